Context: an optimization exercise on an open-source flow, tuned for small area. The choices shown serve that exercise and are no tape-out recipe.
RTL that was checked went through simulation tests only; none was proved equivalent to the original.
The runs stand in the order in which they began. Some may have run side by side, so a run need not build on the results above it, and the first need not be the original design.
The series may have gaps, and a smaller design here may also do less where the tests do not look.
For runs 3 and 4, only the layout was checked, not whether the RTL still works.
The clock cells of runs 6 to 11 come from the design's own scripts or RTL, not from TritonCTS.
The flow treats the clock pin as an ideal source. Dropping or thinning the clock tree relies on that and would not hold on a real chip.
No activity file was given, so power comes from the tool's default toggle rates.

## flow/run.sh

```bash
#!/bin/bash
# synth_recipe.tcl (not shown) runs the flow's synth.tcl, then flattens the netlist and writes it again
# the make line also repeats each setting of config.mk as NAME=value (left out here)
make -C /OpenROAD-flow-scripts/flow DESIGN_CONFIG=/design/flow/config.mk WORK_HOME=/design/flow/orfs CLKGATE_MAP_FILE= SYNTH_SCRIPT=/design/flow/synth_recipe.tcl finish
```

## flow/config.mk

```make
export PLATFORM = sky130hd
export DESIGN_NAME = top
export DESIGN_NICKNAME = top
export VERILOG_FILES = /design/flow/design.v
export SDC_FILE = /design/flow/constraint.sdc
export NUM_CORES = 4
export LEC_CHECK = 0
export CAP_MARGIN = 20
export CORE_MARGIN = 2
export CORE_UTILIZATION = 40
export PLACE_DENSITY = 0.6
export SLEW_MARGIN = 20
```

## flow/constraint.sdc

```tcl
create_clock -name core_clock -period 10.0 [get_ports {clock}]
set_input_delay 2.0000 -clock core_clock [delete_from_list [all_inputs] [get_ports {clock}]]
set_output_delay 2.0000 -clock core_clock [all_outputs]
set_load 0.01 [all_outputs]
```

## flow/design.v

```verilog
module debouncer( 
    input clock, reset, noisy,
    output reg clean 
);
    reg [19:0] count;
    reg new_input;
    always @(posedge clock)
    begin
        if (reset) begin 
            new_input <= noisy; 
            clean <= noisy; 
            count <= 20'd0;
        end
        else  
        begin 
            if (noisy != new_input) begin
                new_input <= noisy; 
                count <= 0;
            end
            else if (count == 20'd100)  
                clean <= new_input;
            else 
                count <= count + 20'd1;
        end
    end
endmodule
module display(
    input clock,
    input reset,
    input [5:0] d1,
    input [5:0] d2,
    input [5:0] d3,
    input [5:0] d4,
    input [5:0] d5,
    input [5:0] d6,
    input [5:0] d7,
    input [5:0] d8,
    output [7:0] dec_cat,
    output [7:0] an
    );    
    reg [2:0] selected;
    always @(posedge clock, posedge reset) begin
        if(reset) begin
            selected <= 3'd0;
        end
        else begin
            if(timer1ms) begin
                selected <= selected + 3'd1;
            end
        end
    end
    reg [7:0] cathode;
    always @* begin
        case(selected)
            3'b000:  cathode = {segments[d1[4:1]], ~d1[0]};
            3'b001:  cathode = {segments[d2[4:1]], ~d2[0]};
            3'b010:  cathode = {segments[d3[4:1]], ~d3[0]};
            3'b011:  cathode = {segments[d4[4:1]], ~d4[0]};
            3'b100:  cathode = {segments[d5[4:1]], ~d5[0]};
            3'b101:  cathode = {segments[d6[4:1]], ~d6[0]};
            3'b110:  cathode = {segments[d7[4:1]], ~d7[0]};
            default: cathode = {segments[d8[4:1]], ~d8[0]};  
        endcase
    end
    reg [7:0] anode;
    always @* begin
        case(selected)
            3'b000:  anode = (d1[5] == 1'b1) ? 8'b0111_1111 : 8'b1111_1111; 
            3'b001:  anode = (d2[5] == 1'b1) ? 8'b1011_1111 : 8'b1111_1111;
            3'b010:  anode = (d3[5] == 1'b1) ? 8'b1101_1111 : 8'b1111_1111;
            3'b011:  anode = (d4[5] == 1'b1) ? 8'b1110_1111 : 8'b1111_1111;
            3'b100:  anode = (d5[5] == 1'b1) ? 8'b1111_0111 : 8'b1111_1111;
            3'b101:  anode = (d6[5] == 1'b1) ? 8'b1111_1011 : 8'b1111_1111;
            3'b110:  anode = (d7[5] == 1'b1) ? 8'b1111_1101 : 8'b1111_1111;
            default: anode = (d8[5] == 1'b1) ? 8'b1111_1110 : 8'b1111_1111;  
        endcase
    end
    wire [6:0] segments [15:0];
    assign segments[0] = 7'b1000000;
    assign segments[1] = 7'b1111001;
    assign segments[2] = 7'b0100100;
    assign segments[3] = 7'b0110000;
    assign segments[4] = 7'b0011001;
    assign segments[5] = 7'b0010010;
    assign segments[6] = 7'b0000010;
    assign segments[7] = 7'b1111000;
    assign segments[8] = 7'b0000000;
    assign segments[9] = 7'b0010000;
    assign segments[10] = 7'b0001000;
    assign segments[11] = 7'b0000011;
    assign segments[12] = 7'b1000110;
    assign segments[13] = 7'b0100001;
    assign segments[14] = 7'b0000110;
    assign segments[15] = 7'b0001110;
    reg timer1ms;
    reg [16:0] counter;
    always @(posedge clock, posedge reset) begin
        if(reset) begin
            timer1ms <=  1'b0;
            counter  <= 17'd0;
        end
        else begin
            if(counter == 17'd10) begin
                timer1ms <= 1'b1;
                counter <= 17'd0;
            end
            else begin
                timer1ms <= 1'b0;
                counter <= counter + 17'd1;
            end
        end
    end
    assign an = anode;
    assign dec_cat = cathode;
endmodule
module fuel_pump(
    input clock, reset, ignition, switch, pedal,
    output status
);
localparam OFF = 0;
localparam ON = 1;
reg EA, PE;
always @(posedge clock, posedge reset) 
begin
    if(reset) begin
        EA <= OFF;
    end else begin
        EA <= PE;
    end
end
always @* 
begin
    case(EA)
        OFF:
            if(switch && pedal && ignition)     PE <= ON;
            else            PE <= OFF;
        ON:
            if(!ignition)   PE <= OFF;
            else            PE <= ON;
        default: PE <= OFF;
    endcase    
end
assign status = (EA == ON) ? 1 : 0;
endmodule
module siren_generator(
    input enable_siren, half_hz_enable,
    output[2:0] siren
);
assign siren = (enable_siren && half_hz_enable) ? 3'b001 :
               (enable_siren && !half_hz_enable) ? 3'b100 : 0;
endmodule
module time_parameters(
    input clock,
    input reset,
    input [1:0]  time_param_sel,
    input [3:0]  time_value, 
    input        reprogram, 
    input [1:0]  interval,
    output [3:0] value
);
localparam P_T_ARM_DELAY       = 2'b00;
localparam P_T_DRIVER_DELAY    = 2'b01;
localparam P_T_PASSENGER_DELAY = 2'b10;
localparam P_T_ALARM_ON        = 2'b11;
reg [3:0] T_ARM_DELAY;               
reg [3:0] T_DRIVER_DELAY;            
reg [3:0] T_PASSENGER_DELAY;         
reg [3:0] T_ALARM_ON;                
always @(posedge clock, posedge reset) begin
    if(reset) begin
        T_ARM_DELAY       <= 4'b0110;    
        T_DRIVER_DELAY    <= 4'b1000;    
        T_PASSENGER_DELAY <= 4'b1111;    
        T_ALARM_ON        <= 4'b1010;    
    end
    else begin
        if(reprogram) begin
            case(time_param_sel)
                2'b00: T_ARM_DELAY       <= time_value;
                2'b01: T_DRIVER_DELAY    <= time_value;
                2'b10: T_PASSENGER_DELAY <= time_value;
                2'b11: T_ALARM_ON        <= time_value;
                default: T_ALARM_ON      <= time_value;
            endcase
        end
    end
end
assign value  =  (interval == P_T_ARM_DELAY)         ? T_ARM_DELAY      :
                 (interval == P_T_DRIVER_DELAY)      ? T_DRIVER_DELAY   :
                 (interval == P_T_PASSENGER_DELAY)   ? T_PASSENGER_DELAY: 
                 (interval == P_T_ALARM_ON)          ? T_ALARM_ON : 4'b0000;
endmodule
module timer(
    input clock, reset, start_timer, 
    input[3:0] value,
    output expired, one_hz_enable, half_hz_enable,
    output[3:0] value_display,
    output[1:0] EA_DISPLAY
);
localparam IDLE = 0;
localparam LOAD = 1;
localparam OPERATE = 2;
localparam DONE = 3;
reg[1:0] EA, PE;
reg[30:0] t, hz_counter;
reg[3:0] t_seg;
reg ohze, hhze;
always @(posedge clock, posedge reset)
begin
    if(reset) begin
        EA <= IDLE;
    end else begin
        EA <= PE;
    end
end
always @*
begin
    case(EA)
    IDLE: 
    begin
        if(start_timer) PE <= LOAD;
        else PE <= IDLE;
    end
    LOAD:      
    begin
            PE <= OPERATE;
    end
    OPERATE: 
    begin
            if(start_timer)      PE <= LOAD;
            else if(t_seg<=0)    PE <= DONE;
            else                 PE <= OPERATE;
    end
    DONE:
    begin
            PE <= IDLE;
    end
    default: PE <= IDLE;
    endcase
end
always @(posedge clock, posedge reset)
begin
    if(reset) begin
        t_seg <= 0;
        t <= 0;  
    end else begin
        case(EA)
        LOAD:
        begin
            t_seg <= value;
            t <= 0;     
        end
        OPERATE: 
        begin
            if(t < 10_000) begin
                t <= t + 1;
            end else begin
                t <= 0;
                t_seg <= t_seg - 1;
            end    
        end
        default:
        begin
            t <= 0;
            t_seg <= 0;
        end
        endcase
    end
end
always @(posedge clock, posedge reset)
begin
    if(reset) begin
        hhze <= 0;
        ohze <= 0;
        hz_counter <= 0;
    end else begin
        if(hz_counter < 10_000) begin
            hz_counter <= hz_counter + 1;
            if(hz_counter == 5_000)
                hhze <= 1;
        end else begin
            hhze <= 0;
            ohze <= !ohze;
            hz_counter <= 0;
        end
    end
end
assign expired = (EA == DONE);
assign one_hz_enable = ohze;
assign half_hz_enable = hhze;
assign value_display = t_seg;
assign EA_DISPLAY = EA;
endmodule
module fsm(
    input clock, reset, ignition, door_driver, door_pass, one_hz_enable, expired, reprogram,
    output start_timer, status, enable_siren, 
    output[1:0] interval, ARM_EA_DISPLAY,
    output[2:0] EA_DISPLAY
);
localparam SET = 0;
localparam OFF = 1;
localparam TRIGGER = 2;
localparam ON = 3;
localparam STOP_ALARM = 4;
localparam WAIT_IGNITION_OFF = 0;
localparam WAIT_DOOR_OPEN = 1;
localparam WAIT_DOOR_CLOSE = 2;
localparam START_ARM_DELAY = 3;
reg[2:0] EA, PE;
reg[1:0] ARM_EA, ARM_PE, time_sel;
wire arm;
always @(posedge clock, posedge reset)
begin
    if(reset) begin
        EA <= SET;
    end else begin
        EA <= PE;
    end
end
always @*
begin
    if(reprogram) begin 
        PE <= SET;
    end else begin 
    if(ignition)  PE <= OFF;
    else begin
        case(EA)
            SET:
            begin
                if(door_driver || door_pass)    PE <= TRIGGER;
                else        PE <= SET;
            end
            OFF:
            begin
                if(expired && arm)  PE <= SET;
                else PE <= OFF;
            end
            TRIGGER:
            begin
                if(expired)     PE <= ON;
                else            PE <= TRIGGER;
            end
            ON:
            begin
                if(!door_driver && !door_pass)     PE <= STOP_ALARM;
                else    PE <= ON;
            end
            STOP_ALARM:
            begin
                if(expired)     PE <= SET;
                else if(door_driver || door_pass)   PE <= ON;
                else    PE <= STOP_ALARM;
            end
            default: PE <= SET;
        endcase
        end
    end
end
always @(posedge clock, posedge reset)
begin
    if(reset) begin
        ARM_EA <= WAIT_IGNITION_OFF;
    end else begin
        ARM_EA <= ARM_PE;
    end
end
always @*
begin
    case(ARM_EA)
        WAIT_IGNITION_OFF:
        begin
            if(!ignition)     ARM_PE <= WAIT_DOOR_OPEN;
            else        ARM_PE <= WAIT_IGNITION_OFF;
        end 
        WAIT_DOOR_OPEN:
        begin
            if(ignition) ARM_PE <= WAIT_IGNITION_OFF;
            else if(door_driver)       ARM_PE <= WAIT_DOOR_CLOSE;
            else        ARM_PE <= WAIT_DOOR_OPEN;
        end
        WAIT_DOOR_CLOSE:
        begin
            if(ignition)      ARM_PE <= WAIT_IGNITION_OFF;
            else if(!door_driver && !door_pass)      ARM_PE <= START_ARM_DELAY;
            else        ARM_PE <= WAIT_DOOR_CLOSE;
        end 
        START_ARM_DELAY:
        begin
            if(ignition)      ARM_PE <= WAIT_IGNITION_OFF;
            else if(door_driver || door_pass)   ARM_PE <= WAIT_DOOR_CLOSE;
            else        ARM_PE <= START_ARM_DELAY;
        end 
        default: ARM_PE <= WAIT_IGNITION_OFF;
    endcase
end
always @(posedge clock, posedge reset)
begin
    if(reset) begin
        time_sel <= 1;
    end else begin
        case(EA)
            SET:
            begin
                if(door_pass) time_sel <= 2;
                else time_sel <= 1;
            end
            OFF:   time_sel <= 0;
            TRIGGER:   time_sel <= 3;
        endcase
    end
end
assign start_timer = (EA == TRIGGER && expired)        || 
                     (EA == OFF && ARM_EA == WAIT_DOOR_CLOSE && ARM_PE == START_ARM_DELAY)  ||
                     (EA == SET && PE == TRIGGER)     ||
                     (EA == ON && PE == STOP_ALARM);
assign arm = (ARM_EA == START_ARM_DELAY);
assign status = ((EA == SET && (one_hz_enable)) || (EA == TRIGGER) || (EA == ON) || EA == (STOP_ALARM));
assign enable_siren = (EA == ON || EA == STOP_ALARM);
assign interval = time_sel;
assign EA_DISPLAY = EA;
assign ARM_EA_DISPLAY = ARM_EA;
endmodule
module top(
    input clock, reset, ignition, door_driver, door_pass, hidden_sw, pedal, reprogram,
    input[1:0] time_select_param,
    input[3:0] time_value,
    output status, fuel_pump_status,
    output[2:0] siren,
    output[7:0] an, dec_cat
);
wire[2:0] EA, PE;
wire c_ignition, c_door_driver, c_door_pass, c_hidden_sw, c_pedal, c_reprogram;
wire tsp1, tsp0, t3, t2, t1, t0; 
wire[1:0] ARM_EA, TIMER_EA, interval;
wire one_hz_enable, half_hz_enable, expired, start_timer, arm, enable_siren;
wire[3:0] value, value_display;
debouncer DEB_IG(
    clock, reset, ignition, c_ignition
);
debouncer DEB_DOOR_DRIVER(
    clock, reset, door_driver, c_door_driver
);
debouncer DEB_DOOR_PASS(
    clock, reset, door_pass, c_door_pass
);
debouncer DEB_HIDDEN_SW(
    clock, reset, hidden_sw, c_hidden_sw
);
debouncer DEB_PEDAL(
    clock, reset, pedal, c_pedal
);
debouncer DEB_REPROGRAM(
    clock, reset, reprogram, c_reprogram
);
debouncer DEB_TIME_SELECT_PARAM_1(
    clock, reset, time_select_param[1], tsp1
);
debouncer DEB_TIME_SELECT_PARAM_0(
    clock, reset, time_select_param[0], tsp0
);
debouncer DEB_TIME_VALUE_3(
    clock, reset, time_value[3], t3
);
debouncer DEB_TIME_VALUE_2(
    clock, reset, time_value[2], t2
);
debouncer DEB_TIME_VALUE_1(
    clock, reset, time_value[1], t1
);
debouncer DEB_TIME_VALUE_0(
    clock, reset, time_value[0], t0
);
fuel_pump FUEL_PUMP_DRIVER(
    clock, reset, c_ignition, c_hidden_sw, c_pedal, fuel_pump_status
);
siren_generator SIREN_GENERATOR_DRIVER(
    enable_siren, half_hz_enable, siren
);
time_parameters TIME_CONTROL_DRIVER(
    clock, reset, {tsp1, tsp0}, {t3, t2, t1, t0}, c_reprogram, interval, value
);
timer TIMER_DRIVER(
    clock, reset, start_timer, value, expired, one_hz_enable, half_hz_enable, value_display, TIMER_EA
);
display DISPLAY_DRIVER(
    .clock(clock), .reset(reset), 
    .d1({1'b1, 1'b0, EA, 1'b0}), 
    .d2({1'b1, 2'b00, ARM_EA, 1'b0}), 
    .d3(6'd0),
    .d4({1'b1, 2'b0, {tsp1, tsp0}, 1'b0}), 
    .d5({1'b1, {t3,t2,t1,t0}, 1'b0}), 
    .d6(6'd0), 
    .d7({1'b1, 2'b00, TIMER_EA, 1'b0}), 
    .d8({1'b1, value_display, 1'b0}),
    .an(an), .dec_cat(dec_cat)
);
fsm FSM_DRIVER(
    .clock(clock), 
    .reset(reset), 
    .ignition(c_ignition), 
    .door_driver(c_door_driver), 
    .door_pass(c_door_pass), 
    .one_hz_enable(one_hz_enable), 
    .expired(expired), 
    .reprogram(c_reprogram),
    .start_timer(start_timer), 
    .status(status), 
    .enable_siren(enable_siren), 
    .interval(interval), 
    .ARM_EA_DISPLAY(ARM_EA),
    .EA_DISPLAY(EA)
);
endmodule
```

==> results.py, run 1 <==
metrics = {
    "status": {
        "outcome": "no timing/DRC/antenna violations",
    },
    "power_and_ir_drop": {
        "pwr-share-clk": 0.475,
        "switchingPower_uw": 911,
        "leakagePower_uw": 0.00728,
        "p_seq_frac": 0.437,
        "p_sw_frac": 0.239,
        "internal_power_uw": 2890,
        "p_comb_frac": 0.088,
        "irDropWorstVdd_uv": 150,
        "totalPowerFinal_uw": 3800,
        "power_density_nw_per_um2": 178,
    },
    "detailed_routing": {
        "via_per_inst": 5.43,
        "drt_iter0_markers": 1062,
        "drc": 0,
        "routed-via-count": 15000,
        "dr.pass1.iters": 5,
        "routed_wl_um": 39800,
        "wire_per_inst_um": 14.4,
        "ant_nets": 0,
    },
    "critical_path": {
        "critical_path_class": "reg -> out",
        "critPathLaunchType": "flip-flop",
        "critPathLaunch": "DISPLAY_DRIVER.selected[2]$_DFFE_PP0P_",
        "crit_required_ns": 8.00,
        "end_kind": "primary output",
        "r2r_end": "DEB_IG.clean$_DFFE_PP_",
        "critPathCapture": "dec_cat[1]",
        "arrival_ns": 3.49,
        "r2r_setup_slack_ns": 7.68,
        "reg2reg_depth": 4,
        "r2r-start": "DEB_IG.count[3]$_SDFFE_PP0N_",
        "worstPathMaxFanout": 15,
    },
    "timing": {
        "fin_worst_skew_ns": 0.0177,
        "finalSetupViolCount": 0,
        "hold_viol_final": 0,
        "relSlewSlack": 0.406,
        "slew_violations": 0,
        "tns_ns": 0,
        "fin_crit_sh": 0.549,
        "finalCriticalPeriod_ns": 5.49,
        "worst-slew-pin-transition_ns": 0.879,
        "grt_setup_unrepaired": "false",
        "fin_hold_ws_ns": 0.465,
        "fmax_ghz": 0.182,
    },
    "final_layout": {
        "fin_util": 0.460,
        "area_growth_pct": 13.9,
        "antenna_cells": 0,
        "instances_no_fill": 2764,
        "nets": 2181,
        "biggestRegsByFlops": "TIMER_DRIVER.hz_counter: 31 flops, TIMER_DRIVER.t: 31 flops",
        "drive_gt1_frac": 0.0705,
    },
    "cts": {
        "cts_root_buffer": "clkbuf_16",
        "cts_buffer_depth": 3,
        "cts_hold_buf": 0,
        "htree_levels": 2,
        "path_clk_slew_ns": 0.06,
        "cts_tree": "built",
        "clk_latency_ns": 0.57,
        "cts-resized-gates": 0,
        "cts_setup_buffers": 0,
        "cts_sinks": 379,
        "cts_buffers": 43,
    },
    "synthesis": {
        "synthArstFlopShare": 0.303,
        "yosysWarnings": 6,
        "yosysSeqAreaShare": 0.449,
        "avgSynthCellArea_sq_um": 9.04,
        "synthFlopType": "dfxtp_1",
        "synth_cell_type_count": 78,
        "ys_seq_elements": 379,
        "synth_edf_count": 24,
        "synth_top_area_share": 0.256,
        "synthTopCellsByArea": "dfxtp_1 26%, dfrtp_1 14%, xnor2_1 4.6%",
        "netlist_instances": 2073,
        "synth_area_leader_cell": "dfxtp_1",
        "synth_area_sq_um": 18700,
    },
    "min_path": {
        "hp-class": "reg -> reg",
        "holdPathStages": 1,
    },
    "floorplan": {
        "initial_utilization": 0.404,
        "dieHeight_um": 221,
        "die_area_sq_um": 48600,
        "pin_count": 35,
        "rows": 79,
        "die_w_um": 221,
        "core-area_sq_um": 46500,
    },
    "run": {
        "timing.max_cap.violations": 0,
    },
    "place": {
        "dp.cells": 2685,
        "gp_routability_congestion": 0.833,
        "portBuffers": 30,
        "dpl.hpwl_um": 27300,
    },
    "global_route": {
        "grt_util_all_layers": 0.164,
        "grt_overflow_total": 0,
        "antenna_found_initial": 0,
        "grt_pass1_vias": 14000,
        "grt_max_degree": 69,
        "grt_pass1_wl_um": 67300,
    },
}
## logic make-up after synthesis
logic type                 after synthesis  synth area share
other                                    2          0.000401
adders and majority gates               46            0.0304
AOI/OAI and AO/OA                      337             0.105
buffers and inverters                  154            0.0323
DFF                                    379             0.449
and+or+nand+nor                        934             0.271
xor gates and xnor gates               165            0.0771
muxes                                   56            0.0344
## Yosys cell counts (24+ instances only)
cell type and number:
dfxtp_1 240, nor2_1 192, nand2_1 150, o21ai_0 123
a21oi_1 121, nand3_1 111, dfrtp_1 105, xnor2_1 98
inv_1 85, nand4_1 77, or3_1 77, nor4_1 72
xor2_1 67, nor3_1 65, ha_1 44, or4_1 39
and4_1 38, clkbuf_1 37, mux2_2 28, edfxtp_1 24
mux2i_1 24
## through the flow
stage / setup slack [ns] / area [sq um]
2_1_floorplan: 3.09 / 18900
3_3_place_gp: 5.18 / 19700
3_5_place_dp: 5.18 / 19700
4_1_cts: 4.56 / 21300
5_1_grt: 4.25 / 21300
6_report: 4.51 / 21300
## final cells by class
cell class / instances / area (sq um)
fill: 4441 / 25100
sequential: 379 / 8420
inverter: 91 / 347
clock inverter: 24 / 425
multi-input combinational: 1576 / 9860
clock buffer: 55 / 1220
timing repair buffer: 32 / 315
tap: 607 / 759
## layer usage
layer | part of all wire | routed length, um | GRT usage | vias to the layer above
li1 | - | - | - | 7605
met1 | 0.48 | 19200 | 0.223 | 7127
met2 | 0.46 | 18300 | 0.269 | 206
met3 | 0.039 | 1540 | 0.0316 | 58
met4 | 0.019 | 754 | 0.0440 | 0
met5 | 0 | 0 | 0 | -
## power by group through the flow
stage	sequential [uW]	clock [uW]	combinational, uW
finish	1660	1810	333
global route	1670	1920	377
CTS	1660	1860	333
detailed placement	1700	0	331
global placement	1690	0	329
floorplan	1660	0	266
## layout by cell type (no fill, tap or decap), types with 44 or more instances in the layout
| cell | n |
|---|---|
| dfxtp_1 | 240 |
| nor2_1 | 192 |
| nand2_1 | 150 |
| o21ai_0 | 123 |
| a21oi_1 | 121 |
| nand3_1 | 111 |
| dfrtp_1 | 105 |
| xnor2_1 | 98 |
| inv_1 | 84 |
| or3_1 | 77 |
| nand4_1 | 77 |
| nor4_1 | 72 |
| xor2_1 | 67 |
| nor3_1 | 65 |
| clkbuf_16 | 45 |
| ha_1 | 44 |
## critical path, cell delays in order (launching register included)
cell	delay [ns]
dfrtp_1	0.59
inv_1	0.16
ha_1	0.33
nor4_1	0.62
inv_1	0.32
o221ai_1	0.28
clkdlybuf4s50_1	0.62
## worst min-delay path by stage
stage | slack (ns) | from | endpoint
2_1_floorplan | 0.43 | TIMER_DRIVER.t[0]$_DFF_PP0_ | TIMER_DRIVER.t[0]$_DFF_PP0_
3_3_place_gp | 0.45 | TIMER_DRIVER.t[0]$_DFF_PP0_ | TIMER_DRIVER.t[0]$_DFF_PP0_
3_5_place_dp | 0.46 | TIMER_DRIVER.t[0]$_DFF_PP0_ | TIMER_DRIVER.t[0]$_DFF_PP0_
4_1_cts | 0.46 | TIMER_DRIVER.t[0]$_DFF_PP0_ | TIMER_DRIVER.t[0]$_DFF_PP0_
5_1_grt | 0.51 | TIMER_DRIVER.ohze$_DFFE_PP0N_ | TIMER_DRIVER.ohze$_DFFE_PP0N_
6_report | 0.46 | TIMER_DRIVER.t[0]$_DFF_PP0_ | TIMER_DRIVER.t[0]$_DFF_PP0_
==> inputs of run 2 (changes only) <==
==> flow/design.v (replaced) <==
module debouncer(
    input clock, reset, noisy,
    output reg clean
);
    reg [6:0] count;
    reg new_input;
    wire change = noisy ^ new_input;
    wire done   = count[6] & count[5] & count[4] & count[2] & count[0];
    always @(posedge clock) begin
        new_input <= noisy;
        if (reset | change)
            count <= 7'd75;
        else
            count <= {count[5:0], count[6] ^ count[0]};
        if (reset | (~change & done))
            clean <= noisy;
    end
endmodule
module display(
    input clock,
    input reset,
    input [2:0] ea,
    input [1:0] arm_ea,
    input [1:0] tsp,
    input [3:0] tv,
    input [1:0] timer_ea,
    input [3:0] tseg,
    output reg [7:0] dec_cat,
    output reg [7:0] an
    );
    reg [2:0] selected;
    reg [3:0] counter;
    wire tick = &counter;
    always @(posedge clock, posedge reset) begin
        if (reset) begin
            selected <= 3'd0;
            counter  <= 4'd4;
        end else begin
            if (tick) begin
                selected <= selected + 3'd1;
                counter  <= 4'd5;
            end else
                counter  <= counter + 4'd1;
        end
    end
    reg [3:0] nib;
    always @* begin
        case (selected)
            3'd0:    nib = {1'b0, ea};
            3'd1:    nib = {2'b00, arm_ea};
            3'd3:    nib = {2'b00, tsp};
            3'd4:    nib = tv;
            3'd6:    nib = {2'b00, timer_ea};
            3'd7:    nib = tseg;
            default: nib = 4'd0;
        endcase
    end
    reg [6:0] seg;
    always @* begin
        case (nib)
            4'd0:  seg = 7'b1000000;
            4'd1:  seg = 7'b1111001;
            4'd2:  seg = 7'b0100100;
            4'd3:  seg = 7'b0110000;
            4'd4:  seg = 7'b0011001;
            4'd5:  seg = 7'b0010010;
            4'd6:  seg = 7'b0000010;
            4'd7:  seg = 7'b1111000;
            4'd8:  seg = 7'b0000000;
            4'd9:  seg = 7'b0010000;
            4'd10: seg = 7'b0001000;
            4'd11: seg = 7'b0000011;
            4'd12: seg = 7'b1000110;
            4'd13: seg = 7'b0100001;
            4'd14: seg = 7'b0000110;
            default: seg = 7'b0001110;
        endcase
    end
    always @* begin
        dec_cat = {seg, 1'b1};
        an = 8'hff;
        case (selected)
            3'd0: an[7] = 1'b0;
            3'd1: an[6] = 1'b0;
            3'd3: an[4] = 1'b0;
            3'd4: an[3] = 1'b0;
            3'd6: an[1] = 1'b0;
            3'd7: an[0] = 1'b0;
            default: ;
        endcase
    end
endmodule
module fuel_pump(
    input clock, reset, ignition, switch, pedal,
    output reg status
);
always @(posedge clock, posedge reset)
    if (reset)
        status <= 1'b0;
    else
        status <= ignition & (status | (switch & pedal));
endmodule
module siren_generator(
    input enable_siren, half_hz_enable,
    output[2:0] siren
);
assign siren = {enable_siren & ~half_hz_enable, 1'b0, enable_siren & half_hz_enable};
endmodule
module time_parameters(
    input clock,
    input reset,
    input [1:0]  time_param_sel,
    input [3:0]  time_value,
    input        reprogram,
    input [1:0]  interval,
    output reg [3:0] value
);
reg [3:0] T_ARM_DELAY, T_DRIVER_DELAY, T_PASSENGER_DELAY, T_ALARM_ON;
always @(posedge clock, posedge reset) begin
    if (reset) begin
        T_ARM_DELAY       <= 4'b0110;
        T_DRIVER_DELAY    <= 4'b1000;
        T_PASSENGER_DELAY <= 4'b1111;
        T_ALARM_ON        <= 4'b1010;
    end else if (reprogram) begin
        case (time_param_sel)
            2'b00: T_ARM_DELAY       <= time_value;
            2'b01: T_DRIVER_DELAY    <= time_value;
            2'b10: T_PASSENGER_DELAY <= time_value;
            default: T_ALARM_ON      <= time_value;
        endcase
    end
end
always @* begin
    case (interval)
        2'b00: value = T_ARM_DELAY;
        2'b01: value = T_DRIVER_DELAY;
        2'b10: value = T_PASSENGER_DELAY;
        default: value = T_ALARM_ON;
    endcase
end
endmodule
module timer(
    input clock, reset, start_timer,
    input [3:0] value,
    output expired, one_hz_enable, half_hz_enable,
    output [3:0] value_display,
    output [1:0] EA_DISPLAY
);
localparam IDLE = 0;
localparam LOAD = 1;
localparam OPERATE = 2;
localparam DONE = 3;
localparam [13:0] START = 14'd13323;
reg [1:0] EA, PE;
reg [13:0] t, hz_counter;
reg [3:0] t_seg;
reg ohze, hhze;
wire t_end  = ~|{t[13:10], t[8], t[6], t[4], t[2:0]};
wire hz_end = ~|{hz_counter[13:10], hz_counter[8], hz_counter[6], hz_counter[4], hz_counter[2:0]};
wire hz_mid = &{hz_counter[13], hz_counter[11], hz_counter[2:0]} &
              ~|{hz_counter[12], hz_counter[9], hz_counter[7], hz_counter[6], hz_counter[3]};
always @(posedge clock, posedge reset)
    if (reset) EA <= IDLE;
    else       EA <= PE;
always @* begin
    case (EA)
    IDLE:    PE = start_timer ? LOAD : IDLE;
    LOAD:    PE = OPERATE;
    OPERATE: PE = start_timer ? LOAD : (t_seg == 4'd0) ? DONE : OPERATE;
    default: PE = IDLE;
    endcase
end
always @(posedge clock) begin
    if (EA == OPERATE && !t_end)
        t <= {t[12:0], t[13] ^ t[12]};
    else
        t <= START;
    case (EA)
    LOAD:    t_seg <= value;
    OPERATE: if (t_end) t_seg <= t_seg - 4'd1;
    default: t_seg <= 4'd0;
    endcase
end
always @(posedge clock) begin
    if (reset | hz_end)
        hz_counter <= START;
    else
        hz_counter <= {hz_counter[12:0], hz_counter[13] ^ hz_counter[12]};
    if (reset)
        ohze <= 1'b0;
    else if (hz_end)
        ohze <= ~ohze;
    if (reset | hz_end)
        hhze <= 1'b0;
    else if (hz_mid)
        hhze <= 1'b1;
end
assign expired = (EA == DONE);
assign one_hz_enable = ohze;
assign half_hz_enable = hhze;
assign value_display = t_seg;
assign EA_DISPLAY = EA;
endmodule
module fsm(
    input clock, reset, ignition, door_driver, door_pass, one_hz_enable, expired, reprogram,
    output start_timer, status, enable_siren, 
    output[1:0] interval, ARM_EA_DISPLAY,
    output[2:0] EA_DISPLAY
);
localparam SET = 0;
localparam OFF = 1;
localparam TRIGGER = 2;
localparam ON = 3;
localparam STOP_ALARM = 4;
localparam WAIT_IGNITION_OFF = 0;
localparam WAIT_DOOR_OPEN = 1;
localparam WAIT_DOOR_CLOSE = 2;
localparam START_ARM_DELAY = 3;
reg[2:0] EA, PE;
reg[1:0] ARM_EA, ARM_PE, time_sel;
wire arm;
always @(posedge clock, posedge reset)
begin
    if(reset) begin
        EA <= SET;
    end else begin
        EA <= PE;
    end
end
always @*
begin
    if(reprogram) begin 
        PE <= SET;
    end else begin 
    if(ignition)  PE <= OFF;
    else begin
        case(EA)
            SET:
            begin
                if(door_driver || door_pass)    PE <= TRIGGER;
                else        PE <= SET;
            end
            OFF:
            begin
                if(expired && arm)  PE <= SET;
                else PE <= OFF;
            end
            TRIGGER:
            begin
                if(expired)     PE <= ON;
                else            PE <= TRIGGER;
            end
            ON:
            begin
                if(!door_driver && !door_pass)     PE <= STOP_ALARM;
                else    PE <= ON;
            end
            STOP_ALARM:
            begin
                if(expired)     PE <= SET;
                else if(door_driver || door_pass)   PE <= ON;
                else    PE <= STOP_ALARM;
            end
            default: PE <= SET;
        endcase
        end
    end
end
always @(posedge clock, posedge reset)
begin
    if(reset) begin
        ARM_EA <= WAIT_IGNITION_OFF;
    end else begin
        ARM_EA <= ARM_PE;
    end
end
always @*
begin
    case(ARM_EA)
        WAIT_IGNITION_OFF:
        begin
            if(!ignition)     ARM_PE <= WAIT_DOOR_OPEN;
            else        ARM_PE <= WAIT_IGNITION_OFF;
        end 
        WAIT_DOOR_OPEN:
        begin
            if(ignition) ARM_PE <= WAIT_IGNITION_OFF;
            else if(door_driver)       ARM_PE <= WAIT_DOOR_CLOSE;
            else        ARM_PE <= WAIT_DOOR_OPEN;
        end
        WAIT_DOOR_CLOSE:
        begin
            if(ignition)      ARM_PE <= WAIT_IGNITION_OFF;
            else if(!door_driver && !door_pass)      ARM_PE <= START_ARM_DELAY;
            else        ARM_PE <= WAIT_DOOR_CLOSE;
        end 
        START_ARM_DELAY:
        begin
            if(ignition)      ARM_PE <= WAIT_IGNITION_OFF;
            else if(door_driver || door_pass)   ARM_PE <= WAIT_DOOR_CLOSE;
            else        ARM_PE <= START_ARM_DELAY;
        end 
        default: ARM_PE <= WAIT_IGNITION_OFF;
    endcase
end
always @(posedge clock, posedge reset)
begin
    if(reset) begin
        time_sel <= 1;
    end else begin
        case(EA)
            SET:
            begin
                if(door_pass) time_sel <= 2;
                else time_sel <= 1;
            end
            OFF:   time_sel <= 0;
            TRIGGER:   time_sel <= 3;
        endcase
    end
end
assign start_timer = (EA == TRIGGER && expired)        || 
                     (EA == OFF && ARM_EA == WAIT_DOOR_CLOSE && ARM_PE == START_ARM_DELAY)  ||
                     (EA == SET && PE == TRIGGER)     ||
                     (EA == ON && PE == STOP_ALARM);
assign arm = (ARM_EA == START_ARM_DELAY);
assign status = ((EA == SET && (one_hz_enable)) || (EA == TRIGGER) || (EA == ON) || EA == (STOP_ALARM));
assign enable_siren = (EA == ON || EA == STOP_ALARM);
assign interval = time_sel;
assign EA_DISPLAY = EA;
assign ARM_EA_DISPLAY = ARM_EA;
endmodule
module top(
    input clock, reset, ignition, door_driver, door_pass, hidden_sw, pedal, reprogram,
    input[1:0] time_select_param,
    input[3:0] time_value,
    output status, fuel_pump_status,
    output[2:0] siren,
    output[7:0] an, dec_cat
);
wire[2:0] EA;
wire c_ignition, c_door_driver, c_door_pass, c_hidden_sw, c_pedal, c_reprogram;
wire[1:0] tsp;
wire[3:0] tv;
wire[1:0] ARM_EA, TIMER_EA, interval;
wire one_hz_enable, half_hz_enable, expired, start_timer, enable_siren;
wire[3:0] value, value_display;
debouncer DEB_IG(clock, reset, ignition, c_ignition);
debouncer DEB_DOOR_DRIVER(clock, reset, door_driver, c_door_driver);
debouncer DEB_DOOR_PASS(clock, reset, door_pass, c_door_pass);
debouncer DEB_HIDDEN_SW(clock, reset, hidden_sw, c_hidden_sw);
debouncer DEB_PEDAL(clock, reset, pedal, c_pedal);
debouncer DEB_REPROGRAM(clock, reset, reprogram, c_reprogram);
debouncer DEB_TIME_SELECT_PARAM_1(clock, reset, time_select_param[1], tsp[1]);
debouncer DEB_TIME_SELECT_PARAM_0(clock, reset, time_select_param[0], tsp[0]);
debouncer DEB_TIME_VALUE_3(clock, reset, time_value[3], tv[3]);
debouncer DEB_TIME_VALUE_2(clock, reset, time_value[2], tv[2]);
debouncer DEB_TIME_VALUE_1(clock, reset, time_value[1], tv[1]);
debouncer DEB_TIME_VALUE_0(clock, reset, time_value[0], tv[0]);
fuel_pump FUEL_PUMP_DRIVER(clock, reset, c_ignition, c_hidden_sw, c_pedal, fuel_pump_status);
siren_generator SIREN_GENERATOR_DRIVER(enable_siren, half_hz_enable, siren);
time_parameters TIME_CONTROL_DRIVER(clock, reset, tsp, tv, c_reprogram, interval, value);
timer TIMER_DRIVER(clock, reset, start_timer, value, expired, one_hz_enable, half_hz_enable,
                   value_display, TIMER_EA);
display DISPLAY_DRIVER(
    .clock(clock), .reset(reset),
    .ea(EA), .arm_ea(ARM_EA), .tsp(tsp), .tv(tv), .timer_ea(TIMER_EA), .tseg(value_display),
    .an(an), .dec_cat(dec_cat)
);
fsm FSM_DRIVER(
    .clock(clock),
    .reset(reset),
    .ignition(c_ignition),
    .door_driver(c_door_driver),
    .door_pass(c_door_pass),
    .one_hz_enable(one_hz_enable),
    .expired(expired),
    .reprogram(c_reprogram),
    .start_timer(start_timer),
    .status(status),
    .enable_siren(enable_siren),
    .interval(interval),
    .ARM_EA_DISPLAY(ARM_EA),
    .EA_DISPLAY(EA)
);
endmodule
==> run 2 against run 1 <==
Net effect:
- register-to-register slack improved by 0.08 ns
- non-clock buffer count did not move
- count of clock-buffer cells in the layout down 35
- flip-flop and latch count decreased by 204
- worst hold slack lost 0.044 ns
- critical endpoint is now dec_cat[4]
- largest cell class is now registers
- largest power group is now sequential cells
==> results.py, run 2 <==
metrics = {
    "status": {
        "outcome": "no timing/DRC/antenna violations",
    },
    "synthesis": {
        "synth_adder_area_share": 0.0376,
        "synth_edf_count": 16,
        "yosysWarnings": 6,
        "synth_compound_area_frac": 0.0730,
        "synthTopCellsByCount": "126 x dfxtp_1, 43 x nand3_1, 41 x and3_1",
        "netlist_instances": 591,
        "synthFlopType": "dfxtp_1",
        "synth_area_leader_cell": "dfxtp_1",
        "synth_top_area_share": 0.379,
        "synthXorXnorAreaFrac": 0.0527,
        "synthTopCellsByArea": "dfxtp_1 38%, dfrtp_1 8.3%, edfxtp_1 7.2%",
        "ys_seq_elements": 175,
        "synth_area_sq_um": 6650,
        "avgSynthCellArea_sq_um": 11.3,
        "yosysSeqAreaShare": 0.577,
        "synth.area.mux_share": 0.0506,
        "synth_cell_type_count": 56,
        "synth_top_family_by_area": "simple AND/OR/NAND/NOR gates",
        "yosys.area_share.simple": 0.178,
        "yosysMostFrequentCell": "dfxtp_1",
        "synthArstFlopShare": 0.189,
    },
    "critical_path": {
        "cp_top_family": "compound AO/OA/AOI/OAI gates",
        "arrival_ns": 3.68,
        "worst-path-buf-inv": 3,
        "crit_required_ns": 8.00,
        "critical_path_class": "reg -> out",
        "cp_cell_sequence": "inv_1 > ha_1 > nor2_1 > o21ai_0 > a21o_1 > inv_1 > ha_1 > and2_1 > nor2_1 > o22ai_1 > a21oi_1 > clkdlybuf4s50_1",
        "worstPathMaxFanout": 10,
        "end_kind": "primary output",
        "critPathLaunchType": "flip-flop",
        "cp_slowest_cell": "clkdlybuf4s50_1",
        "cpPeakStageDelay_ns": 0.55,
    },
    "global_route": {
        "grt_overflow_total": 0,
        "grt_pass1_wl_um": 20500,
        "grt_util_all_layers": 0.143,
        "antenna_found_initial": 0,
        "grt_pass1_vias": 4341,
        "grt_max_degree": 80,
    },
    "detailed_routing": {
        "routed_wl_um": 11700,
        "drc": 0,
        "drt_iter0_markers": 205,
        "wire_per_inst_um": 13.7,
        "ant_nets": 0,
        "via_per_inst": 4.96,
        "dr.pass1.iters": 5,
        "routed-via-count": 4234,
    },
    "cts": {
        "cts_hold_buf": 0,
        "cts-resized-gates": 0,
        "path_clk_slew_ns": 0.07,
        "cts_buffer_depth": 2,
        "cts_root_buffer": "clkbuf_16",
        "cts_buffers": 17,
        "cts_sinks": 175,
        "clk_latency_ns": 0.42,
        "htree_levels": 4,
        "cts_tree": "built",
        "cts_setup_buffers": 0,
    },
    "power_and_ir_drop": {
        "p_sw_frac": 0.256,
        "internal_power_uw": 1240,
        "leakagePower_uw": 0.00316,
        "pwr-share-clk": 0.377,
        "power_density_nw_per_um2": 216,
        "p_seq_frac": 0.507,
        "switchingPower_uw": 425,
        "p_comb_frac": 0.116,
        "irDropWorstVdd_uv": 108,
    },
    "final_layout": {
        "biggestRegsByFlops": "TIMER_DRIVER.hz_counter: 14 flops, TIMER_DRIVER.t: 14 flops",
        "stdcell_area_sq_um": 7700,
        "nets": 655,
        "area_growth_pct": 15.7,
        "final_common_cell": "dfxtp_1",
        "fillerInstances": 1515,
        "antenna_cells": 0,
        "layout_common_cells": "126 x dfxtp_1, 43 x nand3_1, 41 x and3_1, 36 x or3_1",
        "drive_gt1_frac": 0.120,
    },
    "timing": {
        "fin_hold_ws_ns": 0.421,
        "fmax_ghz": 0.176,
        "finalSetupViolCount": 0,
        "tns_ns": 0,
        "fin_crit_sh": 0.568,
        "grt_setup_unrepaired": "false",
        "finalCriticalPeriod_ns": 5.68,
        "worst-slew-pin-transition_ns": 0.831,
        "hold_viol_final": 0,
        "slew_violations": 0,
        "fin_worst_skew_ns": 0.00640,
        "relSlewSlack": 0.439,
    },
    "floorplan": {
        "die_area_sq_um": 17700,
        "dieHeight_um": 133,
        "initial_utilization": 0.406,
        "rows": 47,
        "die_w_um": 133,
        "pin_count": 35,
        "core-area_sq_um": 16400,
    },
    "min_path": {
        "hp-class": "reg -> reg",
    },
    "place": {
        "portBuffers": 30,
        "dpl.hpwl_um": 8010,
        "placed_cell_area_sq_um": 7130,
        "gp_routability_congestion": 0.835,
    },
    "run": {
        "timing.max_cap.violations": 0,
    },
}
## run 2: cells by family after synthesis
kind of cell             Yosys count
AO/OA/AOI/OAI                     70
buffers and inverters             42
XOR/XNOR                          40
other                              2
adder cells (fa/ha/maj)           20
multiplexers                      26
AND/OR/NAND/NOR                  216
flip-flops                       175
## run 2: layer usage
layer,vias to the layer above,share of wire,track usage
li1,2127,-,-
met3,14,0.035,0.0379
met2,57,0.46,0.227
met5,-,0,0
met1,2036,0.49,0.185
met4,0,0.014,0.0621
## run 2: worst paths after layout
check,slack [ns],from,cells past startpoint,end
min in group asynchronous,2.68,reset,4,FUEL_PUMP_DRIVER.status$_DFF_PP0_
max in group asynchronous,6.80,reset,4,TIME_CONTROL_DRIVER.T_DRIVER_DELAY[2]$_DFFE_PP0P_
setup reg to reg,7.76,TIMER_DRIVER.EA[0]$_DFF_PP0_,5,TIMER_DRIVER.t_seg[3]$_DFFE_PN_
setup / recovery,4.32,DISPLAY_DRIVER.selected[0]$_DFFE_PP0P_,12,dec_cat[4]
hold / removal,0.42,TIMER_DRIVER.t[9]$_SDFF_PN0_,1,TIMER_DRIVER.t[10]$_SDFF_PN1_
hold reg to reg,0.42,TIMER_DRIVER.t[9]$_SDFF_PN0_,1,TIMER_DRIVER.t[10]$_SDFF_PN1_
## run 2: power groups by stage
| stage | logic (uW) | registers (uW) | clock network, uW |
|---|---|---|---|
| after global placement | 187 | 855 | 0 |
| final | 193 | 842 | 626 |
| after CTS | 194 | 842 | 640 |
| after detailed placement | 193 | 856 | 0 |
| after global routing | 217 | 853 | 674 |
| after floorplan | 152 | 840 | 0 |
## run 2: cell type report
| class | count | area, sq um | share of cell area |
|---|---|---|---|
| sequential | 175 | 3840 | 0.499 |
| multi-input combinational | 376 | 2630 | 0.341 |
| clock buffer | 20 | 468 | 0.0608 |
| timing repair buffer | 32 | 315 | 0.0410 |
| tap | 220 | 275 | 0.0358 |
| clock inverter | 12 | 98.8 | 0.0128 |
| inverter | 19 | 71.3 | 0.00927 |
## run 2: stage by stage
stage	total power (uW)	setup slack, ns	instances	utilization
after global placement	1040	4.90	822	0.435
final	1660	4.32	854	0.469
after detailed placement	1050	4.78	822	0.435
after floorplan	992	5.67	593	-
after global routing	1740	4.04	854	0.469
after CTS	1680	4.32	854	0.469
==> inputs of run 3 (changes only) <==
==> flow/design.v (replaced) <==
module debouncer(
    input clock, reset, noisy,
    output reg clean
);
    localparam [6:0] POL = 7'b1010101;
    reg [6:0] q;
    reg new_input;
    wire [6:0] s      = q ^ POL;
    wire       change = noisy ^ new_input;
    wire       done   = s[6] & s[4] & s[2] & ~s[1] & s[0];
    wire [6:0] s_next = (reset | change) ? 7'd44 : {s[5:0], s[6] ^ s[0]};
    always @(posedge clock) begin
        new_input <= noisy;
        q <= s_next ^ POL;
        if (reset | (~change & done))
            clean <= noisy;
    end
endmodule
module display(
    input clock,
    input reset,
    input [2:0] ea,
    input [1:0] arm_ea,
    input [1:0] tsp,
    input [3:0] tv,
    input [1:0] timer_ea,
    input [3:0] tseg,
    output [7:0] dec_cat,
    output [7:0] an
    );
    reg [2:0] selected;
    reg [3:0] counter;
    wire tick = &counter;
    always @(posedge clock, posedge reset) begin
        if (reset) begin
            selected <= 3'd0;
            counter  <= 4'd4;
        end else begin
            if (tick) begin
                selected <= selected + 3'd1;
                counter  <= 4'd5;
            end else
                counter  <= counter + 4'd1;
        end
    end
    wire [7:0] dsel = 8'd1 << selected;
    wire [3:0] nib = ({4{dsel[0]}} & {1'b0, ea}) |
                     ({4{dsel[1]}} & {2'b00, arm_ea}) |
                     ({4{dsel[3]}} & {2'b00, tsp}) |
                     ({4{dsel[4]}} & tv) |
                     ({4{dsel[6]}} & {2'b00, timer_ea}) |
                     ({4{dsel[7]}} & tseg);
    reg [6:0] seg;
    always @* begin
        case (nib)
            4'd0:  seg = 7'b1000000;
            4'd1:  seg = 7'b1111001;
            4'd2:  seg = 7'b0100100;
            4'd3:  seg = 7'b0110000;
            4'd4:  seg = 7'b0011001;
            4'd5:  seg = 7'b0010010;
            4'd6:  seg = 7'b0000010;
            4'd7:  seg = 7'b1111000;
            4'd8:  seg = 7'b0000000;
            4'd9:  seg = 7'b0010000;
            4'd10: seg = 7'b0001000;
            4'd11: seg = 7'b0000011;
            4'd12: seg = 7'b1000110;
            4'd13: seg = 7'b0100001;
            4'd14: seg = 7'b0000110;
            default: seg = 7'b0001110;
        endcase
    end
    assign dec_cat = {seg, 1'b1};
    assign an = {~dsel[0], ~dsel[1], 1'b1, ~dsel[3], ~dsel[4], 1'b1, ~dsel[6], ~dsel[7]};
endmodule
module fuel_pump(
    input clock, reset, ignition, switch, pedal,
    output reg status
);
always @(posedge clock, posedge reset)
    if (reset)
        status <= 1'b0;
    else
        status <= ignition & (status | (switch & pedal));
endmodule
module siren_generator(
    input enable_siren, half_hz_enable,
    output[2:0] siren
);
assign siren = {enable_siren & ~half_hz_enable, 1'b0, enable_siren & half_hz_enable};
endmodule
module time_parameters(
    input clock,
    input reset,
    input [1:0]  time_param_sel,
    input [3:0]  time_value,
    input        reprogram,
    input [1:0]  interval,
    output reg [3:0] value
);
reg [3:0] T_ARM_DELAY, T_DRIVER_DELAY, T_PASSENGER_DELAY, T_ALARM_ON;
wire [3:0] we = {4{reprogram}} & (4'b0001 << time_param_sel);
always @(posedge clock) begin
    if (reset | we[0]) T_ARM_DELAY       <= reset ? 4'b0110 : time_value;
    if (reset | we[1]) T_DRIVER_DELAY    <= reset ? 4'b1000 : time_value;
    if (reset | we[2]) T_PASSENGER_DELAY <= reset ? 4'b1111 : time_value;
    if (reset | we[3]) T_ALARM_ON        <= reset ? 4'b1010 : time_value;
end
always @* begin
    case (interval)
        2'b00: value = T_ARM_DELAY;
        2'b01: value = T_DRIVER_DELAY;
        2'b10: value = T_PASSENGER_DELAY;
        default: value = T_ALARM_ON;
    endcase
end
endmodule
module timer(
    input clock, reset, start_timer,
    input [3:0] value,
    output expired, one_hz_enable, half_hz_enable,
    output [3:0] value_display,
    output [1:0] EA_DISPLAY
);
localparam IDLE = 0;
localparam LOAD = 1;
localparam OPERATE = 2;
localparam DONE = 3;
localparam [13:0] START = 14'd13323;
localparam [13:0] POL = 14'b01010101010101;
reg [1:0] EA, PE;
reg [13:0] tq, hq;
reg [3:0] t_seg;
reg ohze, hhze;
wire [13:0] t  = tq ^ POL;
wire [13:0] hz = hq ^ POL;
wire t_end  = ~|{t[13:10], t[8], t[6], t[4], t[2:0]};
wire hz_end = ~|{hz[13:10], hz[8], hz[6], hz[4], hz[2:0]};
wire hz_mid = &{hz[13], hz[11], hz[2:0]} & ~|{hz[12], hz[9], hz[7], hz[6], hz[3]};
wire [13:0] t_next  = (EA == OPERATE && !t_end) ? {t[12:0], t[13] ^ t[12]} : START;
wire [13:0] hz_next = (reset | hz_end) ? START : {hz[12:0], hz[13] ^ hz[12]};
wire [3:0] t_dec = {t_seg[3] ^ ~|t_seg[2:0], t_seg[2] ^ ~|t_seg[1:0], t_seg[1] ^ ~t_seg[0], ~t_seg[0]};
always @(posedge clock, posedge reset)
    if (reset) EA <= IDLE;
    else       EA <= PE;
always @* begin
    case (EA)
    IDLE:    PE = start_timer ? LOAD : IDLE;
    LOAD:    PE = OPERATE;
    OPERATE: PE = start_timer ? LOAD : (t_seg == 4'd0) ? DONE : OPERATE;
    default: PE = IDLE;
    endcase
end
always @(posedge clock) begin
    tq <= t_next ^ POL;
    case (EA)
    LOAD:    t_seg <= value;
    OPERATE: if (t_end) t_seg <= t_dec;
    default: t_seg <= 4'd0;
    endcase
end
always @(posedge clock) begin
    hq <= hz_next ^ POL;
    if (reset)
        ohze <= 1'b0;
    else if (hz_end)
        ohze <= ~ohze;
    if (reset | hz_end)
        hhze <= 1'b0;
    else if (hz_mid)
        hhze <= 1'b1;
end
assign expired = (EA == DONE);
assign one_hz_enable = ohze;
assign half_hz_enable = hhze;
assign value_display = t_seg;
assign EA_DISPLAY = EA;
endmodule
module fsm(
    input clock, reset, ignition, door_driver, door_pass, one_hz_enable, expired, reprogram,
    output start_timer, status, enable_siren,
    output[1:0] interval, ARM_EA_DISPLAY,
    output[2:0] EA_DISPLAY
);
localparam SET = 0;
localparam OFF = 1;
localparam TRIGGER = 2;
localparam ON = 3;
localparam STOP_ALARM = 4;
localparam WAIT_IGNITION_OFF = 0;
localparam WAIT_DOOR_OPEN = 1;
localparam WAIT_DOOR_CLOSE = 2;
localparam START_ARM_DELAY = 3;
reg [2:0] EA, PE;
reg [1:0] ARM_EA, ARM_PE, time_sel;
wire door = door_driver | door_pass;
wire hold = ~reprogram & ~ignition;
always @(posedge clock, posedge reset)
    if (reset) begin
        EA <= SET;
        ARM_EA <= WAIT_IGNITION_OFF;
        time_sel <= 2'd1;
    end else begin
        EA <= PE;
        ARM_EA <= ARM_PE;
        time_sel <= (EA == SET) ? {door_pass, ~door_pass} :
                    (EA == OFF) ? 2'd0 : 2'd3;
    end
always @* begin
    if (reprogram)      PE = SET;
    else if (ignition)  PE = OFF;
    else case (EA)
        SET:        PE = door ? TRIGGER : SET;
        OFF:        PE = (expired && ARM_EA == START_ARM_DELAY) ? SET : OFF;
        TRIGGER:    PE = expired ? ON : TRIGGER;
        ON:         PE = door ? ON : STOP_ALARM;
        STOP_ALARM: PE = expired ? SET : door ? ON : STOP_ALARM;
        default:    PE = SET;
    endcase
end
always @* begin
    if (ignition) ARM_PE = WAIT_IGNITION_OFF;
    else case (ARM_EA)
        WAIT_IGNITION_OFF: ARM_PE = WAIT_DOOR_OPEN;
        WAIT_DOOR_OPEN:    ARM_PE = door_driver ? WAIT_DOOR_CLOSE : WAIT_DOOR_OPEN;
        WAIT_DOOR_CLOSE:   ARM_PE = door ? WAIT_DOOR_CLOSE : START_ARM_DELAY;
        default:           ARM_PE = door ? WAIT_DOOR_CLOSE : START_ARM_DELAY;
    endcase
end
assign start_timer = (EA == TRIGGER && expired) ||
                     (EA == OFF && ARM_EA == WAIT_DOOR_CLOSE && !ignition && !door) ||
                     (EA == SET && hold && door) ||
                     (EA == ON && hold && !door);
assign status = (EA == SET) ? one_hz_enable : (EA != OFF);
assign enable_siren = (EA == ON || EA == STOP_ALARM);
assign interval = time_sel;
assign EA_DISPLAY = EA;
assign ARM_EA_DISPLAY = ARM_EA;
endmodule
module top(
    input clock, reset, ignition, door_driver, door_pass, hidden_sw, pedal, reprogram,
    input[1:0] time_select_param,
    input[3:0] time_value,
    output status, fuel_pump_status,
    output[2:0] siren,
    output[7:0] an, dec_cat
);
wire[2:0] EA;
wire c_ignition, c_door_driver, c_door_pass, c_hidden_sw, c_pedal, c_reprogram;
wire[1:0] tsp;
wire[3:0] tv;
wire[1:0] ARM_EA, TIMER_EA, interval;
wire one_hz_enable, half_hz_enable, expired, start_timer, enable_siren;
wire[3:0] value, value_display;
debouncer DEB_IG(clock, reset, ignition, c_ignition);
debouncer DEB_DOOR_DRIVER(clock, reset, door_driver, c_door_driver);
debouncer DEB_DOOR_PASS(clock, reset, door_pass, c_door_pass);
debouncer DEB_HIDDEN_SW(clock, reset, hidden_sw, c_hidden_sw);
debouncer DEB_PEDAL(clock, reset, pedal, c_pedal);
debouncer DEB_REPROGRAM(clock, reset, reprogram, c_reprogram);
debouncer DEB_TIME_SELECT_PARAM_1(clock, reset, time_select_param[1], tsp[1]);
debouncer DEB_TIME_SELECT_PARAM_0(clock, reset, time_select_param[0], tsp[0]);
debouncer DEB_TIME_VALUE_3(clock, reset, time_value[3], tv[3]);
debouncer DEB_TIME_VALUE_2(clock, reset, time_value[2], tv[2]);
debouncer DEB_TIME_VALUE_1(clock, reset, time_value[1], tv[1]);
debouncer DEB_TIME_VALUE_0(clock, reset, time_value[0], tv[0]);
fuel_pump FUEL_PUMP_DRIVER(clock, reset, c_ignition, c_hidden_sw, c_pedal, fuel_pump_status);
siren_generator SIREN_GENERATOR_DRIVER(enable_siren, half_hz_enable, siren);
time_parameters TIME_CONTROL_DRIVER(clock, reset, tsp, tv, c_reprogram, interval, value);
timer TIMER_DRIVER(clock, reset, start_timer, value, expired, one_hz_enable, half_hz_enable,
                   value_display, TIMER_EA);
display DISPLAY_DRIVER(
    .clock(clock), .reset(reset),
    .ea(EA), .arm_ea(ARM_EA), .tsp(tsp), .tv(tv), .timer_ea(TIMER_EA), .tseg(value_display),
    .an(an), .dec_cat(dec_cat)
);
fsm FSM_DRIVER(
    .clock(clock),
    .reset(reset),
    .ignition(c_ignition),
    .door_driver(c_door_driver),
    .door_pass(c_door_pass),
    .one_hz_enable(one_hz_enable),
    .expired(expired),
    .reprogram(c_reprogram),
    .start_timer(start_timer),
    .status(status),
    .enable_siren(enable_siren),
    .interval(interval),
    .ARM_EA_DISPLAY(ARM_EA),
    .EA_DISPLAY(EA)
);
endmodule
--- a/flow/config.mk
+++ b/flow/config.mk
@@ -7,6 +7,9 @@
 export LEC_CHECK = 0
 export CAP_MARGIN = 20
 export CORE_MARGIN = 2
-export CORE_UTILIZATION = 40
-export PLACE_DENSITY = 0.6
+export CORE_UTILIZATION = 60
+export CTS_BUF_LIST = sky130_fd_sc_hd__clkbuf_8
+export CTS_CLUSTER_DIAMETER = 200
+export CTS_CLUSTER_SIZE = 50
+export PLACE_DENSITY = 0.8
 export SLEW_MARGIN = 20
==> run 3 against run 2 <==
Net effect:
- count of clock-buffer cells in the layout is 1 lower
- clock skew is 0.0018 ns higher
- clock power is 17% lower
- first-iteration DRC count is 15% higher
- final cell count is 12% lower
- critical path depth is 4 lower
- utilization is 23 points higher
- largest cell class unchanged
- largest power group unchanged
- highest routed layer unchanged
==> results.py, run 3 <==
metrics = {
    "timing": {
        "slew_violations": 0,
        "setup_slack_ns": 4.38,
        "worst-slew-pin-transition_ns": 0.730,
        "relSlewSlack": 0.508,
        "fmax_ghz": 0.178,
        "tns_ns": 0,
        "fin_worst_skew_ns": 0.00820,
        "finalCriticalPeriod_ns": 5.62,
        "fin_crit_sh": 0.562,
        "hold_viol_final": 0,
        "grt_setup_unrepaired": "false",
        "finalSetupViolCount": 0,
    },
    "cts": {
        "cts_buffers": 17,
        "htree_levels": 4,
        "cts_buffer_depth": 2,
        "cts_sinks": 175,
        "cts_hold_buf": 0,
        "cts_root_buffer": "clkbuf_8",
        "cts_setup_buffers": 0,
        "cts-resized-gates": 0,
        "cts_tree": "built",
        "path_clk_slew_ns": 0.08,
        "clk_latency_ns": 0.45,
    },
    "final_layout": {
        "drive_gt1_frac": 0.0948,
        "layout_common_cells": "126 x dfxtp_1, 100 x nand2_1, 40 x nor2b_1, 32 x edfxtp_1, 30 x clkdlybuf4s50_1",
        "area_growth_pct": 12.3,
        "final_common_cell": "dfxtp_1",
        "biggestRegsByFlops": "TIMER_DRIVER.hq: 14 flops, TIMER_DRIVER.tq: 14 flops",
        "antenna_cells": 0,
        "nets": 632,
        "fillerInstances": 743,
    },
    "place": {
        "place_ws_ns": 4.86,
        "portBuffers": 30,
        "gp_routability_congestion": 0.816,
        "dpl.hpwl_um": 7210,
    },
    "power_and_ir_drop": {
        "power_density_nw_per_um2": 211,
        "leakagePower_uw": 0.00280,
        "irDropWorstVdd_uv": 111,
    },
    "floorplan": {
        "dieHeight_um": 107,
        "core-area_sq_um": 10300,
        "die_area_sq_um": 11500,
        "rows": 37,
        "initial_utilization": 0.619,
        "die_w_um": 107,
        "pin_count": 35,
    },
    "synthesis": {
        "netlist_instances": 573,
        "synthFlopType": "dfxtp_1",
        "yosysWarnings": 6,
        "synth_edf_count": 32,
        "avgSynthCellArea_sq_um": 11.2,
        "synth_top_area_share": 0.395,
        "synth_cell_type_count": 60,
        "synth_area_sq_um": 6390,
        "synthTopCellsByCount": "126 x dfxtp_1, 100 x nand2_1, 40 x nor2b_1",
        "yosysSeqAreaShare": 0.612,
        "synthArstFlopShare": 0.0971,
        "synth_area_leader_cell": "dfxtp_1",
        "ys_seq_elements": 175,
        "yosysMostFrequentCell": "dfxtp_1",
        "synthTopCellsByArea": "dfxtp_1 39%, edfxtp_1 15%, dfrtp_1 5.9%",
    },
    "global_route": {
        "antenna_found_initial": 0,
        "grt_pass1_wl_um": 17200,
        "grt_overflow_total": 0,
        "grt_util_all_layers": 0.193,
        "grt_pass1_vias": 3809,
        "grt_max_degree": 42,
    },
    "critical_path": {
        "end_kind": "primary output",
        "crit_required_ns": 8.00,
        "worstPathMaxFanout": 7,
        "arrival_ns": 3.62,
        "critPathLaunchType": "flip-flop",
        "critical_path_class": "reg -> out",
    },
    "detailed_routing": {
        "routed-via-count": 3865,
        "drt_iter0_markers": 235,
        "via_per_inst": 5.17,
        "routed_wl_um": 10300,
        "drc": 0,
        "dr.pass1.iters": 5,
        "wire_per_inst_um": 13.8,
        "ant_nets": 0,
    },
    "status": {
        "outcome": "no timing/DRC/antenna violations",
    },
    "min_path": {
        "hp-class": "reg -> reg",
    },
    "run": {
        "timing.max_cap.violations": 0,
    },
}
-- run 3: cell count changes after synthesis, sizes merged, moves of 5 or more --
cell,delta
dfrtp,-7
edfxtp,+16
nor2b,+31
mux2,-15
clkbuf,+5
or3,-35
and3,-39
xnor2,-8
nand2,+83
nand3,-37
nor4,+8
dfstp,-9
-- run 3: cell families (layout without fill, tap and decap cells) --
| logic type | count (synthesis) | in the layout | synth area share |
|---|---|---|---|
| fa+ha+maj | 20 | 20 | 0.0388 |
| flops | 175 | 175 | 0.612 |
| other cells | 2 | 4 | 0.00118 |
| xor+xnor | 30 | 30 | 0.0411 |
| compound gates | 57 | 57 | 0.0658 |
| mux | 10 | 10 | 0.0278 |
| buf+inv | 46 | 83 | 0.0323 |
| simple gates | 233 | 233 | 0.181 |
-- run 3: cell type report --
class | instances | area, sq um | area share
Sequential cell | 175 | 3910 | 0.545
Multi-Input combinational cell | 354 | 2280 | 0.318
Timing Repair Buffer | 31 | 308 | 0.0429
Clock buffer | 19 | 262 | 0.0364
Clock inverter | 13 | 170 | 0.0237
Tap cell | 136 | 170 | 0.0237
Inverter | 20 | 75.1 | 0.0105
-- run 3: path summary, 6_finish.rpt --
check | from | endpoint | slack, ns | depth (start not counted)
setup / recovery | DISPLAY_DRIVER.selected[0]$_DFFE_PP0P_ | dec_cat[4] | 4.38 | 8
hold / removal | DEB_IG.q[3]$_SDFF_PP1_ | DEB_IG.q[4]$_DFF_P_ | 0.36 | 1
setup reg to reg | TIMER_DRIVER.EA[0]$_DFF_PP0_ | TIMER_DRIVER.t_seg[0]$_DFFE_PN_ | 8.24 | 4
hold reg to reg | DEB_IG.q[3]$_SDFF_PP1_ | DEB_IG.q[4]$_DFF_P_ | 0.36 | 1
max in group asynchronous | reset | DISPLAY_DRIVER.counter[2]$_DFF_PP1_ | 7.14 | 3
min in group asynchronous | reset | FUEL_PUMP_DRIVER.status$_DFF_PP0_ | 2.52 | 3
-- run 3: where the power goes --
part | total (uW) | leakage (uW) | internal (uW) | switching (uW)
Clock | 521 | 0.000232 | 283 | 238
Sequential | 829 | 0.00157 | 786 | 43.6
Combinational | 165 | 0.00100 | 78.6 | 86.4
-- run 3: critical path, stage by stage, from the launching register on --
cell	delay, ns
dfrtp_1	0.44
ha_1	0.25
ha_1	0.30
a22o_1	0.26
a2111oi_4	0.50
inv_1	0.14
ha_1	0.28
mux4_1	0.52
clkdlybuf4s50_1	0.49
-- run 3: layer usage --
layer,track usage,up-vias,share of wire
met3,0.0626,14,0.048
met5,0,-,0
li1,-,1951,-
met1,0.244,1828,0.46
met4,0.0677,0,0.013
met2,0.312,72,0.48
-- run 3: through the flow --
step / utilization / area [sq um] / std cells / total power, uW / hold WS (ns)
finish: 0.695 / 7180 / 748 / 1520 / 0.365
detailed placement: 0.653 / 6750 / 716 / 1010 / 0.349
global route: 0.695 / 7180 / 748 / 1580 / 0.378
global placement: 0.653 / 6750 / 716 / 999 / 0.344
floorplan: - / 6400 / 575 / 959 / 0.343
CTS: 0.695 / 7180 / 748 / 1520 / 0.371
==> inputs of run 4 (changes only) <==
==> flow/flow/run.sh (new file) <==
#!/bin/bash
# Own layout flow: the standard ORFS flow (standard.sh) with
#  - an area-oriented ABC script for the combinational logic (flops are
#    mapped by the unchanged standard synthesis before ABC runs),
#  - port buffers of type buf_1,
#  - clock tree of clkbuf_8 without dummy load cells.
set -euo pipefail
cd "$(dirname "$0")/.."
rm -rf scripts_abc
cp -r "$FLOW_HOME/scripts" scripts_abc
cp flow/abc_area.script scripts_abc/abc_speed.script
bash standard.sh \
  SCRIPTS_DIR="$PWD/scripts_abc" \
  "CTS_ARGS=-sink_clustering_enable -repair_clock_nets -dont_use_dummy_load -buf_list sky130_fd_sc_hd__clkbuf_8" \
  "BUFFER_PORTS_ARGS=-buffer_cell sky130_fd_sc_hd__buf_1" \
  finish > standard_flow.log 2>&1
==> flow/flow/abc_area.script (new file) <==
strash
&get -n
&fraig -x
&put
scorr
dc2
dretime
strash
&get -n
&dch -f
&nf -a -R 1000
&put
==> flow/standard.sh (new file) <==
#!/bin/bash
# synth_recipe.tcl (not shown) runs the flow's synth.tcl, then flattens the netlist and writes it again
# the make line also repeats each setting of config.mk as NAME=value (left out here)
make -C /OpenROAD-flow-scripts/flow DESIGN_CONFIG=/design/flow/config.mk WORK_HOME=/design/flow/orfs CLKGATE_MAP_FILE= SYNTH_SCRIPT=/design/flow/synth_recipe.tcl "${@:-finish}"
==> flow/config.mk (replaced) <==
export PLATFORM = sky130hd
export DESIGN_NAME = top
export DESIGN_NICKNAME = top
export VERILOG_FILES = /design/flow/design.v
export SDC_FILE = /design/flow/constraint.sdc
export NUM_CORES = 4
export LEC_CHECK = 0
export CAP_MARGIN = 20
export CORE_MARGIN = 2
export CORE_UTILIZATION = 40
export PLACE_DENSITY = 0.6
export SLEW_MARGIN = 20
removed: flow/run.sh
==> run 4 against run 3 <==
Net effect:
- still clean on timing, DRC and antenna
- area after synthesis is 5.5% lower
- sequential share of layout area grew 4.7 points
- fmax increased by 13%
- flip-flop and latch count unchanged
- register-to-register slack got worse by 0.16 ns
- synthesized cell count fell by 3.1%
- die area is 40% higher
- worst setup slack improved by 0.65 ns
- final cell count increased by 5.1%
- largest cell class unchanged
==> results.py, run 4 <==
metrics = {
    "status": {
        "outcome": "no timing/DRC/antenna violations",
    },
    "global_route": {
        "antenna_found_initial": 0,
        "grt_overflow_total": 0,
        "grt_max_degree": 42,
        "grt_pass1_vias": 3903,
        "grt_util_all_layers": 0.141,
        "grt_pass1_wl_um": 18000,
    },
    "cts": {
        "cts_hold_buf": 0,
        "htree_levels": 4,
        "cts_setup_buffers": 0,
        "cts_tree": "built",
        "cts_buffer_depth": 2,
        "path_clk_slew_ns": 0.09,
        "cts-resized-gates": 0,
        "cts_sinks": 175,
        "cts_root_buffer": "clkbuf_8",
        "cts_buffers": 17,
        "clk_latency_ns": 0.45,
    },
    "critical_path": {
        "cp_slowest_cell": "a21boi_0",
        "cp_top_family": "compound AO/OA/AOI/OAI gates",
        "cp_cell_sequence": "clkinv_1 > ha_1 > nor2b_1 > a21oi_1 > a21boi_0 > nand2_1 > a32oi_1 > buf_1",
        "arrival_ns": 2.96,
        "worst-path-buf-inv": 2,
        "cpPeakStageDelay_ns": 0.75,
        "worstPathMaxFanout": 8,
        "end_kind": "primary output",
        "crit_required_ns": 8.00,
        "critical_path_class": "reg -> out",
        "critPathLaunchType": "flip-flop",
    },
    "detailed_routing": {
        "routed-via-count": 3874,
        "drc": 0,
        "via_per_inst": 4.93,
        "dr.pass1.iters": 4,
        "wire_per_inst_um": 13.3,
        "routed_wl_um": 10500,
        "ant_nets": 0,
        "drt_iter0_markers": 206,
    },
    "timing": {
        "hold_viol_final": 0,
        "fin_hold_ws_ns": 0.342,
        "fmax_ghz": 0.202,
        "finalSetupViolCount": 0,
        "grt_setup_unrepaired": "false",
        "slew_violations": 0,
        "fin_crit_sh": 0.496,
        "finalCriticalPeriod_ns": 4.96,
        "fin_worst_skew_ns": 0.0260,
        "relSlewSlack": 0.392,
        "worst-slew-pin-transition_ns": 0.903,
        "tns_ns": 0,
    },
    "power_and_ir_drop": {
        "power_density_nw_per_um2": 200,
        "irDropWorstVdd_uv": 97.0,
        "p_seq_frac": 0.626,
        "p_sw_frac": 0.248,
        "internal_power_uw": 992,
        "p_comb_frac": 0.106,
        "leakagePower_uw": 0.00249,
        "switchingPower_uw": 327,
        "pwr-share-clk": 0.268,
        "totalPowerFinal_uw": 1320,
    },
    "place": {
        "gp_routability_congestion": 0.874,
        "dpl.hpwl_um": 7630,
        "portBuffers": 30,
        "dp.cells": 769,
    },
    "synthesis": {
        "yosysMostFrequentCell": "dfxtp_1",
        "ys_seq_elements": 175,
        "synthFlopType": "dfxtp_1",
        "synth_area_leader_cell": "dfxtp_1",
        "synth_area_sq_um": 6040,
        "synth_edf_count": 32,
        "synth_cell_type_count": 41,
        "synthTopCellsByCount": "126 x dfxtp_1, 97 x nand2_1, 52 x nor2_1",
        "synthTopCellsByArea": "dfxtp_1 42%, edfxtp_1 16%, dfrtp_1 6.2%",
        "yosysWarnings": 6,
        "netlist_instances": 555,
        "synth_top_area_share": 0.418,
        "synthArstFlopShare": 0.0971,
        "yosysSeqAreaShare": 0.648,
        "avgSynthCellArea_sq_um": 10.9,
    },
    "final_layout": {
        "layout_common_cells": "126 x dfxtp_1, 97 x nand2_1, 52 x nor2_1, 37 x o21ai_0, 33 x a21oi_1",
        "drive_gt1_frac": 0.0415,
        "antenna_cells": 0,
        "final_common_cell": "dfxtp_1",
        "biggestRegsByFlops": "TIMER_DRIVER.hq: 14 flops, TIMER_DRIVER.tq: 14 flops",
        "area_growth_pct": 9.43,
        "instances_no_fill": 786,
        "fillerInstances": 1380,
        "nets": 637,
    },
    "min_path": {
        "hp-class": "reg -> reg",
    },
    "floorplan": {
        "die_area_sq_um": 16100,
        "dieHeight_um": 127,
        "rows": 44,
        "die_w_um": 127,
        "core-area_sq_um": 14600,
        "pin_count": 35,
        "initial_utilization": 0.412,
    },
    "run": {
        "timing.max_cap.violations": 0,
    },
}
run 4: cell types whose count changed in the layout (fill, tap and decap cells not counted), sizes merged, moves of 10 or more:
cell / previous run / this run
nor2b: 40 / 15
inv: 23 / 0
a21oi: 10 / 33
o21ai: 25 / 37
clkdlybuf4s50: 30 / 0
nor2: 29 / 52
clkinv: 6 / 20
buf: 1 / 32
xor2: 13 / 3
run 4: final timing paths:
kind                                                  endpoint  cells past startpoint                                   start  slack (ns)
min in group asynchronous    FUEL_PUMP_DRIVER.status$_DFF_PP0_                      4                                   reset        2.04
max reg2reg                    TIMER_DRIVER.t_seg[2]$_DFFE_PN_                      4            TIMER_DRIVER.EA[0]$_DFF_PP0_        8.08
max                                                 dec_cat[1]                      8  DISPLAY_DRIVER.selected[0]$_DFFE_PP0P_        5.04
max in group asynchronous  DISPLAY_DRIVER.counter[2]$_DFF_PP1_                      4                                   reset        7.56
min                              DEB_TIME_VALUE_0.q[4]$_DFF_P_                      1        DEB_TIME_VALUE_0.q[3]$_SDFF_PP1_        0.34
min reg2reg                      DEB_TIME_VALUE_0.q[4]$_DFF_P_                      1        DEB_TIME_VALUE_0.q[3]$_SDFF_PP1_        0.34
run 4: layer usage:
layer / track usage / routed length, um / vias up
li1: - / - / 1976
met1: 0.184 / 5170 / 1818
met2: 0.220 / 4740 / 67
met3: 0.0468 / 366 / 13
met4: 0.0537 / 191 / 0
met5: 0 / 0 / -
run 4: cells by family after synthesis:
family	count (synthesis)	synth area share
other	2	0.00124
muxes	5	0.0166
buffers and inverters	24	0.0174
adders and majority gates	19	0.0394
AOI/OAI and AO/OA	92	0.0864
xor gates and xnor gates	15	0.0218
and+or+nand+nor	223	0.170
DFF	175	0.648
run 4: stage by stage:
step | instance area (sq um) | utilization | worst slack, ns
after global placement | 6370 | 0.435 | 5.66
after CTS | 6610 | 0.451 | 5.01
after detailed placement | 6370 | 0.435 | 5.49
final | 6610 | 0.451 | 5.04
after global routing | 6610 | 0.451 | 4.72
after floorplan | 6050 | - | 5.84
run 4: power groups by stage:
stage               Clock [uW]  Combinational [uW]  Sequential [uW]
CTS                        371                 141              826
detailed placement           0                 141              841
global placement             0                 136              840
finish                     354                 140              825
global route               399                 162              834
floorplan                    0                 107              827
run 4: cell type report:
class	instances	area, sq um	share of cell area
timing repair buffer	32	128	0.0193
multi-input combinational	358	2030	0.307
sequential	175	3910	0.592
clock buffer	17	234	0.0354
tap	184	230	0.0348
inverter	20	75.1	0.0114
==> inputs of run 5 (changes only) <==
--- a/flow/design.v
+++ b/flow/design.v
@@ -30,17 +30,21 @@
     );
     reg [2:0] selected;
     reg [3:0] counter;
-    wire tick = &counter;
+    reg f;
+    wire tick = counter[0] & ~counter[1] & ~counter[3];
+    always @* begin
+        case (counter)
+            4'd0, 4'd1, 4'd3, 4'd7, 4'd9, 4'd13, 4'd14: f = 1'b1;
+            default: f = 1'b0;
+        endcase
+    end
     always @(posedge clock, posedge reset) begin
         if (reset) begin
             selected <= 3'd0;
-            counter  <= 4'd4;
+            counter  <= 4'd9;
         end else begin
-            if (tick) begin
-                selected <= selected + 3'd1;
-                counter  <= 4'd5;
-            end else
-                counter  <= counter + 4'd1;
+            counter <= {counter[2:0], f};
+            selected <= selected ^ {tick & selected[1] & selected[0], tick & selected[0], tick};
         end
     end
     wire [7:0] dsel = 8'd1 << selected;
@@ -129,17 +133,21 @@
 localparam DONE = 3;
 localparam [13:0] START = 14'd13323;
 localparam [13:0] POL = 14'b01010101010101;
+localparam [12:0] HPOL = 13'b1010101010101;
+localparam [12:0] H_END = 13'd5581;
+localparam [12:0] H_MASK = 13'b0111101011111;
 reg [1:0] EA, PE;
-reg [13:0] tq, hq;
+reg [13:0] tq;
+reg [12:0] hq;
 reg [3:0] t_seg;
 reg ohze, hhze;
 wire [13:0] t  = tq ^ POL;
-wire [13:0] hz = hq ^ POL;
+wire [12:0] hz = hq ^ HPOL;
 wire t_end  = ~|{t[13:10], t[8], t[6], t[4], t[2:0]};
-wire hz_end = ~|{hz[13:10], hz[8], hz[6], hz[4], hz[2:0]};
-wire hz_mid = &{hz[13], hz[11], hz[2:0]} & ~|{hz[12], hz[9], hz[7], hz[6], hz[3]};
+wire hz_end = ((hz ^ H_END) & H_MASK) == 13'd0;
 wire [13:0] t_next  = (EA == OPERATE && !t_end) ? {t[12:0], t[13] ^ t[12]} : START;
-wire [13:0] hz_next = (reset | hz_end) ? START : {hz[12:0], hz[13] ^ hz[12]};
+wire [12:0] hz_next = (reset | hz_end) ? {9'd0, ~(hhze | reset), 3'b111} :
+                                          {hz[11:0], hz[12] ^ hz[2]};
 wire [3:0] t_dec = {t_seg[3] ^ ~|t_seg[2:0], t_seg[2] ^ ~|t_seg[1:0], t_seg[1] ^ ~t_seg[0], ~t_seg[0]};
 always @(posedge clock, posedge reset)
     if (reset) EA <= IDLE;
@@ -161,15 +169,15 @@
     endcase
 end
 always @(posedge clock) begin
-    hq <= hz_next ^ POL;
+    hq <= hz_next ^ HPOL;
     if (reset)
         ohze <= 1'b0;
+    else if (hz_end & hhze)
+        ohze <= ~ohze;
+    if (reset)
+        hhze <= 1'b0;
     else if (hz_end)
-        ohze <= ~ohze;
-    if (reset | hz_end)
-        hhze <= 1'b0;
-    else if (hz_mid)
-        hhze <= 1'b1;
+        hhze <= ~hhze;
 end
 assign expired = (EA == DONE);
 assign one_hz_enable = ohze;
==> run 5 against run 4 <==
Net effect:
- non-clock buffer count down 1
- count of clock-buffer cells in the layout stayed put
- still clean on timing, DRC and antenna
- wire length fell by 3.1%
- die area decreased by 1.5%
- largest power group unchanged
- clock power hardly changed
- critical endpoint is now dec_cat[2]
- via count decreased by 3.3%
==> results.py, run 5 <==
metrics = {
    "status": {
        "outcome": "no timing/DRC/antenna violations",
    },
    "cts": {
        "htree_levels": 4,
        "cts-resized-gates": 0,
        "cts_buffers": 17,
        "cts_setup_buffers": 0,
        "cts_sinks": 174,
        "cts_buffer_depth": 2,
        "cts_tree": "built",
        "path_clk_slew_ns": 0.07,
        "cts_root_buffer": "clkbuf_8",
        "cts_hold_buf": 0,
        "clk_latency_ns": 0.45,
    },
    "synthesis": {
        "synth_top_area_share": 0.421,
        "synth_edf_count": 32,
        "netlist_instances": 551,
        "yosysWarnings": 6,
        "avgSynthCellArea_sq_um": 10.8,
        "synthTopCellsByCount": "125 x dfxtp_1, 101 x nand2_1, 55 x nor2_1",
        "yosysSeqAreaShare": 0.655,
        "synthArstFlopShare": 0.0977,
        "synthFlopType": "dfxtp_1",
        "synth_area_leader_cell": "dfxtp_1",
        "yosysMostFrequentCell": "dfxtp_1",
        "synth_area_sq_um": 5940,
        "ys_seq_elements": 174,
        "synthTopCellsByArea": "dfxtp_1 42%, edfxtp_1 16%, nand2_1 6.4%",
        "synth_cell_type_count": 39,
    },
    "final_layout": {
        "antenna_cells": 0,
        "regMostFlops": "TIMER_DRIVER.tq",
        "layout_common_cells": "125 x dfxtp_1, 101 x nand2_1, 55 x nor2_1, 34 x a21oi_1, 32 x edfxtp_1",
        "final_common_cell": "dfxtp_1",
        "biggestRegsByFlops": "TIMER_DRIVER.tq: 14 flops, TIMER_DRIVER.hq: 13 flops",
        "nets": 626,
        "area_growth_pct": 9.45,
        "largest_reg_flops": 14,
        "instances_no_fill": 781,
        "drive_gt1_frac": 0.0419,
    },
    "timing": {
        "grt_setup_unrepaired": "false",
        "fin_worst_skew_ns": 0.0221,
        "fin_crit_sh": 0.486,
        "tns_ns": 0,
        "fin_hold_ws_ns": 0.354,
        "hold_viol_final": 0,
        "relSlewSlack": 0.523,
        "finalCriticalPeriod_ns": 4.86,
        "finalSetupViolCount": 0,
        "setup_slack_ns": 5.14,
        "fmax_ghz": 0.206,
        "worst-slew-pin-transition_ns": 0.711,
        "slew_violations": 0,
    },
    "critical_path": {
        "critPathLaunchType": "flip-flop",
        "worstPathMaxFanout": 7,
        "critical_path_class": "reg -> out",
        "worst-path-buf-inv": 2,
        "end_kind": "primary output",
        "crit_required_ns": 8.00,
        "cp_top_family": "simple AND/OR/NAND/NOR gates",
        "arrival_ns": 2.86,
        "cp_cell_sequence": "nor3b_1 > a22oi_1 > nand3_1 > clkinv_1 > ha_1 > a21oi_1 > a311oi_1 > buf_1",
        "cp_slowest_cell": "nor3b_1",
        "cpPeakStageDelay_ns": 0.58,
    },
    "floorplan": {
        "dieHeight_um": 126,
        "core-area_sq_um": 14500,
        "die_w_um": 126,
        "initial_utilization": 0.409,
        "rows": 44,
        "die_area_sq_um": 15900,
        "pin_count": 35,
    },
    "global_route": {
        "grt_pass1_vias": 3685,
        "antenna_found_initial": 0,
        "grt_util_all_layers": 0.137,
        "grt_max_degree": 46,
        "grt_overflow_total": 0,
        "grt_pass1_wl_um": 17300,
    },
    "run": {
        "timing.max_cap.violations": 0,
    },
    "detailed_routing": {
        "drc": 0,
        "routed-via-count": 3745,
        "routed_wl_um": 10100,
        "via_per_inst": 4.80,
        "wire_per_inst_um": 13.0,
        "ant_nets": 0,
        "dr.pass1.iters": 4,
        "drt_iter0_markers": 270,
    },
    "place": {
        "dp.cells": 764,
        "dpl.hpwl_um": 7180,
        "portBuffers": 30,
        "gp_routability_congestion": 0.801,
        "place_ws_ns": 5.60,
    },
    "power_and_ir_drop": {
        "irDropWorstVdd_uv": 73.9,
        "leakagePower_uw": 0.00239,
        "power_density_nw_per_um2": 203,
    },
    "min_path": {
        "hp-class": "reg -> reg",
    },
}
[run 5: cell count changes in the layout (fill, tap and decap cells not counted), sizes merged, moves of 4 or more]
cell	change
nor3	+4
ha	-6
a22oi	+6
nor3b	+4
nand2	+4
o21ai	-6
and2	+4
nand3	-7
[run 5: cell type report]
class	instances	area, sq um
fillers	1391	8030
flip-flops and latches	174	3890
multi-input cells	354	1950
clock buffers	17	234
well taps	184	230
repair buffers	31	120
inverters	21	78.8
[run 5: cells by family after synthesis]
family	share of synthesized area
fa+ha+maj	0.0274
other cells	0.00126
simple gates	0.177
buf+inv	0.0183
mux	0.0152
flops	0.655
xor+xnor	0.0221
compound gates	0.0840
[run 5: worst paths after layout]
| path | startpoint | slack, ns | cells after the start | end |
|---|---|---|---|---|
| max | DISPLAY_DRIVER.selected[1]$_DFF_PP0_ | 5.14 | 8 | dec_cat[2] |
| min | DEB_REPROGRAM.q[3]$_SDFF_PP1_ | 0.35 | 1 | DEB_REPROGRAM.q[4]$_DFF_P_ |
| max reg2reg | TIMER_DRIVER.EA[0]$_DFF_PP0_ | 8.02 | 4 | TIMER_DRIVER.t_seg[3]$_DFFE_PN_ |
| min reg2reg | DEB_REPROGRAM.q[3]$_SDFF_PP1_ | 0.35 | 1 | DEB_REPROGRAM.q[4]$_DFF_P_ |
| max in group asynchronous | reset | 7.42 | 3 | DISPLAY_DRIVER.counter[3]$_DFF_PP1_ |
| min in group asynchronous | reset | 2.23 | 3 | FSM_DRIVER.EA[0]$_DFF_PP0_ |
[run 5: worst reg2reg max path, delay by kind of cell (launching register included)]
kind,cells,cell delay (ns)
DFF,1,0.46
AOI/OAI and AO/OA,1,0.35
adders and majority gates,1,0.38
buffers and inverters,2,0.46
[run 5: metrics by stage]
stage	util	area, sq um	power, uW
2_1_floorplan	-	5950	937
3_3_place_gp	0.432	6270	979
6_report	0.448	6510	1320
5_1_grt	0.448	6510	1390
3_5_place_dp	0.432	6270	984
4_1_cts	0.448	6510	1340
[run 5: where the power goes]
group	internal, uW	leakage, uW	total, uW	switching (uW)
logic	59.1	0.000720	146	87.1
registers	782	0.00154	823	40.5
clock network	150	0.000122	351	201
[run 5: metal layers]
layer  GRT usage  part of all wire  vias up
met3      0.0412             0.039       13
li1            -                 -     1947
met1       0.183              0.51     1720
met4      0.0621             0.014        0
met2       0.206              0.44       65
met5           0                 0        -
==> inputs of run 6 (changes only) <==
==> flow/flow/run.sh (replaced) <==
#!/bin/bash
# Own layout flow: the standard ORFS flow (standard.sh) with
#  - an area-oriented ABC script for the combinational logic, and no
#    adder extraction (the flip-flops are mapped by the unchanged standard
#    synthesis steps before ABC runs),
#  - port buffers of type buf_1,
#  - a two-level clock tree built by flow/cts_tree.tcl (one root buffer on
#    the clock port, CTS_LEAVES leaf buffers each driving one cluster of
#    flip-flops) in place of TritonCTS; the rest of the CTS step (timing
#    repair, legalisation) is ORFS's own.
# Each tool's output goes to the ORFS logs under orfs/logs and to
# standard_flow.log here.
set -euo pipefail
cd "$(dirname "$0")/.."
rm -rf scripts_own
cp -r "$FLOW_HOME/scripts" scripts_own
cp flow/abc_area.script scripts_own/abc_speed.script
cp flow/cts.tcl scripts_own/cts.tcl
bash standard.sh \
  SCRIPTS_DIR="$PWD/scripts_own" \
  ADDER_MAP_FILE= \
  MANUAL_CTS="$PWD/flow/cts_tree.tcl" \
  CTS_LEAVES=5 \
  CTS_LEAF_CELL=sky130_fd_sc_hd__clkbuf_16 \
  CTS_ROOT_CELL=sky130_fd_sc_hd__clkbuf_8 \
  "BUFFER_PORTS_ARGS=-buffer_cell sky130_fd_sc_hd__buf_1" \
  finish > standard_flow.log 2>&1
==> flow/flow/cts.tcl (new file) <==
utl::set_metrics_stage "cts__{}"
source $::env(SCRIPTS_DIR)/load.tcl
source $::env(SCRIPTS_DIR)/lec_check.tcl
erase_non_stage_variables cts
load_design 3_place.odb 3_place.sdc
source_step_tcl PRE CTS

# Clone clock tree inverters next to register loads
# so cts does not try to buffer the inverted clocks.
repair_clock_inverters

proc save_progress { stage } {
  puts "Run 'make gui_$stage.odb' to load progress snapshot"
  orfs_write_db $::env(RESULTS_DIR)/$stage.odb
  orfs_write_sdc $::env(RESULTS_DIR)/$stage.sdc
}

# Run CTS
set cts_args [list \
  -sink_clustering_enable \
  -repair_clock_nets]

append_env_var cts_args CTS_BUF_DISTANCE -distance_between_buffers 1
append_env_var cts_args CTS_CLUSTER_SIZE -sink_clustering_size 1
append_env_var cts_args CTS_CLUSTER_DIAMETER -sink_clustering_max_diameter 1
append_env_var cts_args CTS_BUF_LIST -buf_list 1
append_env_var cts_args CTS_LIB_NAME -library 1


if { [env_var_exists_and_non_empty CTS_ARGS] } {
  set cts_args $::env(CTS_ARGS)
}

set_dont_use $::env(DONT_USE_CELLS)

if { [env_var_exists_and_non_empty MANUAL_CTS] } {
  source $::env(MANUAL_CTS)
  build_clock_tree $::env(CTS_LEAVES) $::env(CTS_LEAF_CELL) $::env(CTS_ROOT_CELL)
  set_propagated_clock [all_clocks]
} else {
  log_cmd clock_tree_synthesis {*}$cts_args
}

utl::push_metrics_stage "cts__{}__pre_repair_timing"
log_cmd estimate_parasitics -placement
if { $::env(DETAILED_METRICS) } {
  report_metrics 4 "cts pre-repair-timing"
}
utl::pop_metrics_stage

set_placement_padding -global \
  -left $::env(CELL_PAD_IN_SITES_DETAIL_PLACEMENT) \
  -right $::env(CELL_PAD_IN_SITES_DETAIL_PLACEMENT)

set result [catch { detailed_placement } msg]
if { $result != 0 } {
  save_progress 4_1_error
  error "Detailed placement failed in CTS: $msg"
}

log_cmd estimate_parasitics -placement

if { $::env(CTS_SNAPSHOTS) } {
  save_progress 4_1_pre_repair_hold_setup
}

if { !$::env(SKIP_CTS_REPAIR_TIMING) } {
  if { $::env(EQUIVALENCE_CHECK) } {
    write_eqy_verilog 4_before_rsz.v
  }
  if { $::env(LEC_CHECK) } {
    write_lec_verilog 4_before_rsz_lec.v
  }

  repair_timing_helper

  if { $::env(EQUIVALENCE_CHECK) } {
    run_equivalence_test
  }
  if { $::env(LEC_CHECK) } {
    write_lec_verilog 4_after_rsz_lec.v
    run_lec_test 4_rsz 4_before_rsz_lec.v 4_after_rsz_lec.v
  }

  set result [catch { detailed_placement } msg]
  if { $result != 0 } {
    save_progress 4_1_error
    error "Detailed placement failed in CTS: $msg"
  }

  check_placement -verbose
}

report_metrics 4 "cts final"

source_step_tcl POST CTS

orfs_write_db $::env(RESULTS_DIR)/4_1_cts.odb
orfs_write_sdc $::env(RESULTS_DIR)/4_cts.sdc
==> flow/flow/cts_tree.tcl (new file) <==
# Two-level clock tree built by hand: one root buffer on the clock port,
# driving CTS_LEAVES leaf buffers, each driving one k-means cluster of the
# flip-flop clock pins.
proc build_clock_tree { nleaves leaf_cell root_cell } {
  set block [ord::get_db_block]
  set db [ord::get_db]
  set clk_net [$block findNet clock]
  set sinks {}
  foreach it [$clk_net getITerms] {
    set inst [$it getInst]
    lassign [$inst getLocation] x y
    set m [$inst getMaster]
    lappend sinks [list $it [expr {$x + [$m getWidth] / 2}] [expr {$y + [$m getHeight] / 2}]]
  }
  set n [llength $sinks]
  puts "manual cts: $n sinks, $nleaves leaves"
  # k-means, seeded by sorting on x then y bands
  set sorted [lsort -real -index 1 $sinks]
  set cx {}; set cy {}
  for {set k 0} {$k < $nleaves} {incr k} {
    set s [lindex $sorted [expr {int(($k + 0.5) * $n / $nleaves)}]]
    lappend cx [lindex $s 1]; lappend cy [lindex $s 2]
  }
  set cap [expr {int(ceil(double($n) / $nleaves)) + 2}]
  for {set iter 0} {$iter < 30} {incr iter} {
    # balanced assignment: greedy by distance with capacity
    set pairs {}
    set i 0
    foreach s $sinks {
      for {set k 0} {$k < $nleaves} {incr k} {
        set d [expr {abs([lindex $s 1] - [lindex $cx $k]) + abs([lindex $s 2] - [lindex $cy $k])}]
        lappend pairs [list $d $i $k]
      }
      incr i
    }
    set pairs [lsort -real -index 0 $pairs]
    set assign [lrepeat $n -1]
    set cnt [lrepeat $nleaves 0]
    foreach p $pairs {
      lassign $p d i k
      if {[lindex $assign $i] >= 0} continue
      if {[lindex $cnt $k] >= $cap} continue
      lset assign $i $k
      lset cnt $k [expr {[lindex $cnt $k] + 1}]
    }
    set sx [lrepeat $nleaves 0.0]; set sy [lrepeat $nleaves 0.0]
    for {set i 0} {$i < $n} {incr i} {
      set k [lindex $assign $i]
      set s [lindex $sinks $i]
      lset sx $k [expr {[lindex $sx $k] + [lindex $s 1]}]
      lset sy $k [expr {[lindex $sy $k] + [lindex $s 2]}]
    }
    for {set k 0} {$k < $nleaves} {incr k} {
      set c [lindex $cnt $k]
      if {$c > 0} {
        lset cx $k [expr {[lindex $sx $k] / $c}]
        lset cy $k [expr {[lindex $sy $k] / $c}]
      }
    }
  }
  puts "manual cts: cluster sizes $cnt"
  set leaf_master [$db findMaster $leaf_cell]
  set root_master [$db findMaster $root_cell]
  set root [odb::dbInst_create $block $root_master "cts_root_buf"]
  set root_net [odb::dbNet_create $block "clknet_root"]
  $root_net setSigType CLOCK
  [$root findITerm A] connect $clk_net
  [$root findITerm X] connect $root_net
  set mx 0.0; set my 0.0
  for {set k 0} {$k < $nleaves} {incr k} { set mx [expr {$mx + [lindex $cx $k]}]; set my [expr {$my + [lindex $cy $k]}] }
  $root setLocation [expr {int($mx / $nleaves)}] [expr {int($my / $nleaves)}]
  $root setPlacementStatus PLACED
  set leaves {}
  set nets {}
  for {set k 0} {$k < $nleaves} {incr k} {
    set b [odb::dbInst_create $block $leaf_master "cts_leaf_buf_$k"]
    set net [odb::dbNet_create $block "clknet_leaf_$k"]
    $net setSigType CLOCK
    [$b findITerm A] connect $root_net
    [$b findITerm X] connect $net
    $b setLocation [expr {int([lindex $cx $k])}] [expr {int([lindex $cy $k])}]
    $b setPlacementStatus PLACED
    lappend nets $net
  }
  for {set i 0} {$i < $n} {incr i} {
    set it [lindex [lindex $sinks $i] 0]
    $it disconnect
    $it connect [lindex $nets [lindex $assign $i]]
  }
}
==> run 6 against run 5 <==
Net effect:
- die area is 2.6% lower
- final area is 4.0% lower
- synthesized cell count shrank 1.5%
- highest routed layer unchanged
- largest cell class unchanged
- area after synthesis down 2.7%
- critical endpoint is now dec_cat[1]
- first-iteration DRC count increased by 2.2%
- utilization fell by 0.097 points
- still clean
- total power down 7.5%
- sequential share of layout area grew 2.5 points
- worst setup slack gained 0.23 ns
- global-route usage shrank 1.1 points
- wire length rose by 0.14%
- critical path type unchanged
- clock skew is 0.011 ns lower
==> results.py, run 6 <==
metrics = {
    "status": {
        "outcome": "no timing/DRC/antenna violations",
    },
    "min_path": {
        "hp-class": "reg -> reg",
        "whs_endpoint": "DEB_TIME_VALUE_2.q[6]$_DFF_P_",
        "holdPathStages": 1,
        "min_from": "DEB_TIME_VALUE_2.q[5]$_SDFF_PP1_",
    },
    "floorplan": {
        "pin_count": 35,
        "die_area_sq_um": 15400,
        "rows": 43,
        "core-area_sq_um": 14000,
        "die_w_um": 124,
        "dieHeight_um": 124,
        "initial_utilization": 0.414,
    },
    "final_layout": {
        "regMostFlops": "TIMER_DRIVER.tq",
        "layout_common_cells": "125 x dfxtp_1, 103 x nand2_1, 60 x nor2_1, 34 x o21ai_0, 32 x edfxtp_1",
        "area_growth_pct": 7.98,
        "final_common_cell": "dfxtp_1",
        "largest_reg_flops": 14,
        "biggestRegsByFlops": "TIMER_DRIVER.tq: 14 flops, TIMER_DRIVER.hq: 13 flops",
        "antenna_cells": 0,
        "nets": 594,
        "drive_gt1_frac": 0.0173,
        "stdcell_area_sq_um": 6250,
    },
    "global_route": {
        "grt_util_all_layers": 0.126,
        "grt_overflow_total": 0,
        "grt_pass1_vias": 3674,
        "grt_pass1_wl_um": 16900,
        "antenna_found_initial": 0,
        "grt_max_degree": 59,
    },
    "critical_path": {
        "r2r_end": "TIMER_DRIVER.t_seg[1]$_DFFE_PN_",
        "arrival_ns": 2.63,
        "critical_path_class": "reg -> out",
        "r2r-start": "TIMER_DRIVER.EA[0]$_DFF_PP0_",
        "cpPeakStageDelay_ns": 0.61,
        "r2r_setup_slack_ns": 8.04,
        "reg2reg_depth": 3,
        "cp_slowest_cell": "nor3b_1",
        "worstPathMaxFanout": 8,
        "critPathLaunchType": "flip-flop",
        "end_kind": "primary output",
        "crit_required_ns": 8.00,
        "cp_cell_sequence": "nor3b_1 > a22o_1 > a221oi_1 > nand2_1 > o21ai_0 > o31ai_1 > buf_1",
    },
    "place": {
        "gp_routability_congestion": 0.807,
        "place_ws_ns": 5.88,
        "dpl.hpwl_um": 7250,
        "portBuffers": 30,
        "placed_cell_area_sq_um": 6110,
    },
    "synthesis": {
        "yosysMostFrequentCell": "dfxtp_1",
        "synth_top_area_share": 0.432,
        "synthArstFlopShare": 0.0977,
        "synth_edf_count": 32,
        "synthTopCellsByCount": "125 x dfxtp_1, 103 x nand2_1, 60 x nor2_1",
        "ys_seq_elements": 174,
        "avgSynthCellArea_sq_um": 10.7,
        "synthTopCellsByArea": "dfxtp_1 43%, edfxtp_1 17%, nand2_1 6.7%",
        "yosysSeqAreaShare": 0.673,
        "yosysWarnings": 6,
        "synth_area_sq_um": 5790,
        "synth_area_leader_cell": "dfxtp_1",
        "synth_cell_type_count": 44,
        "synthFlopType": "dfxtp_1",
        "netlist_instances": 543,
    },
    "power_and_ir_drop": {
        "irDropWorstVdd_uv": 98.5,
        "leakagePower_uw": 0.00226,
        "power_density_nw_per_um2": 195,
    },
    "detailed_routing": {
        "drt_iter0_markers": 276,
        "drc": 0,
        "ant_nets": 0,
        "via_per_inst": 5.01,
        "routed-via-count": 3800,
        "wire_per_inst_um": 13.4,
        "routed_wl_um": 10100,
        "dr.pass1.iters": 4,
    },
    "cts": {
        "cts_hold_buf": 0,
        "path_clk_slew_ns": 0.11,
        "clk_latency_ns": 0.41,
        "cts-resized-gates": 0,
        "cts_setup_buffers": 0,
    },
    "timing": {
        "worst-slew-pin-transition_ns": 0.700,
        "hold_viol_final": 0,
        "fin_worst_skew_ns": 0.0113,
        "relSlewSlack": 0.532,
        "finalCriticalPeriod_ns": 4.63,
        "finalSetupViolCount": 0,
        "fmax_ghz": 0.216,
        "tns_ns": 0,
        "slew_violations": 0,
        "setup_slack_ns": 5.37,
        "grt_setup_unrepaired": "false",
        "fin_crit_sh": 0.463,
    },
    "run": {
        "timing.max_cap.violations": 0,
    },
}
[run 6: logic make-up after synthesis]
group,synth area share
simple gates,0.191
flops,0.673
compound gates,0.0951
xor+xnor,0.0272
buf+inv,0.0130
other cells,0.00130
[run 6: critical path: cells and delay by family, from the launching register on]
kind | cells | cell delay (ns)
buffers and inverters | 1 | 0.19
DFF | 1 | 0.48
and+or+nand+nor | 2 | 0.79
AOI/OAI and AO/OA | 4 | 0.77
[run 6: through the flow]
| step | power (uW) | util | std cells | hold WS, ns |
|---|---|---|---|---|
| after floorplan | 912 | - | 545 | 0.343 |
| after global placement | 945 | 0.437 | 752 | 0.345 |
| after detailed placement | 951 | 0.437 | 752 | 0.347 |
| after CTS | 1240 | 0.447 | 758 | 0.376 |
| after global routing | 1280 | 0.447 | 758 | 0.385 |
| final | 1220 | 0.447 | 758 | 0.372 |
[run 6: layer usage]
| metal | global-route usage | share of wire | up-vias | wire [um] |
|---|---|---|---|---|
| met5 | 0 | 0 | - | 0 |
| li1 | - | - | 1923 | - |
| met4 | 0.0185 | 0.016 | 0 | 160 |
| met2 | 0.228 | 0.49 | 59 | 4990 |
| met3 | 0.0103 | 0.031 | 12 | 310 |
| met1 | 0.168 | 0.46 | 1806 | 4680 |
[run 6: power breakdown]
part | switching, uW | internal (uW)
logic | 65.1 | 41.9
clock network | 186 | 101
registers | 44.7 | 783
[run 6: cell type report]
type,count,area [sq um]
Multi-Input combinational cell,355,1830
Inverter,12,45.0
Tap cell,180,225
Fill cell,1345,7740
Timing Repair Buffer,31,120
Sequential cell,174,3890
Buffer,6,139
[run 6: worst max-delay path by stage]
stage,startpoint,to,slack [ns],cells after the start
floorplan,DISPLAY_DRIVER.selected[1]$_DFF_PP0_,dec_cat[1],6.22,6
detailed placement,DISPLAY_DRIVER.selected[1]$_DFF_PP0_,dec_cat[1],5.88,7
global route,DISPLAY_DRIVER.selected[0]$_DFF_PP0_,dec_cat[6],5.28,7
global placement,DISPLAY_DRIVER.selected[1]$_DFF_PP0_,dec_cat[1],6.04,7
finish,DISPLAY_DRIVER.selected[1]$_DFF_PP0_,dec_cat[1],5.37,7
CTS,DISPLAY_DRIVER.selected[1]$_DFF_PP0_,dec_cat[1],5.42,7
==> inputs of run 7 (changes only) <==
--- a/flow/design.v
+++ b/flow/design.v
@@ -8,7 +8,7 @@
     wire [6:0] s      = q ^ POL;
     wire       change = noisy ^ new_input;
     wire       done   = s[6] & s[4] & s[2] & ~s[1] & s[0];
-    wire [6:0] s_next = (reset | change) ? 7'd44 : {s[5:0], s[6] ^ s[0]};
+    wire [6:0] s_next = change ? 7'd44 : {s[5:0], s[6] ^ s[0]};
     always @(posedge clock) begin
         new_input <= noisy;
         q <= s_next ^ POL;
@@ -208,13 +208,13 @@
     if (reset) begin
         EA <= SET;
         ARM_EA <= WAIT_IGNITION_OFF;
-        time_sel <= 2'd1;
     end else begin
         EA <= PE;
         ARM_EA <= ARM_PE;
-        time_sel <= (EA == SET) ? {door_pass, ~door_pass} :
-                    (EA == OFF) ? 2'd0 : 2'd3;
     end
+always @(posedge clock)
+    time_sel <= (EA == SET) ? {door_pass, ~door_pass} :
+                (EA == OFF) ? 2'd0 : 2'd3;
 always @* begin
     if (reprogram)      PE = SET;
     else if (ignition)  PE = OFF;
--- a/flow/flow/run.sh
+++ b/flow/flow/run.sh
@@ -6,7 +6,7 @@
 #  - port buffers of type buf_1,
 #  - a two-level clock tree built by flow/cts_tree.tcl (one root buffer on
 #    the clock port, CTS_LEAVES leaf buffers each driving one cluster of
-#    flip-flops) in place of TritonCTS; the rest of the CTS step (timing
+#    flip-flops; both levels are inverters) in place of TritonCTS; the rest of the CTS step (timing
 #    repair, legalisation) is ORFS's own.
 # Each tool's output goes to the ORFS logs under orfs/logs and to
 # standard_flow.log here.
@@ -21,7 +21,7 @@
   ADDER_MAP_FILE= \
   MANUAL_CTS="$PWD/flow/cts_tree.tcl" \
   CTS_LEAVES=5 \
-  CTS_LEAF_CELL=sky130_fd_sc_hd__clkbuf_16 \
-  CTS_ROOT_CELL=sky130_fd_sc_hd__clkbuf_8 \
+  CTS_LEAF_CELL=sky130_fd_sc_hd__inv_16 \
+  CTS_ROOT_CELL=sky130_fd_sc_hd__inv_8 \
   "BUFFER_PORTS_ARGS=-buffer_cell sky130_fd_sc_hd__buf_1" \
   finish > standard_flow.log 2>&1
--- a/flow/flow/cts_tree.tcl
+++ b/flow/flow/cts_tree.tcl
@@ -1,6 +1,18 @@
 # Two-level clock tree built by hand: one root buffer on the clock port,
 # driving CTS_LEAVES leaf buffers, each driving one k-means cluster of the
 # flip-flop clock pins.
+proc cts_in_pin { inst } {
+  foreach it [$inst getITerms] {
+    if {[$it isInputSignal]} { return $it }
+  }
+}
+proc cts_out_pin { inst } {
+  foreach it [$inst getITerms] {
+    if {[$it isOutputSignal]} { return $it }
+  }
+}
+# Root and leaf cells are both buffers or both inverters, so the flip-flops
+# see the clock port's polarity.
 proc build_clock_tree { nleaves leaf_cell root_cell } {
   set block [ord::get_db_block]
   set db [ord::get_db]
@@ -64,8 +76,8 @@
   set root [odb::dbInst_create $block $root_master "cts_root_buf"]
   set root_net [odb::dbNet_create $block "clknet_root"]
   $root_net setSigType CLOCK
-  [$root findITerm A] connect $clk_net
-  [$root findITerm X] connect $root_net
+  [cts_in_pin $root] connect $clk_net
+  [cts_out_pin $root] connect $root_net
   set mx 0.0; set my 0.0
   for {set k 0} {$k < $nleaves} {incr k} { set mx [expr {$mx + [lindex $cx $k]}]; set my [expr {$my + [lindex $cy $k]}] }
   $root setLocation [expr {int($mx / $nleaves)}] [expr {int($my / $nleaves)}]
@@ -76,8 +88,8 @@
     set b [odb::dbInst_create $block $leaf_master "cts_leaf_buf_$k"]
     set net [odb::dbNet_create $block "clknet_leaf_$k"]
     $net setSigType CLOCK
-    [$b findITerm A] connect $root_net
-    [$b findITerm X] connect $net
+    [cts_in_pin $b] connect $root_net
+    [cts_out_pin $b] connect $net
     $b setLocation [expr {int([lindex $cx $k])}] [expr {int([lindex $cy $k])}]
     $b setPlacementStatus PLACED
     lappend nets $net
==> run 7 against run 6 <==
Net effect:
- first-iteration DRC count is 22% lower
- register-to-register slack better by 0.03 ns
- area after synthesis is 1.2% lower
- clock skew is 0.0022 ns lower
- critical endpoint is now dec_cat[2]
==> results.py, run 7 <==
metrics = {
    "timing": {
        "slew_violations": 0,
        "grt_setup_unrepaired": "false",
        "fin_crit_sh": 0.455,
        "fin_worst_skew_ns": 0.00902,
        "hold_viol_final": 0,
        "tns_ns": 0,
        "finalSetupViolCount": 0,
        "fmax_ghz": 0.220,
        "finalCriticalPeriod_ns": 4.55,
        "fin_hold_ws_ns": 0.371,
        "worst-slew-pin-transition_ns": 0.734,
        "relSlewSlack": 0.510,
        "setup_slack_ns": 5.45,
    },
    "synthesis": {
        "yosysWarnings": 6,
        "synthXorXnorAreaFrac": 0.0459,
        "synthArstFlopShare": 0.0862,
        "synth.area.mux_share": 0,
        "avgSynthCellArea_sq_um": 10.9,
        "synth_area_leader_cell": "dfxtp_1",
        "yosysMostFrequentCell": "dfxtp_1",
        "ys_seq_elements": 174,
        "synth_compound_area_frac": 0.0602,
        "synth_edf_count": 32,
        "synthTopCellsByCount": "127 x dfxtp_1, 117 x nand2_1, 41 x nor2_1",
        "synth_top_area_share": 0.445,
        "synthTopCellsByArea": "dfxtp_1 44%, edfxtp_1 17%, nand2_1 7.7%",
        "yosys.area_share.simple": 0.201,
        "netlist_instances": 523,
        "synth_area_sq_um": 5720,
        "yosysSeqAreaShare": 0.679,
        "synth_cell_type_count": 41,
        "synthFlopType": "dfxtp_1",
        "synth_top_family_by_area": "simple AND/OR/NAND/NOR gates",
        "synth_adder_area_share": 0,
    },
    "global_route": {
        "grt_max_degree": 38,
        "grt_pass1_vias": 3495,
        "antenna_found_initial": 0,
        "grt_util_all_layers": 0.128,
        "grt_overflow_total": 0,
        "grt_pass1_wl_um": 16300,
    },
    "min_path": {
        "hp-class": "reg -> reg",
    },
    "critical_path": {
        "arrival_ns": 2.55,
        "reg2reg_depth": 3,
        "critical_path_class": "reg -> out",
        "critPathCapture": "dec_cat[2]",
        "worstPathMaxFanout": 10,
        "r2r-start": "TIMER_DRIVER.EA[0]$_DFF_PP0_",
        "r2r_setup_slack_ns": 8.07,
        "critPathLaunchType": "flip-flop",
        "end_kind": "primary output",
        "r2r_end": "TIMER_DRIVER.t_seg[1]$_DFFE_PN_",
        "critPathLaunch": "DISPLAY_DRIVER.selected[0]$_DFF_PP0_",
        "crit_required_ns": 8.00,
    },
    "floorplan": {
        "die_area_sq_um": 15300,
        "pin_count": 35,
        "die_w_um": 124,
        "core-area_sq_um": 13900,
        "initial_utilization": 0.410,
        "rows": 43,
        "dieHeight_um": 124,
    },
    "final_layout": {
        "largest_reg_flops": 14,
        "final_common_cell": "dfxtp_1",
        "fin_util": 0.442,
        "layout_common_cells": "127 x dfxtp_1, 117 x nand2_1, 41 x nor2_1, 32 x edfxtp_1, 32 x nor2b_1",
        "biggestRegsByFlops": "TIMER_DRIVER.tq: 14 flops, TIMER_DRIVER.hq: 13 flops",
        "drive_gt1_frac": 0.0161,
        "regMostFlops": "TIMER_DRIVER.tq",
        "nets": 574,
        "antenna_cells": 0,
        "area_growth_pct": 7.59,
    },
    "status": {
        "outcome": "no timing/DRC/antenna violations",
    },
    "detailed_routing": {
        "routed_wl_um": 9530,
        "drc": 0,
        "drt_iter0_markers": 214,
        "routed-via-count": 3577,
        "wire_per_inst_um": 12.9,
        "dr.pass1.iters": 4,
        "ant_nets": 0,
        "via_per_inst": 4.85,
    },
    "cts": {
        "cts-resized-gates": 0,
        "clk_latency_ns": 0.24,
        "cts_hold_buf": 0,
        "cts_setup_buffers": 0,
        "path_clk_slew_ns": 0.10,
    },
    "place": {
        "gp_routability_congestion": 0.791,
        "dpl.hpwl_um": 6940,
        "place_ws_ns": 5.81,
        "portBuffers": 30,
    },
    "power_and_ir_drop": {
        "switchingPower_uw": 369,
        "irDropWorstVdd_uv": 126,
        "totalPowerFinal_uw": 1270,
        "p_seq_frac": 0.685,
        "p_sw_frac": 0.290,
        "power_density_nw_per_um2": 207,
        "internal_power_uw": 905,
        "p_comb_frac": 0.102,
        "leakagePower_uw": 0.00229,
        "pwr-share-clk": 0.213,
    },
    "run": {
        "timing.max_cap.violations": 0,
    },
}
==> run 7: metal layers <==
metal  up-vias  global-route usage  share of wire
li1       1812                   -              -
met1      1662               0.188           0.50
met2        90               0.215           0.44
met3        13             0.00778          0.040
met4         0              0.0199          0.018
met5         -                   0              0
==> run 7: worst min path at each step <==
stage	end	slack [ns]	cells past startpoint	startpoint
detailed placement	DEB_DOOR_DRIVER.q[6]$_DFF_P_	0.35	1	DEB_DOOR_DRIVER.q[5]$_SDFF_PN1_
global placement	DEB_TIME_VALUE_1.q[6]$_DFF_P_	0.34	1	DEB_TIME_VALUE_1.q[5]$_SDFF_PN1_
floorplan	DEB_DOOR_DRIVER.q[4]$_DFF_P_	0.34	1	DEB_DOOR_DRIVER.q[3]$_SDFF_PN1_
finish	DEB_TIME_VALUE_1.q[4]$_DFF_P_	0.37	1	DEB_TIME_VALUE_1.q[3]$_SDFF_PN1_
global route	DEB_TIME_SELECT_PARAM_0.q[4]$_DFF_P_	0.38	1	DEB_TIME_SELECT_PARAM_0.q[3]$_SDFF_PN1_
CTS	DEB_DOOR_DRIVER.q[6]$_DFF_P_	0.37	1	DEB_DOOR_DRIVER.q[5]$_SDFF_PN1_
==> run 7: worst max-delay path, stage by stage (launching register included) <==
cell and delay, ns:
dfrtp_1 0.49, nor3b_1 0.66, a32oi_1 0.17, and4_1 0.31, and2_0 0.22, o32ai_1 0.30
buf_1 0.18
==> run 7: through the flow <==
stage | cell area (sq um) | std cells
global placement | 6040 | 732
global route | 6150 | 738
CTS | 6150 | 738
floorplan | 5730 | 525
detailed placement | 6040 | 732
finish | 6150 | 738
==> run 7: cell type report <==
class / instances / area (sq um)
flip-flops and latches: 174 / 3880
fillers: 1305 / 7780
multi-input cells: 335 / 1770
well taps: 180 / 225
repair buffers: 31 / 120
inverters: 18 / 156
==> run 7: cell families after synthesis <==
logic type	after synthesis
other	2
xor gates and xnor gates	30
AOI/OAI and AO/OA	53
buffers and inverters	16
DFF	174
and+or+nand+nor	248
==> run 7: power groups by stage <==
stage	Combinational, uW	Sequential (uW)	Clock, uW
2_1_floorplan	105	871	0
3_3_place_gp	127	886	0
3_5_place_dp	132	889	0
4_1_cts	132	874	280
5_1_grt	152	886	303
6_report	130	873	271
==> inputs of run 8 (changes only) <==
--- a/flow/design.v
+++ b/flow/design.v
@@ -38,7 +38,7 @@
             default: f = 1'b0;
         endcase
     end
-    always @(posedge clock, posedge reset) begin
+    always @(posedge clock) begin
         if (reset) begin
             selected <= 3'd0;
             counter  <= 4'd9;
@@ -204,7 +204,7 @@
 reg [1:0] ARM_EA, ARM_PE, time_sel;
 wire door = door_driver | door_pass;
 wire hold = ~reprogram & ~ignition;
-always @(posedge clock, posedge reset)
+always @(posedge clock)
     if (reset) begin
         EA <= SET;
         ARM_EA <= WAIT_IGNITION_OFF;
==> run 8 against run 7 <==
Net effect:
- critical path type unchanged
- utilization decreased by 0.081 points
- critical endpoint is now dec_cat[1]
- global-route usage increased by 0.13 points
- total power increased by 0.59%
- area after synthesis decreased by 0.48%
- worst hold slack got worse by 0.0035 ns
- wire length increased by 3.9%
==> results.py, run 8 <==
metrics = {
    "place": {
        "dpl.hpwl_um": 7200,
        "placed_cell_area_sq_um": 6010,
        "gp_routability_congestion": 0.795,
        "portBuffers": 30,
    },
    "final_layout": {
        "area_growth_pct": 7.50,
        "fillerInstances": 1312,
        "biggestRegsByFlops": "TIMER_DRIVER.tq: 14 flops, TIMER_DRIVER.hq: 13 flops",
        "fin_util": 0.441,
        "stdcell_area_sq_um": 6120,
        "drive_gt1_frac": 0.0107,
        "layout_common_cells": "139 x dfxtp_1, 116 x nand2_1, 36 x nor2b_1, 34 x nor2_1, 32 x edfxtp_1",
        "final_common_cell": "dfxtp_1",
        "ff_latch_area_sq_um": 3820,
        "antenna_cells": 0,
        "multi_input_area_sq_um": 1810,
        "nets": 577,
        "regMostFlops": "TIMER_DRIVER.tq",
        "largest_reg_flops": 14,
    },
    "synthesis": {
        "yosysWarnings": 6,
        "synth_area_sq_um": 5690,
        "synthTopCellsByCount": "139 x dfxtp_1, 116 x nand2_1, 36 x nor2b_1",
        "synth_top_area_share": 0.489,
        "synthFlopType": "dfxtp_1",
        "netlist_instances": 527,
        "synth_cell_type_count": 40,
        "avgSynthCellArea_sq_um": 10.8,
        "synthArstFlopShare": 0.0172,
        "ys_seq_elements": 174,
        "synthTopCellsByArea": "dfxtp_1 49%, edfxtp_1 17%, nand2_1 7.7%",
        "synth_area_leader_cell": "dfxtp_1",
        "yosysSeqAreaShare": 0.671,
        "yosysMostFrequentCell": "dfxtp_1",
        "synth_edf_count": 32,
    },
    "floorplan": {
        "die_w_um": 123,
        "die_area_sq_um": 15200,
        "initial_utilization": 0.410,
        "dieHeight_um": 123,
        "rows": 43,
        "pin_count": 35,
        "core-area_sq_um": 13900,
    },
    "run": {
        "timing.max_cap.violations": 0,
    },
    "critical_path": {
        "critPathLaunchType": "flip-flop",
        "end_kind": "primary output",
        "critPathLaunch": "DISPLAY_DRIVER.selected[2]$_SDFF_PP0_",
        "r2r-start": "TIMER_DRIVER.EA[0]$_DFF_PP0_",
        "critical_path_class": "reg -> out",
        "arrival_ns": 2.46,
        "crit_required_ns": 8.00,
        "worstPathMaxFanout": 7,
        "reg2reg_depth": 3,
    },
    "timing": {
        "fmax_ghz": 0.224,
        "finalCriticalPeriod_ns": 4.46,
        "relSlewSlack": 0.409,
        "tns_ns": 0,
        "hold_viol_final": 0,
        "finalSetupViolCount": 0,
        "fin_worst_skew_ns": 0.0210,
        "fin_crit_sh": 0.446,
        "worst-slew-pin-transition_ns": 0.882,
        "slew_violations": 0,
        "grt_setup_unrepaired": "false",
    },
    "detailed_routing": {
        "via_per_inst": 4.85,
        "routed_wl_um": 9910,
        "routed-via-count": 3591,
        "drt_iter0_markers": 244,
        "ant_nets": 0,
        "drc": 0,
        "dr.pass1.iters": 5,
        "wire_per_inst_um": 13.4,
    },
    "power_and_ir_drop": {
        "leakagePower_uw": 0.00228,
        "p_comb_frac": 0.110,
        "p_seq_frac": 0.682,
        "internal_power_uw": 909,
        "p_sw_frac": 0.291,
        "irDropWorstVdd_uv": 101,
        "pwr-share-clk": 0.208,
        "switchingPower_uw": 372,
        "power_density_nw_per_um2": 209,
    },
    "cts": {
        "cts_setup_buffers": 0,
        "cts_hold_buf": 0,
        "cts-resized-gates": 0,
        "path_clk_slew_ns": 0.11,
        "clk_latency_ns": 0.24,
    },
    "global_route": {
        "grt_pass1_wl_um": 16400,
        "grt_max_degree": 38,
        "grt_overflow_total": 0,
        "grt_util_all_layers": 0.130,
        "antenna_found_initial": 0,
        "grt_pass1_vias": 3537,
    },
    "status": {
        "outcome": "no timing/DRC/antenna violations",
    },
    "min_path": {
        "min_from": "TIMER_DRIVER.tq[3]$_SDFF_PN1_",
        "hp-class": "reg -> reg",
        "holdPathStages": 1,
    },
}
run 8: changes by cell type after synthesis, sizes merged, moves of 2 or more:
cell / change
and2: -2
a21oi: +6
nor2: -7
a222oi: +2
dfxtp: +12
xor2: -2
a211oi: +2
dfrtp: -10
dfstp: -2
nor2b: +4
nand3b: +2
a31oi: -2
a32oi: -2
run 8: metrics by stage:
| stage | setup slack (ns) | cells | power (uW) | hold slack (ns) |
|---|---|---|---|---|
| after floorplan | 6.30 | 529 | 983 | 0.343 |
| after global placement | 5.64 | 735 | 1020 | 0.344 |
| after detailed placement | 5.48 | 735 | 1030 | 0.350 |
| after CTS | 5.49 | 741 | 1300 | 0.374 |
| after global routing | 5.16 | 741 | 1350 | 0.383 |
| final | 5.54 | 741 | 1280 | 0.368 |
run 8: metal layers:
metal  wire, um  global-route usage  share of wire
met3        395              0.0125          0.040
met5          0                   0              0
met2       4650               0.227           0.47
met4        199              0.0234          0.020
met1       4660               0.176           0.47
run 8: logic make-up after synthesis:
group | Yosys count | synth area share
AND/OR/NAND/NOR | 249 | 0.207
flip-flops | 174 | 0.671
AO/OA/AOI/OAI | 59 | 0.0657
XOR/XNOR | 27 | 0.0415
buffers and inverters | 16 | 0.0132
other | 2 | 0.00132
run 8: final timing paths:
| kind | end | slack, ns |
|---|---|---|
| worst max-delay path | dec_cat[1] | 5.54 |
| worst min-delay path | TIMER_DRIVER.tq[4]$_DFF_P_ | 0.37 |
| worst max register to register | TIMER_DRIVER.t_seg[3]$_DFFE_PN_ | 8.03 |
| worst min register to register | TIMER_DRIVER.tq[4]$_DFF_P_ | 0.37 |
| max in group asynchronous | TIMER_DRIVER.EA[1]$_DFF_PP0_ | 7.38 |
| min in group asynchronous | FUEL_PUMP_DRIVER.status$_DFF_PP0_ | 2.20 |
run 8: power by group through the flow:
stage / combinational [uW] / clock [uW] / sequential (uW)
2_1_floorplan: 111 / 0 / 872
6_report: 141 / 267 / 874
3_5_place_dp: 142 / 0 / 891
4_1_cts: 143 / 280 / 876
3_3_place_gp: 136 / 0 / 888
5_1_grt: 163 / 301 / 887
run 8: critical path, stage by stage, from the launching register on:
cell      delay (ns)
dfxtp_1         0.43
nor3b_1         0.67
a222oi_1        0.30
nand2_1         0.22
o21ai_0         0.14
o31ai_1         0.27
buf_1           0.18
run 8: cell type report:
| type | count | area share |
|---|---|---|
| Sequential cell | 174 | 0.624 |
| Tap cell | 180 | 0.0368 |
| Inverter | 18 | 0.0256 |
| Multi-Input combinational cell | 339 | 0.295 |
| Timing Repair Buffer | 30 | 0.0184 |
==> inputs of run 9 (changes only) <==
--- a/flow/design.v
+++ b/flow/design.v
@@ -7,8 +7,8 @@
     reg new_input;
     wire [6:0] s      = q ^ POL;
     wire       change = noisy ^ new_input;
-    wire       done   = s[6] & s[4] & s[2] & ~s[1] & s[0];
-    wire [6:0] s_next = change ? 7'd44 : {s[5:0], s[6] ^ s[0]};
+    wire       done   = ~(s[6] | s[4] | s[3] | s[2] | s[1]);
+    wire [6:0] s_next = change ? 7'd42 : {s[5:0], s[6] ^ s[0]};
     always @(posedge clock) begin
         new_input <= noisy;
         q <= s_next ^ POL;
==> run 9 against run 8 <==
Net effect:
- still clean on timing, DRC and antenna
- wire length fell by 3.5%
- clock power hardly changed
- die area fell by 0.51%
- register-to-register slack barely moved
- sequential share of layout area is 0.31 points higher
- first-iteration DRC count grew 20%
==> results.py, run 9 <==
metrics = {
    "status": {
        "outcome": "no timing/DRC/antenna violations",
    },
    "place": {
        "portBuffers": 30,
        "gp_routability_congestion": 0.877,
        "place_ws_ns": 5.42,
        "dpl.hpwl_um": 6880,
    },
    "timing": {
        "setup_slack_ns": 5.39,
        "tns_ns": 0,
        "fin_crit_sh": 0.461,
        "fmax_ghz": 0.217,
        "grt_setup_unrepaired": "false",
        "finalCriticalPeriod_ns": 4.61,
        "slew_violations": 0,
        "fin_worst_skew_ns": 0.0142,
        "finalSetupViolCount": 0,
        "worst-slew-pin-transition_ns": 0.905,
        "hold_viol_final": 0,
        "relSlewSlack": 0.395,
    },
    "min_path": {
        "min_from": "TIMER_DRIVER.tq[5]$_SDFF_PN0_",
        "holdPathStages": 1,
        "whs_endpoint": "TIMER_DRIVER.tq[6]$_DFF_P_",
        "hp-class": "reg -> reg",
    },
    "global_route": {
        "antenna_found_initial": 0,
        "grt_max_degree": 38,
        "grt_pass1_vias": 3389,
        "grt_util_all_layers": 0.126,
        "grt_overflow_total": 0,
        "grt_pass1_wl_um": 15800,
    },
    "detailed_routing": {
        "drc": 0,
        "drt_iter0_markers": 294,
        "routed-via-count": 3589,
        "dr.pass1.iters": 5,
        "via_per_inst": 4.92,
        "wire_per_inst_um": 13.1,
        "routed_wl_um": 9560,
        "ant_nets": 0,
    },
    "floorplan": {
        "pin_count": 35,
        "rows": 43,
        "die_area_sq_um": 15100,
        "die_w_um": 123,
        "core-area_sq_um": 13800,
        "dieHeight_um": 123,
        "initial_utilization": 0.409,
    },
    "final_layout": {
        "area_growth_pct": 7.54,
        "antenna_cells": 0,
        "nets": 565,
        "regMostFlops": "TIMER_DRIVER.tq",
        "largest_reg_flops": 14,
        "layout_common_cells": "139 x dfxtp_1, 117 x nand2_1, 34 x nor2_1, 32 x edfxtp_1, 30 x buf_1",
        "multi_input_area_sq_um": 1780,
        "final_common_cell": "dfxtp_1",
        "ff_latch_area_sq_um": 3820,
        "biggestRegsByFlops": "TIMER_DRIVER.tq: 14 flops, TIMER_DRIVER.hq: 13 flops",
        "drive_gt1_frac": 0.0109,
        "fillerInstances": 1271,
    },
    "synthesis": {
        "synthTopCellsByArea": "dfxtp_1 49%, edfxtp_1 17%, nand2_1 7.8%",
        "synth_area_leader_cell": "dfxtp_1",
        "synth_top_family_by_area": "simple AND/OR/NAND/NOR gates",
        "synthFlopType": "dfxtp_1",
        "netlist_instances": 515,
        "synthArstFlopShare": 0.0172,
        "synthTopCellsByCount": "139 x dfxtp_1, 117 x nand2_1, 34 x nor2_1",
        "yosysMostFrequentCell": "dfxtp_1",
        "synth_area_sq_um": 5660,
        "synth.area.mux_share": 0,
        "yosysWarnings": 6,
        "synthXorXnorAreaFrac": 0.0418,
        "avgSynthCellArea_sq_um": 11.0,
        "synth_top_area_share": 0.491,
        "ys_seq_elements": 174,
        "synth_cell_type_count": 41,
        "synth_compound_area_frac": 0.0758,
        "yosysSeqAreaShare": 0.674,
        "yosys.area_share.simple": 0.193,
        "synth_edf_count": 32,
        "synth_adder_area_share": 0,
    },
    "power_and_ir_drop": {
        "p_sw_frac": 0.291,
        "p_comb_frac": 0.113,
        "p_seq_frac": 0.680,
        "switchingPower_uw": 377,
        "leakagePower_uw": 0.00230,
        "irDropWorstVdd_uv": 96.5,
        "power_density_nw_per_um2": 213,
        "pwr-share-clk": 0.207,
        "internal_power_uw": 918,
        "totalPowerFinal_uw": 1290,
    },
    "critical_path": {
        "cp_cell_sequence": "nor3b_1 > a222oi_1 > nand2_1 > o21ai_0 > o31ai_1 > buf_1",
        "reg2reg_depth": 3,
        "r2r-start": "TIMER_DRIVER.EA[0]$_DFF_PP0_",
        "end_kind": "primary output",
        "worst-path-buf-inv": 1,
        "cpPeakStageDelay_ns": 0.77,
        "r2r_end": "TIMER_DRIVER.t_seg[3]$_DFFE_PN_",
        "cp_slowest_cell": "nor3b_1",
        "arrival_ns": 2.61,
        "cp_top_family": "simple AND/OR/NAND/NOR gates",
        "worstPathMaxFanout": 7,
        "critical_path_class": "reg -> out",
        "critPathLaunchType": "flip-flop",
        "r2r_setup_slack_ns": 8.03,
        "crit_required_ns": 8.00,
        "cp_num_cells": 6,
    },
    "cts": {
        "cts_hold_buf": 0,
        "cts-resized-gates": 0,
        "cts_setup_buffers": 0,
        "path_clk_slew_ns": 0.11,
        "clk_latency_ns": 0.23,
    },
    "run": {
        "timing.max_cap.violations": 0,
    },
}
==> run 9: cell count changes in the layout (fill, tap and decap cells not counted), sizes merged <==
cell     previous run  this run
nand2             116       117
nand4bb             0        12
nor2b              36        12
nor3               10         9
nor4               13         2
o21ai              14        25
==> run 9: how the worst max path moves through the flow <==
stage,startpoint,end,slack [ns]
after floorplan,DISPLAY_DRIVER.selected[2]$_SDFF_PP0_,dec_cat[1],6.30
after global routing,DISPLAY_DRIVER.selected[2]$_SDFF_PP0_,dec_cat[1],5.23
after global placement,reset,TIME_CONTROL_DRIVER.T_DRIVER_DELAY[0]$_SDFFCE_PP0P_,5.59
after CTS,DISPLAY_DRIVER.selected[2]$_SDFF_PP0_,dec_cat[1],5.52
final,DISPLAY_DRIVER.selected[2]$_SDFF_PP0_,dec_cat[1],5.39
after detailed placement,reset,TIME_CONTROL_DRIVER.T_PASSENGER_DELAY[1]$_SDFFCE_PP1P_,5.42
==> run 9: metrics by stage <==
stage                     hold WS, ns  instances  utilization  area, sq um
final                           0.374        729        0.440         6090
after global routing            0.390        729        0.440         6090
after CTS                       0.376        729        0.440         6090
after detailed placement        0.349        723        0.432         5980
after global placement          0.345        723        0.432         5980
after floorplan                 0.343        517            -         5670
==> run 9: cells by family after synthesis <==
logic type                Yosys count
xor gates and xnor gates           27
DFF                               174
and+or+nand+nor                   226
buffers and inverters              16
other                               2
AOI/OAI and AO/OA                  70
==> run 9: cell type report <==
| class | instances | area share |
|---|---|---|
| Timing Repair Buffer | 30 | 0.0185 |
| Sequential cell | 174 | 0.627 |
| Multi-Input combinational cell | 327 | 0.292 |
| Inverter | 18 | 0.0257 |
| Tap cell | 180 | 0.0370 |
==> run 9: metal layers <==
metal	part of all wire	wire length (um)	track usage
met5	0	0	0
met4	0.016	157	0.0213
met3	0.049	470	0.0148
met2	0.45	4290	0.207
met1	0.49	4640	0.183
==> run 9: power by group through the flow <==
stage               Clock, uW  Sequential, uW  Combinational (uW)
global placement            0             895                 142
global route              306             894                 168
floorplan                   0             877                 116
finish                    268             881                 146
detailed placement          0             896                 148
CTS                       278             881                 148
==> inputs of run 10 (changes only) <==
--- a/flow/flow/run.sh
+++ b/flow/flow/run.sh
@@ -3,7 +3,8 @@
 #  - an area-oriented ABC script for the combinational logic, and no
 #    adder extraction (the flip-flops are mapped by the unchanged standard
 #    synthesis steps before ABC runs),
-#  - port buffers of type buf_1,
+#  - port buffers of type buf_1, and the synthesis tie cells kept as they
+#    are (one tie-high, one tie-low) instead of one per constant port,
 #  - a two-level clock tree built by flow/cts_tree.tcl (one root buffer on
 #    the clock port, CTS_LEAVES leaf buffers each driving one cluster of
 #    flip-flops; both levels are inverters) in place of TritonCTS; the rest of the CTS step (timing
@@ -24,4 +25,5 @@
   CTS_LEAF_CELL=sky130_fd_sc_hd__inv_16 \
   CTS_ROOT_CELL=sky130_fd_sc_hd__inv_8 \
   "BUFFER_PORTS_ARGS=-buffer_cell sky130_fd_sc_hd__buf_1" \
+  SKIP_REPAIR_TIE_FANOUT=1 \
   finish > standard_flow.log 2>&1
==> run 10 against run 9 <==
Net effect:
- still clean on timing, DRC and antenna
- flip-flop and latch count did not move
- fmax grew 4.0%
- global-route usage shrank 0.15 points
- synthesized cell count is the same
- worst hold slack lost 0.00092 ns
- largest cell class unchanged
- largest power group unchanged
- highest routed layer unchanged
==> results.py, run 10 <==
metrics = {
    "status": {
        "outcome": "no timing/DRC/antenna violations",
    },
    "place": {
        "gp_routability_congestion": 0.863,
        "dpl.hpwl_um": 6930,
        "portBuffers": 30,
        "placed_cell_area_sq_um": 5970,
    },
    "final_layout": {
        "nets": 563,
        "final_common_cell": "dfxtp_1",
        "regMostFlops": "TIMER_DRIVER.tq",
        "largest_reg_flops": 14,
        "biggestRegsByFlops": "TIMER_DRIVER.tq: 14 flops, TIMER_DRIVER.hq: 13 flops",
        "area_growth_pct": 7.40,
        "antenna_cells": 0,
        "drive_gt1_frac": 0.0110,
        "layout_common_cells": "139 x dfxtp_1, 117 x nand2_1, 34 x nor2_1, 32 x edfxtp_1, 30 x buf_1",
        "stdcell_area_sq_um": 6080,
    },
    "min_path": {
        "hp-class": "reg -> reg",
    },
    "global_route": {
        "antenna_found_initial": 0,
        "grt_pass1_vias": 3318,
        "grt_util_all_layers": 0.125,
        "grt_overflow_total": 0,
        "grt_pass1_wl_um": 15700,
        "grt_max_degree": 38,
    },
    "critical_path": {
        "cp_cell_sequence": "nor3b_1 > a22oi_1 > nand4_1 > a21oi_1 > o32ai_1 > buf_1",
        "end_kind": "primary output",
        "worstPathMaxFanout": 7,
        "crit_required_ns": 8.00,
        "critPathLaunchType": "flip-flop",
        "cpPeakStageDelay_ns": 0.64,
        "cp_slowest_cell": "nor3b_1",
        "worst-path-buf-inv": 1,
        "cp_top_family": "simple AND/OR/NAND/NOR gates",
        "critical_path_class": "reg -> out",
        "arrival_ns": 2.43,
    },
    "timing": {
        "fmax_ghz": 0.226,
        "tns_ns": 0,
        "fin_worst_skew_ns": 0.0219,
        "grt_setup_unrepaired": "false",
        "finalSetupViolCount": 0,
        "hold_viol_final": 0,
        "slew_violations": 0,
        "finalCriticalPeriod_ns": 4.43,
        "fin_crit_sh": 0.443,
        "relSlewSlack": 0.409,
        "worst-slew-pin-transition_ns": 0.887,
    },
    "floorplan": {
        "dieHeight_um": 123,
        "rows": 43,
        "pin_count": 35,
        "die_w_um": 123,
        "initial_utilization": 0.409,
        "die_area_sq_um": 15100,
        "core-area_sq_um": 13800,
    },
    "cts": {
        "cts_hold_buf": 0,
        "clk_latency_ns": 0.24,
        "cts_setup_buffers": 0,
        "path_clk_slew_ns": 0.11,
        "cts-resized-gates": 0,
    },
    "synthesis": {
        "ys_seq_elements": 174,
        "synth_cell_type_count": 41,
        "synthFlopType": "dfxtp_1",
        "synthTopCellsByCount": "139 x dfxtp_1, 117 x nand2_1, 34 x nor2_1",
        "synth_edf_count": 32,
        "netlist_instances": 515,
        "yosysSeqAreaShare": 0.674,
        "avgSynthCellArea_sq_um": 11.0,
        "synth_area_sq_um": 5660,
        "yosysMostFrequentCell": "dfxtp_1",
        "synthTopCellsByArea": "dfxtp_1 49%, edfxtp_1 17%, nand2_1 7.8%",
        "yosysWarnings": 6,
        "synthArstFlopShare": 0.0172,
        "synth_area_leader_cell": "dfxtp_1",
        "synth_top_area_share": 0.491,
    },
    "detailed_routing": {
        "routed-via-count": 3573,
        "drt_iter0_markers": 318,
        "routed_wl_um": 9660,
        "via_per_inst": 4.91,
        "wire_per_inst_um": 13.3,
        "ant_nets": 0,
        "dr.pass1.iters": 4,
        "drc": 0,
    },
    "power_and_ir_drop": {
        "power_density_nw_per_um2": 213,
        "p_comb_frac": 0.112,
        "p_seq_frac": 0.682,
        "p_sw_frac": 0.291,
        "leakagePower_uw": 0.00229,
        "pwr-share-clk": 0.206,
        "switchingPower_uw": 376,
        "internal_power_uw": 918,
        "irDropWorstVdd_uv": 82.5,
    },
    "run": {
        "timing.max_cap.violations": 0,
    },
}
run 10: cell counts after synthesis:
No cell type changed its count.
run 10: cell families after synthesis:
group | count (synthesis) | share of synthesized area
compound gates | 70 | 0.0758
flops | 174 | 0.674
other cells | 2 | 0.00133
buf+inv | 16 | 0.0133
simple gates | 226 | 0.193
xor+xnor | 27 | 0.0418
run 10: final timing paths:
| check | from | endpoint | slack, ns | cells past startpoint |
|---|---|---|---|---|
| max | DISPLAY_DRIVER.selected[2]$_SDFF_PP0_ | dec_cat[2] | 5.57 | 6 |
| min in group asynchronous | reset | TIMER_DRIVER.EA[1]$_DFF_PP0_ | 2.23 | 2 |
| max reg2reg | TIMER_DRIVER.EA[0]$_DFF_PP0_ | TIMER_DRIVER.t_seg[1]$_DFFE_PN_ | 8.04 | 3 |
| max in group asynchronous | reset | FUEL_PUMP_DRIVER.status$_DFF_PP0_ | 7.39 | 2 |
| min reg2reg | DEB_TIME_SELECT_PARAM_1.q[5]$_SDFF_PN1_ | DEB_TIME_SELECT_PARAM_1.q[6]$_DFF_P_ | 0.37 | 1 |
| min | DEB_TIME_SELECT_PARAM_1.q[5]$_SDFF_PN1_ | DEB_TIME_SELECT_PARAM_1.q[6]$_DFF_P_ | 0.37 | 1 |
run 10: worst reg2reg max path: stages, from the launching register on:
cell and delay, ns:
dfrtp_1 0.47, nand2b_1 0.31, nor2_1 0.47, clkinv_1 0.39
run 10: layout make-up:
class / instances / area, sq um
fillers: 1305 / 7750
flip-flops and latches: 174 / 3820
multi-input cells: 325 / 1770
well taps: 180 / 225
inverters: 18 / 156
repair buffers: 30 / 113
run 10: stage by stage:
stage / power (uW) / worst slack, ns / utilization / hold WS [ns] / cells
CTS: 1310 / 5.61 / 0.440 / 0.375 / 727
detailed placement: 1040 / 5.42 / 0.432 / 0.351 / 721
global route: 1360 / 5.31 / 0.440 / 0.389 / 727
finish: 1290 / 5.57 / 0.440 / 0.373 / 727
floorplan: 993 / 6.30 / - / 0.343 / 515
global placement: 1040 / 5.60 / 0.432 / 0.346 / 721
run 10: per-layer routing:
layer  track usage  wire length (um)
met4        0.0227               195
met3       0.00830               328
met1         0.183              4710
met2         0.205              4430
met5             0                 0
run 10: power groups by stage:
stage | Sequential, uW | Combinational [uW] | Clock (uW)
6_report | 883 | 145 | 266
2_1_floorplan | 877 | 116 | 0
3_3_place_gp | 895 | 142 | 0
4_1_cts | 883 | 147 | 277
3_5_place_dp | 898 | 147 | 0
5_1_grt | 896 | 167 | 300
==> inputs of run 11 (changes only) <==
--- a/flow/flow/run.sh
+++ b/flow/flow/run.sh
@@ -1,6 +1,7 @@
 #!/bin/bash
 # Own layout flow: the standard ORFS flow (standard.sh) with
-#  - an area-oriented ABC script for the combinational logic, and no
+#  - an area-oriented ABC script (flow/abc_area.script) for the
+#    combinational logic, and no
 #    adder extraction (the flip-flops are mapped by the unchanged standard
 #    synthesis steps before ABC runs),
 #  - port buffers of type buf_1, and the synthesis tie cells kept as they
==> flow/flow/abc_area.script (replaced) <==
strash
&get -n
&fraig -x
&put
dc2
strash
&get -n
&deepsyn -T 60
&put
strash
&get -n
&st
&if -K 4 -a
&mfs
&st
&syn2
&dch -f
&nf -a -R 1000
&put
==> run 11 against run 10 <==
Net effect:
- still clean on timing, DRC and antenna
- area after synthesis fell by 1.4%
- flip-flop and latch count is the same
- combinational power is essentially flat
- wire length grew 2.2%
- synthesized cell count shrank 1.2%
- clock skew increased by 0.0033 ns
- worst hold slack worse by 0.0081 ns
- fmax down 4.1%
- utilization shrank 0.31 points
- highest routed layer unchanged
==> results.py, run 11 <==
metrics = {
    "status": {
        "outcome": "no timing/DRC/antenna violations",
    },
    "final_layout": {
        "final_common_cell": "dfxtp_1",
        "regMostFlops": "TIMER_DRIVER.tq",
        "area_growth_pct": 7.73,
        "fin_util": 0.437,
        "drive_gt1_frac": 0.0147,
        "biggestRegsByFlops": "TIMER_DRIVER.tq: 14 flops, TIMER_DRIVER.hq: 13 flops",
        "instances_no_fill": 723,
        "largest_reg_flops": 14,
        "antenna_cells": 0,
        "nets": 559,
        "stdcell_area_sq_um": 6010,
        "layout_common_cells": "139 x dfxtp_1, 127 x nand2_1, 37 x nor2_1, 32 x edfxtp_1, 30 x buf_1",
    },
    "detailed_routing": {
        "routed-via-count": 3532,
        "drc": 0,
        "dr.pass1.iters": 4,
        "ant_nets": 0,
        "via_per_inst": 4.89,
        "drt_iter0_markers": 196,
        "wire_per_inst_um": 13.7,
        "routed_wl_um": 9880,
    },
    "synthesis": {
        "synth_top_area_share": 0.498,
        "yosysWarnings": 6,
        "synthTopCellsByCount": "139 x dfxtp_1, 127 x nand2_1, 37 x nor2_1",
        "yosysMostFrequentCell": "dfxtp_1",
        "ys_seq_elements": 174,
        "netlist_instances": 509,
        "synth_cell_type_count": 39,
        "synthArstFlopShare": 0.0172,
        "avgSynthCellArea_sq_um": 11.0,
        "synth_edf_count": 32,
        "synth_area_leader_cell": "dfxtp_1",
        "yosysSeqAreaShare": 0.684,
        "synth_area_sq_um": 5580,
        "synthFlopType": "dfxtp_1",
        "synthTopCellsByArea": "dfxtp_1 50%, edfxtp_1 17%, nand2_1 8.5%",
    },
    "floorplan": {
        "pin_count": 35,
        "die_area_sq_um": 14900,
        "dieHeight_um": 122,
        "core-area_sq_um": 13800,
        "die_w_um": 122,
        "initial_utilization": 0.405,
        "rows": 43,
    },
    "timing": {
        "fin_worst_skew_ns": 0.0252,
        "worst-slew-pin-transition_ns": 0.831,
        "grt_setup_unrepaired": "false",
        "fin_crit_sh": 0.462,
        "finalCriticalPeriod_ns": 4.62,
        "finalSetupViolCount": 0,
        "tns_ns": 0,
        "slew_violations": 0,
        "fmax_ghz": 0.216,
        "hold_viol_final": 0,
        "relSlewSlack": 0.442,
    },
    "cts": {
        "path_clk_slew_ns": 0.12,
        "cts-resized-gates": 0,
        "cts_setup_buffers": 0,
        "clk_latency_ns": 0.25,
        "cts_hold_buf": 0,
    },
    "run": {
        "timing.max_cap.violations": 0,
    },
    "power_and_ir_drop": {
        "power_density_nw_per_um2": 215,
        "leakagePower_uw": 0.00230,
        "irDropWorstVdd_uv": 90.3,
    },
    "critical_path": {
        "crit_required_ns": 8.00,
        "r2r_end": "TIMER_DRIVER.hq[0]$_DFF_P_",
        "critical_path_class": "reg -> out",
        "end_kind": "primary output",
        "r2r-start": "TIMER_DRIVER.hq[2]$_DFF_P_",
        "critPathLaunchType": "flip-flop",
        "reg2reg_depth": 4,
        "arrival_ns": 2.62,
        "r2r_setup_slack_ns": 7.93,
        "worstPathMaxFanout": 8,
    },
    "global_route": {
        "antenna_found_initial": 0,
        "grt_util_all_layers": 0.132,
        "grt_pass1_wl_um": 16200,
        "grt_max_degree": 38,
        "grt_pass1_vias": 3393,
        "grt_overflow_total": 0,
    },
    "min_path": {
        "whs_endpoint": "TIMER_DRIVER.tq[6]$_DFF_P_",
        "holdPathStages": 1,
        "hp-class": "reg -> reg",
        "min_from": "TIMER_DRIVER.tq[5]$_SDFF_PN0_",
    },
    "place": {
        "dp.cells": 716,
        "gp_routability_congestion": 0.817,
        "placed_cell_area_sq_um": 5900,
        "dpl.hpwl_um": 7160,
        "portBuffers": 30,
    },
}
-- run 11: cell families after synthesis --
group,synth area share
XOR/XNOR,0.0439
other,0.00135
flip-flops,0.684
AND/OR/NAND/NOR,0.180
AO/OA/AOI/OAI,0.0778
buffers and inverters,0.0128
-- run 11: power breakdown --
group,internal [uW],switching [uW],total (uW)
clock,36.7,234,271
sequential,819,61.4,880
combinational,56.7,86.2,143
-- run 11: area by class of cell --
cell class	instances	area, sq um
multi-input cells	320	1690
inverters	17	153
repair buffers	32	125
flip-flops and latches	174	3820
well taps	180	225
fillers	1357	7760
-- run 11: layer usage --
layer | track usage | routed length, um | share of wire
met2 | 0.223 | 4590 | 0.46
met3 | 0.0131 | 358 | 0.036
met4 | 0.0309 | 249 | 0.025
met1 | 0.183 | 4680 | 0.47
met5 | 0 | 0 | 0
-- run 11: worst max-delay path by stage --
stage          depth (start not counted)  slack, ns                             startpoint    endpoint
6_report                               9       5.38  DISPLAY_DRIVER.selected[1]$_SDFF_PP0_  dec_cat[4]
5_1_grt                                8       5.18  DISPLAY_DRIVER.selected[0]$_SDFF_PP0_  dec_cat[4]
4_1_cts                                7       5.16  DISPLAY_DRIVER.selected[1]$_SDFF_PP0_  dec_cat[3]
3_5_place_dp                           7       5.44  DISPLAY_DRIVER.selected[1]$_SDFF_PP0_  dec_cat[3]
3_3_place_gp                           7       5.53  DISPLAY_DRIVER.selected[1]$_SDFF_PP0_  dec_cat[3]
2_1_floorplan                          6       5.83  DISPLAY_DRIVER.selected[1]$_SDFF_PP0_  dec_cat[3]
-- run 11: metrics by stage --
stage | power (uW) | setup WS [ns] | hold WS, ns
2_1_floorplan | 987 | 5.83 | 0.343
3_3_place_gp | 1030 | 5.53 | 0.344
3_5_place_dp | 1040 | 5.44 | 0.351
4_1_cts | 1310 | 5.16 | 0.372
5_1_grt | 1360 | 5.18 | 0.378
6_report | 1290 | 5.38 | 0.365
-- run 11: critical path: stages, from the launching register on --
cell and delay, ns:
dfxtp_1 0.44, nor2_1 0.11, a32o_1 0.27, a221o_1 0.26, a221oi_1 0.49, clkbuf_2 0.28, xnor2_1 0.15, nand3_1 0.11
o21ai_0 0.12, buf_1 0.17

static timing again, ports no longer ideal:
The results above use ideal ports. As a check the final layouts listed here were re-extracted and re-timed, cells and wires unchanged. Step 1 assumes that a clkbuf_16 drives the clock port and a buf_2 every other input. Step 2 moves the port delays by t, midway between the first and last clock arrival at a register: inputs arrive t later, outputs are due t later. That takes back most of the time a late clock gives input paths. a / b / c = no drivers / after step 1 / after step 2; a / b = the first two.
run	t (ns)	setup slack, ns	worst register clock-pin slew, ns
run 1	0.617	4.510 / 4.453 / 5.070	0.06 / 0.06
run 2	0.455	4.323 / 4.286 / 4.741	0.07 / 0.07
run 3	0.480	4.385 / 4.350 / 4.830	0.09 / 0.09
run 4	0.462	5.038 / 5.001 / 5.463	0.09 / 0.09
run 5	0.473	5.144 / 5.105 / 5.578	0.09 / 0.09
run 6	0.440	5.373 / 5.338 / 5.777	0.12 / 0.12
run 7	0.285	5.454 / 5.401 / 5.686	0.11 / 0.11
run 8	0.280	5.536 / 5.484 / 5.507	0.11 / 0.11
run 9	0.280	5.392 / 5.338 / 5.531	0.11 / 0.11
run 10	0.287	5.570 / 5.515 / 5.423	0.11 / 0.11
run 11	0.288	5.380 / 5.323 / 5.611	0.12 / 0.12
After both steps every run listed still meets setup and hold. The setup slack of run 10, which loses most, moves by -0.055 ns with the drivers and by -0.147 ns with both steps.
